What follows belongs to an exercise in optimizing a design on an open flow for small area, a short achievable clock period and few clock cycles; a production flow would make more cautious choices.
RTL that was checked went through simulation tests only; none was proved equivalent to the original.
Order is by start time. A run may have started before the one above it ended, and the first run may already hold edits.
Some runs may be left out. An edit can pass the tests and still lose a function that they never use.
No functional check of the RTL was part of run 2.
Power is estimated from default activity; no workload was simulated.

$ cat design/flow/run.sh
#!/bin/bash
# synth_recipe.tcl (not shown) runs the flow's synth.tcl, then flattens the netlist and writes it again
# the make line also repeats each setting of config.mk as NAME=value (left out here)
make -C /OpenROAD-flow-scripts/flow DESIGN_CONFIG=/design/flow/config.mk WORK_HOME=/design/flow/orfs CLKGATE_MAP_FILE= SYNTH_SCRIPT=/design/flow/synth_recipe.tcl finish
$ cat design/flow/constraint.sdc
create_clock -name core_clock -period 8.0 [get_ports {i_clk}]
set_input_delay 1.6000 -clock core_clock [delete_from_list [all_inputs] [get_ports {i_clk}]]
set_output_delay 1.6000 -clock core_clock [all_outputs]
set_load 0.01 [all_outputs]
$ cat design/flow/design.v
module ADD(i_data1,i_data2,o_sum);
	input [31:0] i_data1,i_data2;
	output [31:0] o_sum;
	cla32 U0_cla32(.a(i_data1),.b(i_data2),.ci(1'b0),.s(o_sum),.co());
endmodule  
module cla32(a,b,ci,s,co);
	input [31:0] a,b;
	input ci;
	output [31:0] s;
	output co;
	wire c1,c2,c3,c4,c5,c6,c7;
	cla4 U0_cla4(.a(a[3:0]), .b(b[3:0]), .ci(ci), .s(s[3:0]), .co(c1));
	cla4 U1_cla4(.a(a[7:4]), .b(b[7:4]), .ci(c1), .s(s[7:4]), .co(c2));
	cla4 U2_cla4(.a(a[11:8]), .b(b[11:8]), .ci(c2), .s(s[11:8]), .co(c3));
	cla4 U3_cla4(.a(a[15:12]), .b(b[15:12]), .ci(c3), .s(s[15:12]), .co(c4));
	cla4 U4_cla4(.a(a[19:16]), .b(b[19:16]), .ci(c4), .s(s[19:16]), .co(c5));
	cla4 U5_cla4(.a(a[23:20]), .b(b[23:20]), .ci(c5), .s(s[23:20]), .co(c6));
	cla4 U6_cla4(.a(a[27:24]), .b(b[27:24]), .ci(c6), .s(s[27:24]), .co(c7));
	cla4 U7_cla4(.a(a[31:28]), .b(b[31:28]), .ci(c7), .s(s[31:28]), .co(co));
endmodule  
module cla4(a,b,ci,s,co);
	input [3:0] a, b;
	input ci;
	output [3:0] s;
	output co;
	wire [3:0] g,p;
	wire c1, c2, c3;
	wire w0_c2, w1_c2;
	wire w0_c3, w1_c3, w2_c3;
	wire w0_co, w1_co, w2_co, w3_co;
	assign g=a&b;
	assign p=a|b;
	assign c1=(g[0])|(p[0]&ci);
	assign w0_c2=p[1]&g[0];
	assign w1_c2=p[1]&p[0]&ci;
	assign c2=g[1]|w0_c2|w1_c2;
	assign w0_c3=p[2]&g[1];
	assign w1_c3=p[2]&p[1]&g[0];
	assign w2_c3=p[2]&p[1]&p[0]&ci;
	assign c3=g[2]|w0_c3|w1_c3|w2_c3;
	assign w0_co=p[3]&g[2];
	assign w1_co=p[3]&p[2]&g[1];
	assign w2_co=p[3]&p[2]&p[1]&g[0];
	assign w3_co=p[3]&p[2]&p[1]&p[0]&ci;
	assign co=g[3]|w0_co|w1_co|w2_co|w3_co;
	assign s[0]=a[0]^b[0]^ci;
	assign s[1]=a[1]^b[1]^c1;
	assign s[2]=a[2]^b[2]^c2;
	assign s[3]=a[3]^b[3]^c3;
endmodule  
module ALU(i_data1, i_data2, shamt, ALUop, o_result, o_zero);
	input [31:0] i_data1, i_data2;
	input [4:0] shamt;
	input [3:0] ALUop;	
	output reg [31:0] o_result;
	output o_zero;
	wire [31:0] w_and, w_or, w_add, w_sub, w_slt, w_nor, w_sll, w_srl, w_sra;
	parameter AND = 4'b0000;
	parameter OR = 4'b0001;
	parameter ADD = 4'b0010;
	parameter SUB = 4'b0110;
	parameter SLT = 4'b0111;
	parameter NOR = 4'b1100;
	parameter SLL = 4'b1000;
	parameter SRL = 4'b1001;
	parameter SRA = 4'b1010;
	assign w_and = i_data1&i_data2;  
	assign w_or = i_data1|i_data2;  
	assign w_nor = ~(i_data1|i_data2);  
	assign w_slt = (i_data1<i_data2) ? 32'h0000_0001 : 32'h0000_0000;  
	assign w_sll = i_data2<<shamt;  
	assign w_srl = i_data2>>shamt;  
	assign o_zero = (o_result==32'b0) ? 1'b1 : 1'b0;   
	cla32 U0_cla32(.a(i_data1),.b(i_data2),.ci(1'b0),.s(w_add));  
	cla32 U1_cla32(.a(i_data1),.b(~i_data2),.ci(1'b1),.s(w_sub));  
	ASR32 U2_ASR32(.d_in(i_data2), .shamt(shamt), .d_out(w_sra));  
	always@(*)
		begin
		case(ALUop)
			AND	: o_result <= w_and;
			OR : o_result <= w_or;
			ADD : o_result <= w_add;
			SUB : o_result <= w_sub;
			SLT : o_result <= w_slt;
			NOR : o_result <= w_nor;
			SLL : o_result <= w_sll;
			SRL : o_result <= w_srl;
			SRA : o_result <= w_sra;
			default	: o_result <= 32'h00;
		endcase
		end
endmodule
module ASR32(d_in, shamt, d_out);
	input[31:0] d_in;  
	input[4:0] shamt;  
	output reg[31:0] d_out;  
	always@(*)
	begin
		case(shamt)
			5'b00000 : d_out <= d_in[31:0];
			5'b00001 : d_out <= {d_in[31],d_in[31:1]};
			5'b00010 : d_out <= {d_in[31],d_in[31],d_in[31:2]};
			5'b00011 : d_out <= {d_in[31],d_in[31],d_in[31],d_in[31:3]};
			5'b00100 : d_out <= {d_in[31],d_in[31],d_in[31],d_in[31],d_in[31:4]};
			5'b00101 : d_out <= {d_in[31],d_in[31],d_in[31],d_in[31],d_in[31],d_in[31:5]};
			5'b00110 : d_out <= {d_in[31],d_in[31],d_in[31],d_in[31],d_in[31],d_in[31],d_in[31:6]};
			5'b00111 : d_out <= {d_in[31],d_in[31],d_in[31],d_in[31],d_in[31],d_in[31],d_in[31],d_in[31:7]};
			5'b01000 : d_out <= {d_in[31],d_in[31],d_in[31],d_in[31],d_in[31],d_in[31],d_in[31],d_in[31],d_in[31:8]};
			5'b01001 : d_out <= {d_in[31],d_in[31],d_in[31],d_in[31],d_in[31],d_in[31],d_in[31],d_in[31],d_in[31],d_in[31:9]};
			5'b01010 : d_out <= {d_in[31],d_in[31],d_in[31],d_in[31],d_in[31],d_in[31],d_in[31],d_in[31],d_in[31],d_in[31],d_in[31:10]};
			5'b01011 : d_out <= {d_in[31],d_in[31],d_in[31],d_in[31],d_in[31],d_in[31],d_in[31],d_in[31],d_in[31],d_in[31],d_in[31],d_in[31:11]};
			5'b01100 : d_out <= {d_in[31],d_in[31],d_in[31],d_in[31],d_in[31],d_in[31],d_in[31],d_in[31],d_in[31],d_in[31],d_in[31],d_in[31],d_in[31:12]};
			5'b01101 : d_out <= {d_in[31],d_in[31],d_in[31],d_in[31],d_in[31],d_in[31],d_in[31],d_in[31],d_in[31],d_in[31],d_in[31],d_in[31],d_in[31],d_in[31:13]};
			5'b01110 : d_out <= {d_in[31],d_in[31],d_in[31],d_in[31],d_in[31],d_in[31],d_in[31],d_in[31],d_in[31],d_in[31],d_in[31],d_in[31],d_in[31],d_in[31],d_in[31:14]};
			5'b01111 : d_out <= {d_in[31],d_in[31],d_in[31],d_in[31],d_in[31],d_in[31],d_in[31],d_in[31],d_in[31],d_in[31],d_in[31],d_in[31],d_in[31],d_in[31],d_in[31],d_in[31:15]};
			5'b10000 : d_out <= {d_in[31],d_in[31],d_in[31],d_in[31],d_in[31],d_in[31],d_in[31],d_in[31],d_in[31],d_in[31],d_in[31],d_in[31],d_in[31],d_in[31],d_in[31],d_in[31],d_in[31:16]};
			5'b10001 : d_out <= {d_in[31],d_in[31],d_in[31],d_in[31],d_in[31],d_in[31],d_in[31],d_in[31],d_in[31],d_in[31],d_in[31],d_in[31],d_in[31],d_in[31],d_in[31],d_in[31],d_in[31],d_in[31:17]};
			5'b10010 : d_out <= {d_in[31],d_in[31],d_in[31],d_in[31],d_in[31],d_in[31],d_in[31],d_in[31],d_in[31],d_in[31],d_in[31],d_in[31],d_in[31],d_in[31],d_in[31],d_in[31],d_in[31],d_in[31],d_in[31:18]};
			5'b10011 : d_out <= {d_in[31],d_in[31],d_in[31],d_in[31],d_in[31],d_in[31],d_in[31],d_in[31],d_in[31],d_in[31],d_in[31],d_in[31],d_in[31],d_in[31],d_in[31],d_in[31],d_in[31],d_in[31],d_in[31],d_in[31:19]};
			5'b10100 : d_out <= {d_in[31],d_in[31],d_in[31],d_in[31],d_in[31],d_in[31],d_in[31],d_in[31],d_in[31],d_in[31],d_in[31],d_in[31],d_in[31],d_in[31],d_in[31],d_in[31],d_in[31],d_in[31],d_in[31],d_in[31],d_in[31:20]};
			5'b10101 : d_out <= {d_in[31],d_in[31],d_in[31],d_in[31],d_in[31],d_in[31],d_in[31],d_in[31],d_in[31],d_in[31],d_in[31],d_in[31],d_in[31],d_in[31],d_in[31],d_in[31],d_in[31],d_in[31],d_in[31],d_in[31],d_in[31],d_in[31:21]};
			5'b10110 : d_out <= {d_in[31],d_in[31],d_in[31],d_in[31],d_in[31],d_in[31],d_in[31],d_in[31],d_in[31],d_in[31],d_in[31],d_in[31],d_in[31],d_in[31],d_in[31],d_in[31],d_in[31],d_in[31],d_in[31],d_in[31],d_in[31],d_in[31],d_in[31:22]};
			5'b10111 : d_out <= {d_in[31],d_in[31],d_in[31],d_in[31],d_in[31],d_in[31],d_in[31],d_in[31],d_in[31],d_in[31],d_in[31],d_in[31],d_in[31],d_in[31],d_in[31],d_in[31],d_in[31],d_in[31],d_in[31],d_in[31],d_in[31],d_in[31],d_in[31],d_in[31:23]};
			5'b11000 : d_out <= {d_in[31],d_in[31],d_in[31],d_in[31],d_in[31],d_in[31],d_in[31],d_in[31],d_in[31],d_in[31],d_in[31],d_in[31],d_in[31],d_in[31],d_in[31],d_in[31],d_in[31],d_in[31],d_in[31],d_in[31],d_in[31],d_in[31],d_in[31],d_in[31],d_in[31:24]};
			5'b11001 : d_out <= {d_in[31],d_in[31],d_in[31],d_in[31],d_in[31],d_in[31],d_in[31],d_in[31],d_in[31],d_in[31],d_in[31],d_in[31],d_in[31],d_in[31],d_in[31],d_in[31],d_in[31],d_in[31],d_in[31],d_in[31],d_in[31],d_in[31],d_in[31],d_in[31],d_in[31],d_in[31:25]};
			5'b11010 : d_out <= {d_in[31],d_in[31],d_in[31],d_in[31],d_in[31],d_in[31],d_in[31],d_in[31],d_in[31],d_in[31],d_in[31],d_in[31],d_in[31],d_in[31],d_in[31],d_in[31],d_in[31],d_in[31],d_in[31],d_in[31],d_in[31],d_in[31],d_in[31],d_in[31],d_in[31],d_in[31],d_in[31:26]};
			5'b11011 : d_out <= {d_in[31],d_in[31],d_in[31],d_in[31],d_in[31],d_in[31],d_in[31],d_in[31],d_in[31],d_in[31],d_in[31],d_in[31],d_in[31],d_in[31],d_in[31],d_in[31],d_in[31],d_in[31],d_in[31],d_in[31],d_in[31],d_in[31],d_in[31],d_in[31],d_in[31],d_in[31],d_in[31],d_in[31:27]};
			5'b11100 : d_out <= {d_in[31],d_in[31],d_in[31],d_in[31],d_in[31],d_in[31],d_in[31],d_in[31],d_in[31],d_in[31],d_in[31],d_in[31],d_in[31],d_in[31],d_in[31],d_in[31],d_in[31],d_in[31],d_in[31],d_in[31],d_in[31],d_in[31],d_in[31],d_in[31],d_in[31],d_in[31],d_in[31],d_in[31],d_in[31:28]};
			5'b11101 : d_out <= {d_in[31],d_in[31],d_in[31],d_in[31],d_in[31],d_in[31],d_in[31],d_in[31],d_in[31],d_in[31],d_in[31],d_in[31],d_in[31],d_in[31],d_in[31],d_in[31],d_in[31],d_in[31],d_in[31],d_in[31],d_in[31],d_in[31],d_in[31],d_in[31],d_in[31],d_in[31],d_in[31],d_in[31],d_in[31],d_in[31:29]};
			5'b11110 : d_out <= {d_in[31],d_in[31],d_in[31],d_in[31],d_in[31],d_in[31],d_in[31],d_in[31],d_in[31],d_in[31],d_in[31],d_in[31],d_in[31],d_in[31],d_in[31],d_in[31],d_in[31],d_in[31],d_in[31],d_in[31],d_in[31],d_in[31],d_in[31],d_in[31],d_in[31],d_in[31],d_in[31],d_in[31],d_in[31],d_in[31],d_in[31:30]};
			5'b11111 : d_out <= {d_in[31],d_in[31],d_in[31],d_in[31],d_in[31],d_in[31],d_in[31],d_in[31],d_in[31],d_in[31],d_in[31],d_in[31],d_in[31],d_in[31],d_in[31],d_in[31],d_in[31],d_in[31],d_in[31],d_in[31],d_in[31],d_in[31],d_in[31],d_in[31],d_in[31],d_in[31],d_in[31],d_in[31],d_in[31],d_in[31],d_in[31],d_in[31:31]};
			default : d_out <= 32'b0;
		endcase
	end
endmodule
module ALUControl(funct,ALUOp,ALU_control_signal);
	input [5:0] funct;
	input [1:0] ALUOp;
	output reg [3:0] ALU_control_signal;
	always@(funct or ALUOp)
	begin
	casex({funct,ALUOp})
		{6'bxxxxxx,2'b00} : ALU_control_signal<=4'b0010;  
		{6'bxxxxxx,2'b01} : ALU_control_signal<=4'b0110;  
		{6'b100000,2'b10} : ALU_control_signal<=4'b0010;  
		{6'b100010,2'b10} : ALU_control_signal<=4'b0110;  
		{6'b100100,2'b10} : ALU_control_signal<=4'b0000;  
		{6'b100101,2'b10} : ALU_control_signal<=4'b0001;  
		{6'b101010,2'b10} : ALU_control_signal<=4'b0111;  
		{6'b100111,2'b10} : ALU_control_signal<=4'b1100;  
		{6'b000000,2'b10} : ALU_control_signal<=4'b1000;  
		{6'b000010,2'b10} : ALU_control_signal<=4'b1001;  
		{6'b000011,2'b10} : ALU_control_signal<=4'b1010;  
		default : ALU_control_signal<=4'b1111;  
	endcase
	end
endmodule  
module MainControl(op,RegDst,Jump,Branch,MemRead,MemtoReg,ALUOp,MemWrite,ALUSrc,RegWrite);
	input [5:0] op;
	output reg RegDst,Jump,Branch,MemRead,MemtoReg,MemWrite,ALUSrc,RegWrite;
	output reg [1:0] ALUOp;
	parameter R_format = 6'b000000;
	parameter lw = 6'b100011;
	parameter sw = 6'b101011;
	parameter beq = 6'b000100;
	parameter addi = 6'b001000;
	parameter j = 6'b000010;
	always@(op)
	begin
	case(op)
		R_format :  
		begin
			RegDst<=1'b1;
			ALUSrc<=1'b0;
			MemtoReg<=1'b0;
			RegWrite<=1'b1;
			MemRead<=1'b0;
			MemWrite<=1'b0;
			Branch<=1'b0;
			Jump<=1'b0;
			ALUOp<=2'b10;
		end
		lw :  
		begin
			RegDst<=1'b0;
			ALUSrc<=1'b1;
			MemtoReg<=1'b1;
			RegWrite<=1'b1;
			MemRead<=1'b1;
			MemWrite<=1'b0;
			Branch<=1'b0;
			Jump<=1'b0;
			ALUOp<=2'b00;
		end
		sw :  
		begin
			RegDst<=1'b0;
			ALUSrc<=1'b1;
			MemtoReg<=1'b0;
			RegWrite<=1'b0;
			MemRead<=1'b0;
			MemWrite<=1'b1;
			Branch<=1'b0;
			Jump<=1'b0;
			ALUOp<=2'b00;
		end
		beq :  
		begin
			RegDst<=1'b0;
			ALUSrc<=1'b0;
			MemtoReg<=1'b0;
			RegWrite<=1'b0;
			MemRead<=1'b0;
			MemWrite<=1'b0;
			Branch<=1'b1;
			Jump<=1'b0;
			ALUOp<=2'b01;
		end
		addi :  
		begin
			RegDst<=1'b0;
			ALUSrc<=1'b1;
			MemtoReg<=1'b0;
			RegWrite<=1'b1;
			MemRead<=1'b0;
			MemWrite<=1'b0;
			Branch<=1'b0;
			Jump<=1'b0;
			ALUOp<=2'b00;
		end
		j :  
		begin
			RegDst<=1'b0;
			ALUSrc<=1'b0;
			MemtoReg<=1'b0;
			RegWrite<=1'b0;
			MemRead<=1'b0;
			MemWrite<=1'b0;
			Branch<=1'b0;
			Jump<=1'b1;
			ALUOp<=2'b00;
		end
		default :  
		begin
			RegDst<=1'b0;
			ALUSrc<=1'b0;
			MemtoReg<=1'b0;
			RegWrite<=1'b0;
			MemRead<=1'b0;
			MemWrite<=1'b0;
			Branch<=1'b0;
			Jump<=1'b0;
			ALUOp<=2'b00;
		end
	endcase
	end
endmodule  
module SEU(i_halfword,o_word);
	input [15:0] i_halfword;
	output [31:0] o_word;
	wire [15:0] sign;
	assign sign[0]=i_halfword[15]&1'b1;
	assign sign[1]=i_halfword[15]&1'b1;
	assign sign[2]=i_halfword[15]&1'b1;
	assign sign[3]=i_halfword[15]&1'b1;
	assign sign[4]=i_halfword[15]&1'b1;
	assign sign[5]=i_halfword[15]&1'b1;
	assign sign[6]=i_halfword[15]&1'b1;
	assign sign[7]=i_halfword[15]&1'b1;
	assign sign[8]=i_halfword[15]&1'b1;
	assign sign[9]=i_halfword[15]&1'b1;
	assign sign[10]=i_halfword[15]&1'b1;
	assign sign[11]=i_halfword[15]&1'b1;
	assign sign[12]=i_halfword[15]&1'b1;
	assign sign[13]=i_halfword[15]&1'b1;
	assign sign[14]=i_halfword[15]&1'b1;
	assign sign[15]=i_halfword[15]&1'b1;
	assign o_word={sign, i_halfword};
endmodule
module MUX32_1(i_data0,i_data1,i_data2,i_data3,i_data4,i_data5,i_data6,i_data7,i_data8,i_data9,i_data10,i_data11,i_data12,i_data13,i_data14,i_data15,i_data16,i_data17,i_data18,i_data19,i_data20,i_data21,i_data22,i_data23,i_data24,i_data25,i_data26,i_data27,i_data28,i_data29,i_data30,i_data31,sel,o_data);
	input [31:0] i_data0,i_data1,i_data2,i_data3,i_data4,i_data5,i_data6,i_data7,i_data8,i_data9,i_data10,i_data11,i_data12,i_data13,i_data14,i_data15,i_data16,i_data17,i_data18,i_data19,i_data20,i_data21,i_data22,i_data23,i_data24,i_data25,i_data26,i_data27,i_data28,i_data29,i_data30,i_data31;
	input [4:0] sel;
	output [31:0] o_data;
	wire [31:0] w_data1,w_data2,w_data3,w_data4,w_data5,w_data6,w_data7,w_data8,w_data9,w_data10,w_data11,w_data12,w_data13,w_data14,w_data15,w_data16,w_data17,w_data18,w_data19,w_data20,w_data21,w_data22,w_data23,w_data24,w_data25,w_data26,w_data27,w_data28,w_data29,w_data30;
	assign w_data1=(sel[0]==0) ? i_data0 : i_data1;
	assign w_data2=(sel[0]==0) ? i_data2 : i_data3;
	assign w_data3=(sel[0]==0) ? i_data4 : i_data5;
	assign w_data4=(sel[0]==0) ? i_data6 : i_data7;
	assign w_data5=(sel[0]==0) ? i_data8 : i_data9;
	assign w_data6=(sel[0]==0) ? i_data10 : i_data11;
	assign w_data7=(sel[0]==0) ? i_data12 : i_data13;
	assign w_data8=(sel[0]==0) ? i_data14 : i_data15;
	assign w_data9=(sel[0]==0) ? i_data16 : i_data17;
	assign w_data10=(sel[0]==0) ? i_data18 : i_data19;
	assign w_data11=(sel[0]==0) ? i_data20 : i_data21;
	assign w_data12=(sel[0]==0) ? i_data22 : i_data23;
	assign w_data13=(sel[0]==0) ? i_data24 : i_data25;
	assign w_data14=(sel[0]==0) ? i_data26 : i_data27;
	assign w_data15=(sel[0]==0) ? i_data28 : i_data29;
	assign w_data16=(sel[0]==0) ? i_data30 : i_data31;
	assign w_data17=(sel[1]==0) ? w_data1 : w_data2;
	assign w_data18=(sel[1]==0) ? w_data3 : w_data4;
	assign w_data19=(sel[1]==0) ? w_data5 : w_data6;
	assign w_data20=(sel[1]==0) ? w_data7 : w_data8;
	assign w_data21=(sel[1]==0) ? w_data9 : w_data10;
	assign w_data22=(sel[1]==0) ? w_data11 : w_data12;
	assign w_data23=(sel[1]==0) ? w_data13 : w_data14;
	assign w_data24=(sel[1]==0) ? w_data15 : w_data16;
	assign w_data25=(sel[2]==0) ? w_data17 : w_data18;
	assign w_data26=(sel[2]==0) ? w_data19 : w_data20;
	assign w_data27=(sel[2]==0) ? w_data21 : w_data22;
	assign w_data28=(sel[2]==0) ? w_data23 : w_data24;
	assign w_data29=(sel[3]==0) ? w_data25 : w_data26;
	assign w_data30=(sel[3]==0) ? w_data27 : w_data28;
	assign o_data=(sel[4]==0) ? w_data29 : w_data30;
endmodule  
module MUX4_1(i_data1,i_data2,i_data3,i_data4,sel,o_data);
	input [31:0] i_data1,i_data2,i_data3,i_data4;
	input [1:0] sel;
	output [31:0] o_data;
	wire [31:0] w_data1,w_data2;
	assign w_data1=(sel[0]==0) ? i_data1 : i_data2;
	assign w_data2=(sel[0]==0) ? i_data3 : i_data4;
	assign o_data=(sel[1]==0) ? w_data1 : w_data2;
endmodule  
module MUX3_1(i_data1,i_data2,i_data3,sel,o_data);
	input [31:0] i_data1,i_data2,i_data3;
	input [1:0] sel;
	output [31:0] o_data;
	wire [31:0] w_data1,w_data2;
	assign w_data1=(sel[0]==0) ? i_data1 : i_data2;
	assign o_data=(sel[1]==0) ? w_data1 : i_data3;
endmodule  
module MUX2_1(i_data1,i_data2,sel,o_data);
	input [31:0] i_data1,i_data2;
	input sel;
	output [31:0] o_data;
	assign o_data=(sel==0) ? i_data1 : i_data2;
endmodule  
module MUX2_1_5bits(i_data1,i_data2,sel,o_data);
	input [4:0] i_data1,i_data2;
	input sel;
	output [4:0] o_data;
	assign o_data=(sel==0) ? i_data1 : i_data2;
endmodule  
module RF(i_Write_reg,RegWrite,i_Write_data,i_rst_n,i_clk,i_Read_reg1,i_Read_reg2,o_Read_data1,o_Read_data2);
	input RegWrite,i_rst_n,i_clk;
	input [4:0] i_Write_reg,i_Read_reg1,i_Read_reg2;
	input [31:0] i_Write_data;
	output [31:0] o_Read_data1,o_Read_data2;
	wire [31:0] w_dec0,w_dec1,
					w_reg0,w_reg1,w_reg2,w_reg3,w_reg4,w_reg5,w_reg6,w_reg7,w_reg8,w_reg9,w_reg10,w_reg11,
					w_reg12,w_reg13,w_reg14,w_reg15,w_reg16,w_reg17,w_reg18,w_reg19,w_reg20,w_reg21,
					w_reg22,w_reg23,w_reg24,w_reg25,w_reg26,w_reg27,w_reg28,w_reg29,w_reg30,w_reg31;
	wire [31:0] w_rd1,w_rd2;
	assign o_Read_data1 = (RegWrite && (i_Write_reg!=5'd0) && (i_Write_reg==i_Read_reg1)) ? i_Write_data : w_rd1;
	assign o_Read_data2 = (RegWrite && (i_Write_reg!=5'd0) && (i_Write_reg==i_Read_reg2)) ? i_Write_data : w_rd2;
	assign w_dec1[31:0]={w_dec0[31:1],1'b0}&{RegWrite,RegWrite,RegWrite,RegWrite,RegWrite,RegWrite,RegWrite,RegWrite,
												RegWrite,RegWrite,RegWrite,RegWrite,RegWrite,RegWrite,RegWrite,RegWrite,
												RegWrite,RegWrite,RegWrite,RegWrite,RegWrite,RegWrite,RegWrite,RegWrite,
												RegWrite,RegWrite,RegWrite,RegWrite,RegWrite,RegWrite,RegWrite,RegWrite};
	MUX32_1 U0_MUX32_1(.i_data0(w_reg0),.i_data1(w_reg1),.i_data2(w_reg2),.i_data3(w_reg3),.i_data4(w_reg4),.i_data5(w_reg5),
						.i_data6(w_reg6),.i_data7(w_reg7),.i_data8(w_reg8),.i_data9(w_reg9),.i_data10(w_reg10),.i_data11(w_reg11),
						.i_data12(w_reg12),.i_data13(w_reg13),.i_data14(w_reg14),.i_data15(w_reg15),.i_data16(w_reg16),.i_data17(w_reg17),
						.i_data18(w_reg18),.i_data19(w_reg19),.i_data20(w_reg20),.i_data21(w_reg21),.i_data22(w_reg22),.i_data23(w_reg23),
						.i_data24(w_reg24),.i_data25(w_reg25),.i_data26(w_reg26),.i_data27(w_reg27),.i_data28(w_reg28),.i_data29(w_reg29),
						.i_data30(w_reg30),.i_data31(w_reg31),.sel(i_Read_reg1),.o_data(w_rd1));
	MUX32_1 U1_MUX32_1(.i_data0(w_reg0),.i_data1(w_reg1),.i_data2(w_reg2),.i_data3(w_reg3),.i_data4(w_reg4),.i_data5(w_reg5),
						.i_data6(w_reg6),.i_data7(w_reg7),.i_data8(w_reg8),.i_data9(w_reg9),.i_data10(w_reg10),.i_data11(w_reg11),
						.i_data12(w_reg12),.i_data13(w_reg13),.i_data14(w_reg14),.i_data15(w_reg15),.i_data16(w_reg16),.i_data17(w_reg17),
						.i_data18(w_reg18),.i_data19(w_reg19),.i_data20(w_reg20),.i_data21(w_reg21),.i_data22(w_reg22),.i_data23(w_reg23),
						.i_data24(w_reg24),.i_data25(w_reg25),.i_data26(w_reg26),.i_data27(w_reg27),.i_data28(w_reg28),.i_data29(w_reg29),
						.i_data30(w_reg30),.i_data31(w_reg31),.sel(i_Read_reg2),.o_data(w_rd2));
	_register32 U2_register32(.clk(i_clk),.reset_n(i_rst_n),.en(w_dec1[0]),.d(i_Write_data),.q(w_reg0));
	_register32 U3_register32(.clk(i_clk),.reset_n(i_rst_n),.en(w_dec1[1]),.d(i_Write_data),.q(w_reg1));
	_register32 U4_register32(.clk(i_clk),.reset_n(i_rst_n),.en(w_dec1[2]),.d(i_Write_data),.q(w_reg2));
	_register32 U5_register32(.clk(i_clk),.reset_n(i_rst_n),.en(w_dec1[3]),.d(i_Write_data),.q(w_reg3));
	_register32 U6_register32(.clk(i_clk),.reset_n(i_rst_n),.en(w_dec1[4]),.d(i_Write_data),.q(w_reg4));
	_register32 U7_register32(.clk(i_clk),.reset_n(i_rst_n),.en(w_dec1[5]),.d(i_Write_data),.q(w_reg5));
	_register32 U8_register32(.clk(i_clk),.reset_n(i_rst_n),.en(w_dec1[6]),.d(i_Write_data),.q(w_reg6));
	_register32 U9_register32(.clk(i_clk),.reset_n(i_rst_n),.en(w_dec1[7]),.d(i_Write_data),.q(w_reg7));
	_register32 U10_register32(.clk(i_clk),.reset_n(i_rst_n),.en(w_dec1[8]),.d(i_Write_data),.q(w_reg8));
	_register32 U11_register32(.clk(i_clk),.reset_n(i_rst_n),.en(w_dec1[9]),.d(i_Write_data),.q(w_reg9));
	_register32 U12_register32(.clk(i_clk),.reset_n(i_rst_n),.en(w_dec1[10]),.d(i_Write_data),.q(w_reg10));
	_register32 U13_register32(.clk(i_clk),.reset_n(i_rst_n),.en(w_dec1[11]),.d(i_Write_data),.q(w_reg11));
	_register32 U14_register32(.clk(i_clk),.reset_n(i_rst_n),.en(w_dec1[12]),.d(i_Write_data),.q(w_reg12));
	_register32 U15_register32(.clk(i_clk),.reset_n(i_rst_n),.en(w_dec1[13]),.d(i_Write_data),.q(w_reg13));
	_register32 U16_register32(.clk(i_clk),.reset_n(i_rst_n),.en(w_dec1[14]),.d(i_Write_data),.q(w_reg14));
	_register32 U17_register32(.clk(i_clk),.reset_n(i_rst_n),.en(w_dec1[15]),.d(i_Write_data),.q(w_reg15));
	_register32 U18_register32(.clk(i_clk),.reset_n(i_rst_n),.en(w_dec1[16]),.d(i_Write_data),.q(w_reg16));
	_register32 U19_register32(.clk(i_clk),.reset_n(i_rst_n),.en(w_dec1[17]),.d(i_Write_data),.q(w_reg17));
	_register32 U20_register32(.clk(i_clk),.reset_n(i_rst_n),.en(w_dec1[18]),.d(i_Write_data),.q(w_reg18));
	_register32 U21_register32(.clk(i_clk),.reset_n(i_rst_n),.en(w_dec1[19]),.d(i_Write_data),.q(w_reg19));
	_register32 U22_register32(.clk(i_clk),.reset_n(i_rst_n),.en(w_dec1[20]),.d(i_Write_data),.q(w_reg20));
	_register32 U23_register32(.clk(i_clk),.reset_n(i_rst_n),.en(w_dec1[21]),.d(i_Write_data),.q(w_reg21));
	_register32 U24_register32(.clk(i_clk),.reset_n(i_rst_n),.en(w_dec1[22]),.d(i_Write_data),.q(w_reg22));
	_register32 U25_register32(.clk(i_clk),.reset_n(i_rst_n),.en(w_dec1[23]),.d(i_Write_data),.q(w_reg23));
	_register32 U26_register32(.clk(i_clk),.reset_n(i_rst_n),.en(w_dec1[24]),.d(i_Write_data),.q(w_reg24));
	_register32 U27_register32(.clk(i_clk),.reset_n(i_rst_n),.en(w_dec1[25]),.d(i_Write_data),.q(w_reg25));
	_register32 U28_register32(.clk(i_clk),.reset_n(i_rst_n),.en(w_dec1[26]),.d(i_Write_data),.q(w_reg26));
	_register32 U29_register32(.clk(i_clk),.reset_n(i_rst_n),.en(w_dec1[27]),.d(i_Write_data),.q(w_reg27));
	_register32 U30_register32(.clk(i_clk),.reset_n(i_rst_n),.en(w_dec1[28]),.d(i_Write_data),.q(w_reg28));
	_register32 U31_register32(.clk(i_clk),.reset_n(i_rst_n),.en(w_dec1[29]),.d(i_Write_data),.q(w_reg29));
	_register32 U32_register32(.clk(i_clk),.reset_n(i_rst_n),.en(w_dec1[30]),.d(i_Write_data),.q(w_reg30));
	_register32 U33_register32(.clk(i_clk),.reset_n(i_rst_n),.en(w_dec1[31]),.d(i_Write_data),.q(w_reg31));
	dec532 U34_dec532(.a(i_Write_reg),.y(w_dec0));
endmodule
module dec532(a,y);
	input [4:0] a;
	output reg [32:0] y;
	always@(a)
	begin
	case(a)
		5'b00000 : y <= 32'b00000000_00000000_00000000_00000001;
		5'b00001 : y <= 32'b00000000_00000000_00000000_00000010;
		5'b00010 : y <= 32'b00000000_00000000_00000000_00000100;
		5'b00011 : y <= 32'b00000000_00000000_00000000_00001000;
		5'b00100 : y <= 32'b00000000_00000000_00000000_00010000; 
		5'b00101 : y <= 32'b00000000_00000000_00000000_00100000; 
		5'b00110 : y <= 32'b00000000_00000000_00000000_01000000; 
		5'b00111 : y <= 32'b00000000_00000000_00000000_10000000; 
		5'b01000 : y <= 32'b00000000_00000000_00000001_00000000; 
		5'b01001 : y <= 32'b00000000_00000000_00000010_00000000; 
		5'b01010 : y <= 32'b00000000_00000000_00000100_00000000; 
		5'b01011 : y <= 32'b00000000_00000000_00001000_00000000; 
		5'b01100 : y <= 32'b00000000_00000000_00010000_00000000; 
		5'b01101 : y <= 32'b00000000_00000000_00100000_00000000;
		5'b01110 : y <= 32'b00000000_00000000_01000000_00000000;
		5'b01111 : y <= 32'b00000000_00000000_10000000_00000000;
		5'b10000 : y <= 32'b00000000_00000001_00000000_00000000;
		5'b10001 : y <= 32'b00000000_00000010_00000000_00000000;
		5'b10010 : y <= 32'b00000000_00000100_00000000_00000000;
		5'b10011 : y <= 32'b00000000_00001000_00000000_00000000;
		5'b10100 : y <= 32'b00000000_00010000_00000000_00000000;
		5'b10101 : y <= 32'b00000000_00100000_00000000_00000000;
		5'b10110 : y <= 32'b00000000_01000000_00000000_00000000;
		5'b10111 : y <= 32'b00000000_10000000_00000000_00000000;
		5'b11000 : y <= 32'b00000001_00000000_00000000_00000000;
		5'b11001 : y <= 32'b00000010_00000000_00000000_00000000;
		5'b11010 : y <= 32'b00000100_00000000_00000000_00000000;
		5'b11011 : y <= 32'b00001000_00000000_00000000_00000000;
		5'b11100 : y <= 32'b00010000_00000000_00000000_00000000;
		5'b11101 : y <= 32'b00100000_00000000_00000000_00000000;
		5'b11110 : y <= 32'b01000000_00000000_00000000_00000000;
		5'b11111 : y <= 32'b10000000_00000000_00000000_00000000;
	endcase
	end
endmodule 
module _register32(clk,reset_n,en,d,q);
	input clk,reset_n,en;  
	input [31:0] d;  
	output reg [31:0] q;  
	always@(posedge clk or negedge reset_n)
	begin
		if(reset_n==0) q <= 32'b0;
		else if(en==1) q <= d;
	end
endmodule  
module R_IF_ID(i_clk,i_rst_n,IFID_Write,IFFlush,i_next_pc,i_data,o_next_pc,o_data);
	input i_clk,i_rst_n,IFID_Write,IFFlush;
	input [31:0] i_next_pc,i_data;
	output reg [31:0] o_next_pc,o_data;
	always@(posedge i_clk or negedge i_rst_n) begin
		if(i_rst_n==0) o_next_pc <= 32'b0;
		else if(IFFlush==1) o_next_pc <= 32'b0;
		else if(IFID_Write==1) o_next_pc <= i_next_pc;
		else o_next_pc <= o_next_pc;
	end
	always@(posedge i_clk or negedge i_rst_n) begin
		if(i_rst_n==0) o_data <= 32'b0;
		else if(IFFlush==1) o_data <= 32'b0;
		else if(IFID_Write==1) o_data <= i_data;
		else o_data <= o_data;
	end
endmodule  
module R_ID_EX(i_clk,i_rst_n,i_next_pc,i_read_data1,i_read_data2,i_imm,i_src_reg,i_tar_reg,i_des_reg,i_WB_control,i_MEM_control,i_EX_control,o_next_pc,o_read_data1,o_read_data2,o_imm,o_src_reg,o_tar_reg,o_des_reg,o_WB_control,o_MEM_control,o_EX_control);
	input i_clk,i_rst_n;
	input [1:0] i_WB_control;
	input [2:0] i_MEM_control;
	input [3:0] i_EX_control;
	input [4:0] i_src_reg,i_tar_reg,i_des_reg;
	input [31:0] i_next_pc,i_read_data1,i_read_data2,i_imm;
	output reg [1:0] o_WB_control;
	output reg [2:0] o_MEM_control;
	output reg [3:0] o_EX_control;
	output reg [4:0] o_src_reg,o_tar_reg,o_des_reg;
	output reg [31:0] o_next_pc,o_read_data1,o_read_data2,o_imm;
	always@(posedge i_clk or negedge i_rst_n) begin
		if(i_rst_n==0) o_WB_control <= 2'b0;
		else o_WB_control <= i_WB_control;
	end
	always@(posedge i_clk or negedge i_rst_n) begin
		if(i_rst_n==0) o_MEM_control <= 3'b0;
		else o_MEM_control <= i_MEM_control;
	end
	always@(posedge i_clk or negedge i_rst_n) begin
		if(i_rst_n==0) o_EX_control <= 4'b0;
		else o_EX_control <= i_EX_control;
	end
	always@(posedge i_clk or negedge i_rst_n) begin
		if(i_rst_n==0) o_src_reg <= 5'b0;
		else o_src_reg <= i_src_reg;
	end
	always@(posedge i_clk or negedge i_rst_n) begin
		if(i_rst_n==0) o_tar_reg <= 5'b0;
		else o_tar_reg <= i_tar_reg;
	end
	always@(posedge i_clk or negedge i_rst_n) begin
		if(i_rst_n==0) o_des_reg <= 5'b0;
		else o_des_reg <= i_des_reg;
	end
	always@(posedge i_clk or negedge i_rst_n) begin
		if(i_rst_n==0) o_next_pc <= 32'b0;
		else o_next_pc <= i_next_pc;
	end
	always@(posedge i_clk or negedge i_rst_n) begin
		if(i_rst_n==0) o_read_data1 <= 32'b0;
		else o_read_data1 <= i_read_data1;
	end
	always@(posedge i_clk or negedge i_rst_n) begin
		if(i_rst_n==0) o_read_data2 <= 32'b0;
		else o_read_data2 <= i_read_data2;
	end
	always@(posedge i_clk or negedge i_rst_n) begin
		if(i_rst_n==0) o_imm <= 32'b0;
		else o_imm <= i_imm;
	end
endmodule  
module R_EX_MEM(i_clk,i_rst_n,i_branch_pc,i_result,i_zero,i_read_data2,i_write_reg,i_WB_control,i_MEM_control,o_branch_pc,o_result,o_zero,o_read_data2,o_write_reg,o_WB_control,o_MEM_control);
	input i_clk,i_rst_n,i_zero;
	input [1:0] i_WB_control;
	input [2:0] i_MEM_control;
	input [4:0] i_write_reg;
	input [31:0] i_branch_pc,i_result,i_read_data2;
	output reg o_zero;
	output reg [1:0] o_WB_control;
	output reg [2:0] o_MEM_control;
	output reg [4:0] o_write_reg;
	output reg [31:0] o_branch_pc,o_result,o_read_data2;
	always@(posedge i_clk or negedge i_rst_n) begin
		if(i_rst_n==0) o_zero <= 1'b0;
		else o_zero <= i_zero;
	end
	always@(posedge i_clk or negedge i_rst_n) begin
		if(i_rst_n==0) o_WB_control <= 2'b0;
		else o_WB_control <= i_WB_control;
	end
	always@(posedge i_clk or negedge i_rst_n) begin
		if(i_rst_n==0) o_MEM_control <= 3'b0;
		else o_MEM_control <= i_MEM_control;
	end
	always@(posedge i_clk or negedge i_rst_n) begin
		if(i_rst_n==0) o_write_reg <= 5'b0;
		else o_write_reg <= i_write_reg;
	end
	always@(posedge i_clk or negedge i_rst_n) begin
		if(i_rst_n==0) o_branch_pc <= 32'b0;
		else o_branch_pc <= i_branch_pc;
	end
	always@(posedge i_clk or negedge i_rst_n) begin
		if(i_rst_n==0) o_result <= 32'b0;
		else o_result <= i_result;
	end
	always@(posedge i_clk or negedge i_rst_n) begin
		if(i_rst_n==0) o_read_data2 <= 32'b0;
		else o_read_data2 <= i_read_data2;
	end
endmodule  
module R_MEM_WB(i_clk,i_rst_n,i_write_reg,i_write_data,i_result,i_WB_control,o_write_reg,o_write_data,o_result,o_WB_control);
	input i_clk,i_rst_n;
	input [1:0] i_WB_control;
	input [4:0] i_write_reg;
	input [31:0] i_write_data,i_result;
	output reg [1:0] o_WB_control;
	output reg [4:0] o_write_reg;
	output reg [31:0] o_write_data,o_result;
	always@(posedge i_clk or negedge i_rst_n) begin
		if(i_rst_n==0) o_WB_control <= 2'b0;
		else o_WB_control <= i_WB_control;
	end
	always@(posedge i_clk or negedge i_rst_n) begin
		if(i_rst_n==0) o_write_reg <= 5'b0;
		else o_write_reg <= i_write_reg;
	end
	always@(posedge i_clk or negedge i_rst_n) begin
		if(i_rst_n==0) o_write_data <= 32'b0;
		else o_write_data <= i_write_data;
	end
	always@(posedge i_clk or negedge i_rst_n) begin
		if(i_rst_n==0) o_result <= 32'b0;
		else o_result <= i_result;
	end
endmodule  
module PC(i_next_pc,o_pc,i_rst_n,i_clk,PC_Write);
	input [31:0] i_next_pc;
 	input i_rst_n,i_clk,PC_Write;
	output reg [31:0] o_pc;
	always @ (posedge i_clk or negedge i_rst_n)  
	begin
		if(i_rst_n==0) o_pc <= 32'h0000_0000;  
		else if(PC_Write==1) o_pc <= i_next_pc;  
		else o_pc <= o_pc;
	end
endmodule
module FU(IDEX_Rs,IDEX_Rt,EXMEM_Rd,EXMEM_RegWrite,MEMWB_Rd,MEMWB_RegWrite,ForwardA,ForwardB);
	input EXMEM_RegWrite,MEMWB_RegWrite;
	input [4:0] IDEX_Rs,IDEX_Rt,EXMEM_Rd,MEMWB_Rd;
	output reg [1:0] ForwardA,ForwardB;
	always @ (*)
	begin
		if(EXMEM_RegWrite && (EXMEM_Rd != 0) && (EXMEM_Rd == IDEX_Rs))	 
			ForwardA <= 2'b10;
		else if(MEMWB_RegWrite && (MEMWB_Rd != 0) && (MEMWB_Rd == IDEX_Rs))	 
			ForwardA <= 2'b01;
		else
			ForwardA <= 2'b00;
		if(EXMEM_RegWrite && (EXMEM_Rd != 0) && (EXMEM_Rd == IDEX_Rt))	 
			ForwardB <= 2'b10;
		else if(MEMWB_RegWrite && (MEMWB_Rd != 0) && (MEMWB_Rd == IDEX_Rt))	 
			ForwardB <= 2'b01;
		else
			ForwardB <= 2'b00;
	end
endmodule  
module HDU(IDEX_Rt,IFID_Rs,IFID_Rt,IDEX_MemRead,EX_Bubble,PC_Write,IFID_Write);
	input IDEX_MemRead;
	input [4:0] IDEX_Rt,IFID_Rs,IFID_Rt;
	output reg EX_Bubble,PC_Write,IFID_Write;
	always @ (*)
	begin
		if(IDEX_MemRead && ((IDEX_Rt == IFID_Rs) || (IDEX_Rt == IFID_Rt)))
		begin
			EX_Bubble <= 1'b1;
			PC_Write <= 1'b0;
			IFID_Write <= 1'b0;
		end
		else
		begin
			EX_Bubble <= 1'b0;
			PC_Write <= 1'b1;
			IFID_Write <= 1'b1;
		end
	end
endmodule  
module IF(i_clk,i_rst_n,i_PCSrc,i_jump_addr,i_branch_addr,PC_Write,IFID_Write,Jump,o_imem_addr,i_imem_data,o_next_pc,o_data);
	input i_clk,i_rst_n,i_PCSrc,PC_Write,IFID_Write,Jump;
	input [31:0] i_jump_addr,i_branch_addr;
	input [31:0] i_imem_data;  
	output [31:0] o_imem_addr;  
	output [31:0] o_next_pc,o_data;
	wire IFFlush;
	wire [31:0] w_pc,w_ADD_pc,w_next_pc,w_data;
	assign IFFlush = i_PCSrc | Jump;
	assign w_next_pc = (i_PCSrc==1) ? i_branch_addr : ((Jump==0) ? w_ADD_pc : i_jump_addr);  
	PC				U0_PC(.i_next_pc(w_next_pc),.o_pc(w_pc),.i_rst_n(i_rst_n),.i_clk(i_clk),.PC_Write(PC_Write|IFFlush));  
	assign o_imem_addr = w_pc;  
	assign w_data = i_imem_data;
	R_IF_ID		U2_IF_ID(.i_clk(i_clk),.i_rst_n(i_rst_n),.IFID_Write(IFID_Write),.IFFlush(IFFlush),.i_next_pc(w_ADD_pc),.i_data(w_data),.o_next_pc(o_next_pc),.o_data(o_data));  
	ADD			U3_ADD_PC(.i_data1(w_pc),.i_data2(32'h0000_0004),.o_sum(w_ADD_pc));  
endmodule  
module ID(i_clk,i_rst_n,RegWrite,i_next_PC,i_write_reg,i_write_data,i_data,IDFlush,EX_Bubble,o_jump,o_next_pc,o_read_data1,o_read_data2,o_imm,o_src_reg,o_tar_reg,o_des_reg,o_WB_control,o_MEM_control,o_EX_control);
	input i_clk,i_rst_n,RegWrite,IDFlush,EX_Bubble;
	input [4:0] i_write_reg;
	input [31:0]i_next_PC,i_data,i_write_data;
	output o_jump;
	output [1:0] o_WB_control;
	output [2:0] o_MEM_control;
	output [3:0] o_EX_control;
	output [4:0] o_src_reg,o_tar_reg,o_des_reg;
	output [31:0]o_next_pc,o_read_data1,o_read_data2,o_imm;
	wire w_RegDst,w_Branch,w_MemRead,w_MemtoReg,w_MemWrite,w_ALUSrc,w_RegWrite,w_sel;
	wire [1:0] w_ALUOp;
	wire [8:0] w_control;
	wire [31:0] w_read_data1,w_read_data2,w_imm,w_next_pc;
	assign w_sel = EX_Bubble | IDFlush;
	assign w_control = (w_sel==0) ? {w_MemtoReg,w_RegWrite,w_MemWrite,w_MemRead,w_Branch,w_ALUSrc,w_ALUOp,w_RegDst} : 9'b0;
	RF				U0_RF(.i_Write_reg(i_write_reg),.RegWrite(RegWrite),.i_Write_data(i_write_data),.i_rst_n(i_rst_n),.i_clk(i_clk),
						.i_Read_reg1(i_data[25:21]),.i_Read_reg2(i_data[20:16]),.o_Read_data1(w_read_data1),.o_Read_data2(w_read_data2));  
	R_ID_EX		U1_ID_EX(.i_clk(i_clk),.i_rst_n(i_rst_n),.i_next_pc(w_next_pc),.i_read_data1(w_read_data1),.i_read_data2(w_read_data2),
						.i_imm(w_imm),.i_src_reg(i_data[25:21]),.i_tar_reg(i_data[20:16]),.i_des_reg(i_data[15:11]),.i_WB_control(w_control[8:7]),
						.i_MEM_control(w_control[6:4]),.i_EX_control(w_control[3:0]),.o_next_pc(o_next_pc),
						.o_read_data1(o_read_data1),.o_read_data2(o_read_data2),.o_imm(o_imm),.o_src_reg(o_src_reg),.o_tar_reg(o_tar_reg),
						.o_des_reg(o_des_reg),.o_WB_control(o_WB_control),.o_MEM_control(o_MEM_control),.o_EX_control(o_EX_control));  
	MainControl	U2_MainControl(.op(i_data[31:26]),.RegDst(w_RegDst),.Jump(o_jump),.Branch(w_Branch),.MemRead(w_MemRead),
										.MemtoReg(w_MemtoReg),.ALUOp(w_ALUOp),.MemWrite(w_MemWrite),.ALUSrc(w_ALUSrc),.RegWrite(w_RegWrite));  
	SEU			U3_SEU(.i_halfword(i_data[15:0]),.o_word(w_imm));  
	assign w_next_pc = i_next_PC;  
endmodule  
module EX(i_clk,i_rst_n,i_next_pc,i_read_data1,i_read_data2,i_imm,i_tar_reg,i_des_reg,i_WB_control,i_MEM_control,i_EX_control,ForwardA,ForwardB,i_mem_data,EXFlush,o_branch_pc,o_result,o_zero,o_read_data2,o_write_reg,o_WB_control,o_MEM_control);
	input i_clk,i_rst_n,EXFlush;
	input [1:0] i_WB_control,ForwardA,ForwardB;
	input [2:0] i_MEM_control;
	input [3:0] i_EX_control;
	input [4:0] i_tar_reg,i_des_reg;
	input [31:0] i_next_pc,i_read_data1,i_read_data2,i_imm,i_mem_data;
	output o_zero;
	output [1:0] o_WB_control;
	output [2:0] o_MEM_control;
	output [4:0] o_write_reg;
	output [31:0] o_branch_pc,o_result,o_read_data2;
	wire w_zero;
	wire [1:0] w_WB_control;
	wire [2:0] w_MEM_control;
	wire [3:0] w_ALUop;
	wire [31:0] w_result,w_branch_pc,w_read_data1,w_read_data2,w_read_data3,w_write_reg;
	assign w_WB_control = (EXFlush==0) ? i_WB_control : 2'b0;
	assign w_MEM_control = (EXFlush==0) ? i_MEM_control : 3'b0;
	assign w_read_data1 = (ForwardA[1]==0) ? ((ForwardA[0]==0) ? i_read_data1 : i_mem_data) : o_result;
	assign w_read_data2 = (ForwardB[1]==0) ? ((ForwardB[0]==0) ? i_read_data2 : i_mem_data) : o_result;
	assign w_read_data3 = (i_EX_control[3]==0) ? w_read_data2 : i_imm;
	assign w_write_reg = (i_EX_control[0]==0) ? i_tar_reg : i_des_reg;
	ALU				U0_ALU(.i_data1(w_read_data1),.i_data2(w_read_data3),.shamt(i_imm[10:6]),.ALUop(w_ALUop),.o_result(w_result),.o_zero(w_zero));  
	R_EX_MEM			U1_EX_MEM(.i_clk(i_clk),.i_rst_n(i_rst_n),.i_branch_pc(w_branch_pc),.i_result(w_result),.i_zero(w_zero),.i_read_data2(w_read_data2),
									.i_write_reg(w_write_reg),.i_WB_control(w_WB_control),.i_MEM_control(w_MEM_control),.o_branch_pc(o_branch_pc),.o_result(o_result),
									.o_zero(o_zero),.o_read_data2(o_read_data2),.o_write_reg(o_write_reg),.o_WB_control(o_WB_control),.o_MEM_control(o_MEM_control));  
	ADD				U3_ADD_Branch(.i_data1(i_next_pc),.i_data2({i_imm[29:0],2'b00}),.o_sum(w_branch_pc));  
	ALUControl		U6_ALUControl(.funct(i_imm[5:0]),.ALUOp(i_EX_control[2:1]),.ALU_control_signal(w_ALUop));  
endmodule  
module MEM(i_clk,i_rst_n,i_result,i_zero,i_read_data2,i_write_reg,i_WB_control,i_MEM_control,i_branch_pc,o_write_reg,o_write_data,o_result,o_WB_control,o_branch,o_branch_pc,o_dmem_addr,o_dmem_wdata,o_dmem_we,o_dmem_re,i_dmem_rdata);
	input i_clk,i_rst_n,i_zero;
	input [1:0] i_WB_control;
	input [2:0] i_MEM_control;
	input [4:0] i_write_reg;
	input [31:0] i_result,i_read_data2,i_branch_pc;
	output o_branch;
	output [1:0] o_WB_control;
	output [4:0] o_write_reg;
	output [31:0] o_write_data,o_result,o_branch_pc;
	input [31:0] i_dmem_rdata;  
	output [31:0] o_dmem_addr,o_dmem_wdata;  
	output o_dmem_we,o_dmem_re;  
	wire [31:0] w_data;
	assign o_branch_pc=i_branch_pc;
	assign o_branch=i_MEM_control[0]&i_zero;
	assign o_dmem_addr = i_result;
	assign o_dmem_wdata = i_read_data2;
	assign o_dmem_we = i_MEM_control[2] & ~i_MEM_control[1];
	assign o_dmem_re = i_MEM_control[1] & ~i_MEM_control[2];
	assign w_data = o_dmem_re ? i_dmem_rdata : 32'h0000_0000;
	R_MEM_WB		U1_MEM_WB(.i_clk(i_clk),.i_rst_n(i_rst_n),.i_write_reg(i_write_reg),.i_write_data(w_data),.i_result(i_result),.i_WB_control(i_WB_control),
								.o_write_reg(o_write_reg),.o_write_data(o_write_data),.o_result(o_result),.o_WB_control(o_WB_control));  
endmodule  
module WB(i_clk,i_rst_n,i_write_reg,i_write_data,i_result,i_WB_control,o_write_reg,o_write_data,o_RegWrite);
	input i_clk,i_rst_n;
	input [1:0] i_WB_control;
	input [4:0] i_write_reg;
	input [31:0] i_write_data,i_result;
	output o_RegWrite;
	output [4:0] o_write_reg;
	output [31:0] o_write_data;
	assign o_RegWrite=i_WB_control[0];
	assign o_write_reg=i_write_reg;
	MUX2_1		U4_MUX_data(.i_data1(i_result),.i_data2(i_write_data),.sel(i_WB_control[1]),.o_data(o_write_data));  
endmodule  
module PipelineCPU_Hazards(i_clk,i_rst_n,o_imem_addr,i_imem_data,o_dmem_addr,o_dmem_wdata,o_dmem_we,o_dmem_re,i_dmem_rdata);
	input i_clk,i_rst_n;
	input [31:0] i_imem_data,i_dmem_rdata;  
	output [31:0] o_imem_addr,o_dmem_addr,o_dmem_wdata;  
	output o_dmem_we,o_dmem_re;  
	wire w_PCSrc,w_RegWrite,w_EX_MEM_zero,EX_Bubble,PC_Write,IFID_Write,Jump;
	wire [1:0] w_ID_EX_WB,w_EX_MEM_WB,w_MEM_WB_ctrl,ForwardA,ForwardB;
	wire [2:0] w_ID_EX_MEM,w_EX_MEM_ctrl;
	wire [3:0] w_ID_EX_ctrl;
	wire [4:0] w_WB_ID_reg,w_ID_FU_reg,w_ID_EX_tar,w_ID_EX_des,w_EX_MEM_reg,w_MEM_WB_reg;
	wire [31:0] w_IF_ID_PC,w_IF_ID_data,
					w_ID_EX_PC,w_ID_EX_read1,w_ID_EX_read2,w_ID_EX_imm,
					w_EX_MEM_PC,w_EX_MEM_result,w_EX_MEM_read,
					w_MEM_IF_PC,w_MEM_WB_data,w_MEM_WB_result,
					w_WB_ID_data;
	IF		U0_IF(.i_clk(i_clk),.i_rst_n(i_rst_n),.i_PCSrc(w_PCSrc),.i_jump_addr({w_IF_ID_PC[31:28],w_IF_ID_data[25:0],2'b0}),.i_branch_addr(w_MEM_IF_PC),.PC_Write(PC_Write),.IFID_Write(IFID_Write),.Jump(Jump),.o_imem_addr(o_imem_addr),.i_imem_data(i_imem_data),.o_next_pc(w_IF_ID_PC),.o_data(w_IF_ID_data));
	ID		U1_ID(.i_clk(i_clk),.i_rst_n(i_rst_n),.RegWrite(w_RegWrite),.i_next_PC(w_IF_ID_PC),.i_write_reg(w_WB_ID_reg),.i_write_data(w_WB_ID_data),
					.i_data(w_IF_ID_data),.IDFlush(w_PCSrc),.EX_Bubble(EX_Bubble),.o_jump(Jump),.o_next_pc(w_ID_EX_PC),.o_read_data1(w_ID_EX_read1),.o_read_data2(w_ID_EX_read2),
					.o_imm(w_ID_EX_imm),.o_src_reg(w_ID_FU_reg),.o_tar_reg(w_ID_EX_tar),.o_des_reg(w_ID_EX_des),.o_WB_control(w_ID_EX_WB),.o_MEM_control(w_ID_EX_MEM),.o_EX_control(w_ID_EX_ctrl));
	EX		U2_EX(.i_clk(i_clk),.i_rst_n(i_rst_n),.i_next_pc(w_ID_EX_PC),.i_read_data1(w_ID_EX_read1),.i_read_data2(w_ID_EX_read2),.i_imm(w_ID_EX_imm),
					.i_tar_reg(w_ID_EX_tar),.i_des_reg(w_ID_EX_des),.i_WB_control(w_ID_EX_WB),.i_MEM_control(w_ID_EX_MEM),.i_EX_control(w_ID_EX_ctrl),
					.ForwardA(ForwardA),.ForwardB(ForwardB),.i_mem_data(w_WB_ID_data),.EXFlush(w_PCSrc),.o_branch_pc(w_EX_MEM_PC),.o_result(w_EX_MEM_result),
					.o_zero(w_EX_MEM_zero),.o_read_data2(w_EX_MEM_read),.o_write_reg(w_EX_MEM_reg),.o_WB_control(w_EX_MEM_WB),.o_MEM_control(w_EX_MEM_ctrl));
	MEM	U3_MEM(.i_clk(i_clk),.i_rst_n(i_rst_n),.i_result(w_EX_MEM_result),.i_zero(w_EX_MEM_zero),.i_read_data2(w_EX_MEM_read),.i_write_reg(w_EX_MEM_reg),
					.i_WB_control(w_EX_MEM_WB),.i_MEM_control(w_EX_MEM_ctrl),.i_branch_pc(w_EX_MEM_PC),.o_write_reg(w_MEM_WB_reg),.o_write_data(w_MEM_WB_data),
					.o_result(w_MEM_WB_result),.o_WB_control(w_MEM_WB_ctrl),.o_branch(w_PCSrc),.o_branch_pc(w_MEM_IF_PC),
					.o_dmem_addr(o_dmem_addr),.o_dmem_wdata(o_dmem_wdata),.o_dmem_we(o_dmem_we),.o_dmem_re(o_dmem_re),.i_dmem_rdata(i_dmem_rdata));
	WB		U4_WB(.i_clk(i_clk),.i_rst_n(i_rst_n),.i_write_reg(w_MEM_WB_reg),.i_write_data(w_MEM_WB_data),.i_result(w_MEM_WB_result),
					.i_WB_control(w_MEM_WB_ctrl),.o_write_reg(w_WB_ID_reg),.o_write_data(w_WB_ID_data),.o_RegWrite(w_RegWrite));
	FU		U5_FU(.IDEX_Rs(w_ID_FU_reg),.IDEX_Rt(w_ID_EX_tar),.EXMEM_Rd(w_EX_MEM_reg),.EXMEM_RegWrite(w_EX_MEM_WB[0]),.MEMWB_Rd(w_MEM_WB_reg),.MEMWB_RegWrite(w_MEM_WB_ctrl[0]),.ForwardA(ForwardA),.ForwardB(ForwardB));
	HDU	U6_HDU(.IDEX_Rt(w_ID_EX_tar),.IFID_Rs(w_IF_ID_data[25:21]),.IFID_Rt(w_IF_ID_data[20:16]),.IDEX_MemRead(w_ID_EX_MEM[1]),.EX_Bubble(EX_Bubble),.PC_Write(PC_Write),.IFID_Write(IFID_Write));
endmodule
$ cat design/flow/config.mk
export PLATFORM = sky130hd
export DESIGN_NAME = PipelineCPU_Hazards
export DESIGN_NICKNAME = PipelineCPU_Hazards
export VERILOG_FILES = /design/flow/design.v
export SDC_FILE = /design/flow/constraint.sdc
export NUM_CORES = 8
export LEC_CHECK = 0
export CAP_MARGIN = 20
export CORE_MARGIN = 2
export CORE_UTILIZATION = 40
export SLEW_MARGIN = 20
==> run_results.csv, run 1 <==
group,metric,value,unit
outcome,status,"timing/DRC/antenna clean",
timing,max_freq,0.1324,GHz
floorplan,core-area,0.2146,sq mm
cells_and_area,drive_gt1_frac,0.1987,
place,place_area,0.09321,sq mm
clock_tree,hold_buffers,0,
timing,slew_headroom,0.1402,
timing,grt_setup_unrepaired,"false",
timing,drv_slew,0,
floorplan,floorplan.die_area,0.2197,sq mm
clock_tree,cts_tree,"built",
power_and_ir_drop,finalPower,22.15,mW
place,port_buffers,163,
clock_tree,clock_path_buffers,3,
cells_and_area,nFillCells,19990,
critical_path,crit_slowest_cell,"a21oi_1",
floorplan,ios,164,
cells_and_area,area_growth,14.73,%
detailed_routing,drc,0,
logic_synthesis,synth_area_leader_cell,"dfrtp_1",
detailed_routing,vias,81879,
cells_and_area,final_core_util,0.4617,
detailed_routing,ant_nets,0,
place,gp_congestion,1.155,
critical_path,critical_path.startpoint_type,"flip-flop",
global_route,grt_pass1_wl,666.9,mm
timing,holdWs,349.3,ps
clock_tree,htree_levels,4,
critical_path,end_kind,"flip-flop",
power_and_ir_drop,vdd_ir_drop_max,0.2290,mV
critical_path,slowest_delay,540,ps
clock_tree,path_clk_slew,60,ps
timing,setup_ws,445.6,ps
global_route,grt_pass1_vias,78909,
critical_path,worstPathRequired,8720,ps
logic_synthesis,yosys-top-cells-area,"dfrtp_1 (40%), mux4_2 (15%), a21oi_1 (5.9%)",
logic_synthesis,synth_edf_count,0,
detailed_routing,drt-pass1-iter-count,15,
logic_synthesis,synth_warnings,15,
logic_synthesis,async_flop_share,1.000,
place,place_hpwl,332.0,mm
logic_synthesis,netlist_instances,8806,
critical_path,crit_type,"flip-flop to flip-flop",
timing,final_hold_viol_count,0,
logic_synthesis,synth.most_common_cell,"dfrtp_1",
place,dp_slack,260.4,ps
job,max_cap_violations,0,
logic_synthesis,yosysSeqAreaShare,0.4039,
logic_synthesis,syn_area_per_cell,9.808,sq um
global_route,grt_overflow,0,
min_path,hp-class,"flip-flop to flip-flop",
cells_and_area,nets,9058,
logic_synthesis,ys_types,104,
global_route,grt_max_degree,171,
floorplan,dieHeight,468.7,um
logic_synthesis,syn_area,0.08637,sq mm
timing,tightest_slew,1276,ps
detailed_routing,wl,489.7,mm
critical_path,crit_family,"simple AND/OR/NAND/NOR gates",
logic_synthesis,ys_ff_latch,1394,
detailed_routing,wl_per_cell,41.55,um
floorplan,die_w,468.7,um
global_route,grtUsageTotal,0.4407,
clock_tree,postCtsSetupBuffers,0,
cells_and_area,stdcell_count,11787,
timing,setup_violations,0,
clock_tree,root_buffer,"clkbuf_16",
timing,skew,83.10,ps
critical_path,critPathArrivalTime,8270,ps
power_and_ir_drop,leakage,41.32,nW
place,dp.cells,11445,
clock_tree,clk_latency,860,ps
floorplan,initial_core_util,0.4024,
floorplan,core.rowCount,170,
global_route,antenna_found_initial,72,
clock_tree,cts_buffers,161,
critical_path,critPathMaxFanout,23,
logic_synthesis,ys.flop_type,"dfrtp_1",
detailed_routing,drtIter0Drc,12804,
timing,finalCritPeriodShare,0.9443,
detailed_routing,routed_via_density,6.947,
logic_synthesis,ys_top_cells_by_count,"dfrtp_1 (1394), nor2_1 (1087), a21oi_1 (1020)",
critical_path,crit_top_cell,"buf_4",
cells_and_area,stdcell_area,0.09909,sq mm
timing,fin_setup_tns,0,ps
power_and_ir_drop,powerDensity,223.6,mW/mm^2
logic_synthesis,synth.top_cell.area_share,0.4039,
timing,fin_crit,7554,ps
clock_tree,clock-sinks,1394,
critical_path,critPathBufInv,5,
==> layer usage <==
| layer | part of all wire | global-route usage | up-vias |
|---|---|---|---|
| met5 | 0.0011 | 0.009307 | - |
| met4 | 0.092 | 0.3225 | 50 |
| met3 | 0.11 | 0.1620 | 2109 |
| met2 | 0.43 | 0.6393 | 5899 |
| met1 | 0.37 | 0.5373 | 41232 |
| li1 | - | - | 32589 |
==> worst register-to-register path: cells and delay by family, from the launching register on <==
kind,cells,cell delay [ps]
AOI/OAI and AO/OA,10,2470
adders and majority gates,2,790
buffers and inverters,5,890
DFF,1,440
and+or+nand+nor,11,2860
==> area by class of cell <==
type / instances / area, sq um / area share
diodes: 39 / 97.59 / 0.0009849
clock buffers: 230 / 4628 / 0.04671
clock inverters: 68 / 960.9 / 0.009698
inverters: 174 / 654.4 / 0.006604
multi-input cells: 6349 / 48340 / 0.4878
flip-flops and latches: 1394 / 34930 / 0.3526
well taps: 2838 / 3551 / 0.03584
repair buffers: 695 / 5923 / 0.05978
==> layout by cell type, fill, tap and decap left out, drive strengths merged, types with 33 or more instances in the layout <==
cell type and n:
mux2 139, o31ai 33, nand2 803, clkinv 46, xor2 33, a31oi 107, xnor2 62, buf 532
a221oi 93, mux4 588, o221ai 74, and2 55, nor2 1087, nand3 111, mux2i 80, and3 51
a21oi 1023, nand4 33, o211ai 71, clkdlybuf4s50 162, a22o 83, o21ai 579, inv 180, a22oi 137
clkbuf 231, nor2b 35, diode 39, dfrtp 1394, ha 194, o22ai 104, a211oi 74, nor4 43
nor3 122
==> where the power goes <==
| part | internal, mW | total [mW] | switching (mW) |
|---|---|---|---|
| Combinational | 1.96 | 5.86 | 3.90 |
| Sequential | 7.75 | 8.51 | 0.761 |
| Clock | 4.42 | 7.78 | 3.36 |
==> kinds of logic (layout without fill, tap and decap cells) <==
logic type | after synthesis | after routing | share of synthesized area
AOI/OAI and AO/OA | 2717 | 2717 | 0.1972
and+or+nand+nor | 2513 | 2513 | 0.1267
DFF | 1394 | 1394 | 0.4039
buffers and inverters | 1063 | 1167 | 0.04839
muxes | 807 | 807 | 0.1807
adders and majority gates | 217 | 217 | 0.03344
xor gates and xnor gates | 95 | 95 | 0.009634
other | 0 | 39 | 0
==> what timing repair did <==
action                                 CTS  global route
setup endpoints to repair                0             1
endpoints found under the hold margin    0             0
gates resized for setup                  0            15
==> worst paths after layout <==
check | end | start | cells past startpoint | slack [ps]
hold / removal | U2_EX.U1_EX_MEM.o_branch_pc[0] | U1_ID.U1_ID_EX.o_next_pc[0] | 0 | 350
min in group asynchronous | U1_ID.U0_RF.U27_register32.q[29] | i_rst_n | 1 | 710
setup / recovery | U2_EX.U1_EX_MEM.o_zero | U3_MEM.U1_MEM_WB.o_write_reg[2] | 28 | 450
hold reg to reg | U2_EX.U1_EX_MEM.o_branch_pc[0] | U1_ID.U1_ID_EX.o_next_pc[0] | 0 | 350
max in group asynchronous | U1_ID.U0_RF.U9_register32.q[4] | i_rst_n | 3 | 5200
setup reg to reg | U2_EX.U1_EX_MEM.o_zero | U3_MEM.U1_MEM_WB.o_write_reg[2] | 28 | 450
Testbench counts, summed over its fixed seeds: cycles 24,930.
==> inputs of run 2 (changes only) <==
==> design/flow/design.v (replaced) <==
module PipelineCPU_Hazards(i_clk,i_rst_n,o_imem_addr,i_imem_data,o_dmem_addr,o_dmem_wdata,o_dmem_we,o_dmem_re,i_dmem_rdata);
	input i_clk,i_rst_n;
	input [31:0] i_imem_data,i_dmem_rdata;
	output [31:0] o_imem_addr,o_dmem_addr,o_dmem_wdata;
	output o_dmem_we,o_dmem_re;
	reg [31:2] pc;             
	reg        e_we;           
	reg        e_ld, e_st, e_br;
	reg [4:0]  e_rd;
	reg [31:0] e_a, e_b;       
	reg [15:0] e_imm;          
	reg        e_isub;         
	reg        e_sub;          
	reg        e_addi;         
	reg        e_add;          
	reg        e_slt, e_and, e_or, e_nor, e_sll, e_srl, e_sra;
	reg [31:1] rf_v;           
	wire [31:0] rf [0:31];
	wire [31:0] simm_e = {{16{e_imm[15]}}, e_imm};
	wire [31:0] addr = e_a + simm_e;
	wire [32:0] as = {1'b0, e_a} + {1'b0, e_b ^ {32{e_sub}}} + {32'b0, e_sub};
	wire        ltu = ~as[32];
	wire [4:0]  sh = e_imm[10:6];
	wire [31:0] b_rev;
	genvar gi;
	generate for (gi = 0; gi < 32; gi = gi + 1) begin : g_rev
		assign b_rev[gi] = e_b[31-gi];
	end endgenerate
	wire [31:0] sh_in = e_sll ? b_rev : e_b;
	wire        sh_fill = e_sra & e_b[31];
	wire [63:0] sh_ext = {{32{sh_fill}}, sh_in} >> sh;
	wire [31:0] sh_r = sh_ext[31:0];
	wire [31:0] sh_l;
	generate for (gi = 0; gi < 32; gi = gi + 1) begin : g_revo
		assign sh_l[gi] = sh_r[31-gi];
	end endgenerate
	wire [31:0] result = ({32{e_addi}} & addr)
	                   | ({32{e_add}} & as[31:0])
	                   | {31'b0, e_slt & ltu}
	                   | ({32{e_and}} & (e_a & e_b))
	                   | ({32{e_or}} & (e_a | e_b))
	                   | ({32{e_nor}} & ~(e_a | e_b))
	                   | ({32{e_sll}} & sh_l)
	                   | ({32{e_srl | e_sra}} & sh_r);
	wire [31:0] wd = e_ld ? i_dmem_rdata : result;
	wire        taken = e_br & (e_a == e_b);
	assign o_dmem_addr = addr;
	assign o_dmem_wdata = e_b;
	assign o_dmem_we = e_st;
	assign o_dmem_re = e_ld;
	assign rf[0] = 32'b0;
	generate for (gi = 1; gi < 32; gi = gi + 1) begin : g_rf
		reg [31:0] q;
		always @(posedge i_clk) begin
			if (e_we && e_rd == gi) q <= wd;
		end
		assign rf[gi] = q;
	end endgenerate
	always @(posedge i_clk or negedge i_rst_n) begin
		if (!i_rst_n) rf_v <= 31'b0;
		else if (e_we) rf_v[e_rd] <= 1'b1;
	end
	wire [31:0] ins = i_imem_data;
	wire [5:0]  op = ins[31:26];
	wire [4:0]  rs = ins[25:21];
	wire [4:0]  rt = ins[20:16];
	wire [4:0]  rd = ins[15:11];
	wire [5:0]  fn = ins[5:0];
	wire is_r    = (op == 6'h00);
	wire is_addi = (op == 6'h08);
	wire is_lw   = (op == 6'h23);
	wire is_sw   = (op == 6'h2B);
	wire is_beq  = (op == 6'h04);
	wire is_j    = (op == 6'h02);
	wire [4:0] dst = is_r ? rd : rt;
	wire       wen = (is_r | is_addi | is_lw) & (dst != 5'd0);
	wire [31:0] v = {rf_v, 1'b0};
	reg  [31:0] rf_a, rf_b;
	integer k;
	always @(*) begin
		rf_a = 32'b0;
		rf_b = 32'b0;
		for (k = 1; k < 32; k = k + 1) begin
			rf_a = rf_a | ({32{v[k] && rs == k}} & rf[k]);
			rf_b = rf_b | ({32{v[k] && rt == k}} & rf[k]);
		end
	end
	wire fwd_a = e_we & (e_rd == rs);
	wire fwd_b = e_we & (e_rd == rt);
	wire [31:0] a_n = fwd_a ? wd : rf_a;
	wire [31:0] b_n = fwd_b ? wd : rf_b;
	wire [31:2] pc4 = pc + 30'd1;
	always @(posedge i_clk) begin
		e_rd   <= dst;
		e_a    <= a_n;
		e_b    <= b_n;
		e_imm  <= ins[15:0];
		e_addi <= is_addi | is_lw | is_sw;
		e_sub  <= (fn == 6'h22) | (fn == 6'h2A);
		e_add  <= is_r & ((fn == 6'h20) | (fn == 6'h22));
		e_slt  <= is_r & (fn == 6'h2A);
		e_and  <= is_r & (fn == 6'h24);
		e_or   <= is_r & (fn == 6'h25);
		e_nor  <= is_r & (fn == 6'h27);
		e_sll  <= is_r & (fn == 6'h00);
		e_srl  <= is_r & (fn == 6'h02);
		e_sra  <= is_r & (fn == 6'h03);
	end
	always @(posedge i_clk or negedge i_rst_n) begin
		if (!i_rst_n) begin
			pc   <= 30'b0;
			e_we <= 1'b0;
			e_ld <= 1'b0;
			e_st <= 1'b0;
			e_br <= 1'b0;
		end else begin
			e_we <= wen & ~taken;
			e_ld <= is_lw & ~taken;
			e_st <= is_sw & ~taken;
			e_br <= is_beq & ~taken;
			if (taken)     pc <= pc + {{14{e_imm[15]}}, e_imm};    
			else if (is_j) pc <= {pc4[31:28], ins[25:0]};
			else           pc <= pc4;
		end
	end
	assign o_imem_addr = {pc, 2'b00};
endmodule
==> run_results.csv, run 2 <==
group,metric,value,unit
power_and_ir_drop,vdd_ir_drop_max,0.1654,mV
global_route,antenna_found_initial,22,
power_and_ir_drop,seqPwrFrac,0.478,
timing,setup_ws,1393,ps
clock_tree,clk_latency,780,ps
floorplan,ios,164,
critical_path,slowest_delay,930,ps
critical_path,crit_family,"compound AO/OA/AOI/OAI gates",
logic_synthesis,synth_warnings,1,
floorplan,core-area,0.1438,sq mm
detailed_routing,wl_per_cell,42.82,um
critical_path,critPathMaxFanout,36,
logic_synthesis,yosys-top-cells-area,"edfxtp_1 (51%), a221oi_1 (5.0%), a22o_1 (4.8%)",
timing,slew_headroom,0.1198,
critical_path,crit_slowest_cell,"dfxtp_2",
place,dp.cells,6524,
cells_and_area,nFillCells,12678,
cells_and_area,stdcell_area,0.06652,sq mm
place,dp_slack,2196,ps
outcome,status,"timing/DRC/antenna clean",
place,gp_congestion,1.025,
logic_synthesis,ys_top_cells_by_count,"edfxtp_1 (992), clkbuf_1 (339), a221oi_1 (332)",
logic_synthesis,synth.most_common_cell,"edfxtp_1",
timing,fin_crit,6607,ps
critical_path,end_kind,"primary output",
floorplan,die_w,384.8,um
power_and_ir_drop,switching_share,0.2630,
timing,grt_setup_unrepaired,"false",
global_route,grt_pass1_vias,47946,
global_route,grt_max_degree,66,
clock_tree,clock_path_buffers,3,
clock_tree,hold_buffers,0,
cells_and_area,stdcell_count,6758,
timing,finalCritPeriodShare,0.8259,
power_and_ir_drop,leakage,23.19,nW
timing,tightest_slew,1310,ps
logic_synthesis,ys.flop_type,"edfxtp_1",
timing,drv_slew,0,
floorplan,dieHeight,384.8,um
place,place_area,0.06262,sq mm
power_and_ir_drop,p_int,10.50,mW
detailed_routing,wl,289.4,mm
detailed_routing,ant_nets,0,
detailed_routing,routed_via_density,7.598,
timing,skew,61.14,ps
job,max_cap_violations,0,
clock_tree,clock-sinks,1152,
power_and_ir_drop,powerDensity,214.2,mW/mm^2
logic_synthesis,ys_ff_latch,1152,
floorplan,core.rowCount,139,
power_and_ir_drop,p_comb_frac,0.132,
cells_and_area,reg_top3,"g_rf.q x992, e_a x32, e_b x32",
critical_path,critPathBufInv,1,
cells_and_area,drive_gt1_frac,0.1278,
logic_synthesis,synth_edf_count,992,
global_route,grt_pass1_wl,391.3,mm
min_path,hp-class,"flip-flop to flip-flop",
power_and_ir_drop,p_switching,3.746,mW
power_and_ir_drop,finalPower,14.25,mW
detailed_routing,drt-pass1-iter-count,15,
critical_path,path_depth,10,
place,place_hpwl,178.6,mm
timing,fin_setup_tns,0,ps
logic_synthesis,syn_area,0.05800,sq mm
cells_and_area,final_core_util,0.4625,
cells_and_area,top_register,"g_rf.q",
clock_tree,cts_buffers,114,
clock_tree,htree_levels,3,
timing,max_freq,0.1514,GHz
cells_and_area,final_cell_mix,"edfxtp_1 (992), a221oi_1 (332), a22o_1 (315)",
detailed_routing,drc,0,
place,port_buffers,161,
logic_synthesis,syn_area_per_cell,12.50,sq um
clock_tree,postCtsSetupBuffers,0,
logic_synthesis,ys_types,94,
global_route,grt_overflow,0,
cells_and_area,nets,4976,
critical_path,worstPathRequired,6400,ps
logic_synthesis,synth.top_cell.area_share,0.5136,
detailed_routing,drtIter0Drc,11671,
floorplan,floorplan.die_area,0.1481,sq mm
cells_and_area,area_growth,14.70,%
logic_synthesis,async_flop_share,0.05642,
clock_tree,cts_tree,"built",
cells_and_area,layout_commonest_cell,"edfxtp_1",
global_route,grtUsageTotal,0.3808,
logic_synthesis,netlist_instances,4638,
logic_synthesis,yosysSeqAreaShare,0.5744,
critical_path,crit_top_cell,"a21oi_1",
critical_path,critPathArrivalTime,5010,ps
clock_tree,post_cts_resized,0,
critical_path,critical_path.startpoint_type,"flip-flop",
power_and_ir_drop,p_clk_frac,0.390,
logic_synthesis,synth_area_leader_cell,"edfxtp_1",
critical_path,crit_chain,"ha_1 -> a21oi_1 -> nand2b_1 -> o311ai_0 -> a21oi_1 -> nor3_1 -> o21ai_1 -> o21ai_0 -> xor2_1 -> clkdlybuf4s50_1",
clock_tree,path_clk_slew,70,ps
timing,setup_violations,0,
floorplan,initial_core_util,0.4032,
min_path,holdPathStages,1,
timing,holdWs,476.2,ps
detailed_routing,vias,51349,
cells_and_area,largest_register_ffs,992,
critical_path,crit_type,"flip-flop to primary output",
critical_path,reg2regPathDepth,11,
timing,final_hold_viol_count,0,
clock_tree,root_buffer,"clkbuf_16",
## run 2: power by group through the flow
stage	Combinational (mW)	Sequential (mW)	Clock (mW)
2_1_floorplan	1.12	6.88	0
3_3_place_gp	1.82	6.93	0
3_5_place_dp	1.83	6.93	0
4_1_cts	1.84	6.81	5.55
5_1_grt	2.03	6.83	5.77
6_report	1.87	6.82	5.55
## run 2: worst paths after layout
path	start	to	slack, ps
max in group asynchronous	i_rst_n	e_ld	6410
min in group asynchronous	i_rst_n	rf_v[27]	940
setup / recovery	e_imm[15]	o_dmem_addr[30]	1390
setup reg to reg	e_imm[6]	g_rf[15].q[15]	2710
hold reg to reg	pc[31]	pc[31]	480
hold / removal	pc[31]	pc[31]	480
## run 2: per-layer routing
metal  wire length, um  track usage
met3             46110       0.1532
met2            118300       0.5517
met5               480     0.009747
met4             30710       0.2985
met1             93840       0.4479
## run 2: cells by family (layout without fill, tap and decap cells)
kind of cell,Yosys count,in the layout,synth area share
compound gates,1603,1603,0.2138
flops,1152,1152,0.5744
simple gates,891,891,0.07827
buf+inv,515,711,0.03434
fa+ha+maj,171,171,0.03728
mux,155,155,0.03918
xor+xnor,150,150,0.02265
other cells,1,22,0.00006466
## run 2: final cells by class
class	count	area, sq um	share of cell area
sequential	1152	33330	0.5010
multi-input combinational	2972	23160	0.3481
timing repair buffer	374	3343	0.05026
clock buffer	147	3058	0.04597
tap	1903	2381	0.03579
clock inverter	65	737.0	0.01108
inverter	125	469.2	0.007053
antenna	20	50.05	0.0007523
## run 2: worst reg2reg max path, delay by kind of cell (launching register included)
| kind | cells | cell delay (ps) |
|---|---|---|
| multiplexers | 3 | 1440 |
| AO/OA/AOI/OAI | 4 | 1440 |
| buffers and inverters | 2 | 1290 |
| flip-flops | 1 | 490 |
| AND/OR/NAND/NOR | 2 | 140 |
==> inputs of run 3 (changes only) <==
==> design/flow/design.v (replaced) <==
module PipelineCPU_Hazards(i_clk,i_rst_n,o_imem_addr,i_imem_data,o_dmem_addr,o_dmem_wdata,o_dmem_we,o_dmem_re,i_dmem_rdata);
	input i_clk,i_rst_n;
	input [31:0] i_imem_data,i_dmem_rdata;
	output [31:0] o_imem_addr,o_dmem_addr,o_dmem_wdata;
	output o_dmem_we,o_dmem_re;
	genvar gi;
	integer k;
	reg [31:2] pc;             
	reg        e_we, e_ld, e_st, e_br;
	reg [4:0]  e_rd;
	reg [31:0] e_a, e_b;       
	reg        e_fa_m, e_fa_l, e_fa_r, e_fb_m, e_fb_l, e_fb_r;
	reg [15:0] e_imm;          
	reg [31:2] e_tgt;          
	reg        e_sub;          
	reg        e_addi;         
	reg        e_add;          
	reg        e_slt, e_and, e_or, e_nor, e_sll, e_srl, e_sra;
	reg        m_we, m_ld, m_st;
	reg [4:0]  m_rd;
	reg [31:0] m_res;          
	reg [31:0] m_sd;           
	reg [31:1] rf_v;           
	wire [31:0] rf [0:31];
	wire [31:0] wd = m_ld ? i_dmem_rdata : m_res;
	assign o_dmem_addr  = m_res;
	assign o_dmem_wdata = m_sd;
	assign o_dmem_we    = m_st;
	assign o_dmem_re    = m_ld;
	assign rf[0] = 32'b0;
	generate for (gi = 1; gi < 32; gi = gi + 1) begin : g_rf
		reg [31:0] q;
		always @(posedge i_clk) begin
			if (m_we && m_rd == gi) q <= wd;
		end
		assign rf[gi] = q;
	end endgenerate
	always @(posedge i_clk or negedge i_rst_n) begin
		if (!i_rst_n) rf_v <= 31'b0;
		else if (m_we) rf_v[m_rd] <= 1'b1;
	end
	wire [31:0] a = ({32{e_fa_m}} & m_res) | ({32{e_fa_l}} & i_dmem_rdata) | ({32{e_fa_r}} & e_a);
	wire [31:0] b = ({32{e_fb_m}} & m_res) | ({32{e_fb_l}} & i_dmem_rdata) | ({32{e_fb_r}} & e_b);
	wire [31:0] simm_e = {{16{e_imm[15]}}, e_imm};
	wire [31:0] addr, as;
	wire        as_co;
	add32 u_addr(.a(a), .b(simm_e), .ci(1'b0), .s(addr), .co());
	add32 u_as(.a(a), .b(b ^ {32{e_sub}}), .ci(e_sub), .s(as), .co(as_co));
	wire        ltu = ~as_co;
	wire [4:0]  sh = e_imm[10:6];
	wire [31:0] b_rev;
	generate for (gi = 0; gi < 32; gi = gi + 1) begin : g_rev
		assign b_rev[gi] = b[31-gi];
	end endgenerate
	wire [31:0] sh_in = e_sll ? b_rev : b;
	wire        sh_fill = e_sra & b[31];
	wire [63:0] sh_ext = {{32{sh_fill}}, sh_in} >> sh;
	wire [31:0] sh_r = sh_ext[31:0];
	wire [31:0] sh_l;
	generate for (gi = 0; gi < 32; gi = gi + 1) begin : g_revo
		assign sh_l[gi] = sh_r[31-gi];
	end endgenerate
	wire [31:0] result = ({32{e_addi}} & addr)
	                   | ({32{e_add}} & as)
	                   | {31'b0, e_slt & ltu}
	                   | ({32{e_and}} & (a & b))
	                   | ({32{e_or}} & (a | b))
	                   | ({32{e_nor}} & ~(a | b))
	                   | ({32{e_sll}} & sh_l)
	                   | ({32{e_srl | e_sra}} & sh_r);
	wire taken = e_br & (a == b);
	always @(posedge i_clk) begin
		m_rd  <= e_rd;
		m_res <= result;
		m_sd  <= b;
	end
	always @(posedge i_clk or negedge i_rst_n) begin
		if (!i_rst_n) begin
			m_we <= 1'b0;
			m_ld <= 1'b0;
			m_st <= 1'b0;
		end else begin
			m_we <= e_we;
			m_ld <= e_ld;
			m_st <= e_st;
		end
	end
	wire [31:0] ins = i_imem_data;
	wire [5:0]  op = ins[31:26];
	wire [4:0]  rs = ins[25:21];
	wire [4:0]  rt = ins[20:16];
	wire [4:0]  rd = ins[15:11];
	wire [5:0]  fn = ins[5:0];
	wire is_r    = (op == 6'h00);
	wire is_addi = (op == 6'h08);
	wire is_lw   = (op == 6'h23);
	wire is_sw   = (op == 6'h2B);
	wire is_beq  = (op == 6'h04);
	wire is_j    = (op == 6'h02);
	wire [4:0] dst = is_r ? rd : rt;
	wire       wen = (is_r | is_addi | is_lw) & (dst != 5'd0);
	wire       ub  = is_beq & (rs == rt);       
	wire d_go  = ~taken;                        
	wire [31:0] v = {rf_v, 1'b0};
	reg  [31:0] rf_a, rf_b;
	always @(*) begin
		rf_a = 32'b0;
		rf_b = 32'b0;
		for (k = 1; k < 32; k = k + 1) begin
			rf_a = rf_a | ({32{v[k] && rs == k}} & rf[k]);
			rf_b = rf_b | ({32{v[k] && rt == k}} & rf[k]);
		end
	end
	wire [31:0] a_n = (m_we && m_rd == rs) ? wd : rf_a;
	wire [31:0] b_n = (m_we && m_rd == rt) ? wd : rf_b;
	wire [31:2] pc4 = pc + 30'd1;
	wire [30:0] tsum = {pc, 1'b1} + {{14{ins[15]}}, ins[15:0], 1'b1};
	wire [31:2] d_tgt = tsum[30:1];
	always @(posedge i_clk) begin
		e_rd   <= dst;
		e_a    <= a_n;
		e_b    <= b_n;
		e_fa_m <= e_we & ~e_ld & (e_rd == rs);
		e_fa_l <= e_we & e_ld & (e_rd == rs);
		e_fa_r <= ~(e_we & (e_rd == rs));
		e_fb_m <= e_we & ~e_ld & (e_rd == rt);
		e_fb_l <= e_we & e_ld & (e_rd == rt);
		e_fb_r <= ~(e_we & (e_rd == rt));
		e_imm  <= ins[15:0];
		e_tgt  <= d_tgt;
		e_addi <= is_addi | is_lw | is_sw;
		e_sub  <= is_r & ((fn == 6'h22) | (fn == 6'h2A));
		e_add  <= is_r & ((fn == 6'h20) | (fn == 6'h22));
		e_slt  <= is_r & (fn == 6'h2A);
		e_and  <= is_r & (fn == 6'h24);
		e_or   <= is_r & (fn == 6'h25);
		e_nor  <= is_r & (fn == 6'h27);
		e_sll  <= is_r & (fn == 6'h00);
		e_srl  <= is_r & (fn == 6'h02);
		e_sra  <= is_r & (fn == 6'h03);
	end
	always @(posedge i_clk or negedge i_rst_n) begin
		if (!i_rst_n) begin
			pc   <= 30'b0;
			e_we <= 1'b0;
			e_ld <= 1'b0;
			e_st <= 1'b0;
			e_br <= 1'b0;
		end else begin
			e_we <= d_go & wen;
			e_ld <= d_go & is_lw;
			e_st <= d_go & is_sw;
			e_br <= d_go & is_beq & ~ub;
			if (taken)              pc <= e_tgt;
			else if (is_j)          pc <= {pc4[31:28], ins[25:0]};
			else if (ub)            pc <= d_tgt;
			else                    pc <= pc4;
		end
	end
	assign o_imem_addr = {pc, 2'b00};
endmodule
module add32(a, b, ci, s, co);
	input [31:0] a, b;
	input ci;
	output [31:0] s;
	output co;
	assign {co, s} = {1'b0, a} + {1'b0, b} + {32'b0, ci};
endmodule
--- a/design/flow/config.mk
+++ b/design/flow/config.mk
@@ -6,6 +6,10 @@
 export NUM_CORES = 8
 export LEC_CHECK = 0
+export ABC_AREA = 1
 export CAP_MARGIN = 20
 export CORE_MARGIN = 2
 export CORE_UTILIZATION = 40
+export SETUP_SLACK_MARGIN = 4.5
 export SLEW_MARGIN = 20
+export SYNTH_HIERARCHICAL = 1
+export SYNTH_MINIMUM_KEEP_SIZE = 0
==> run_results.csv, run 3 <==
group,metric,value,unit
critical_path,critical_path.startpoint_type,"input port",
critical_path,worstPathRequired,8690,ps
timing,drv_slew,0,
floorplan,dieHeight,417.6,um
power_and_ir_drop,p_clk_frac,0.413,
timing,skew,71.11,ps
logic_synthesis,netlist_instances,8070,
timing,max_freq,0.2837,GHz
detailed_routing,drt-pass1-iter-count,9,
place,dp_slack,2186,ps
detailed_routing,ant_nets,0,
cells_and_area,final_cell_mix,"nand2_1 (1826), inv_1 (1308), edfxtp_1 (992)",
critical_path,timing.rr.end,"e_b[9]",
logic_synthesis,syn_area,0.06842,sq mm
critical_path,critPathArrivalTime,4210,ps
power_and_ir_drop,seqPwrFrac,0.437,
timing,fin_setup_tns,0,ps
clock_tree,clk_latency,850,ps
place,place_hpwl,253.5,mm
timing,grt_setup_unrepaired,"true",
global_route,grt_max_degree,69,
global_route,grtUsageTotal,0.4437,
critical_path,crit_chain,"clkbuf_2 -> inv_2 -> nand2_1 -> inv_1 -> nand3_1 -> buf_4 -> buf_6 -> o22ai_1 -> nor2_1 -> nand2_1 -> nor2_1 -> nand3_1 -> o21ai_2 -> inv_1",
timing,setup_violations,0,
cells_and_area,drive_gt1_frac,0.1523,
detailed_routing,wl,399.5,mm
outcome,status,"timing/DRC/antenna clean",
floorplan,die_w,417.6,um
power_and_ir_drop,p_comb_frac,0.150,
cells_and_area,area_growth,21.46,%
floorplan,ios,164,
timing,slew_headroom,0.1146,
cells_and_area,layout_commonest_cell,"nand2_1",
place,gp_congestion,1.069,
clock_tree,clock_path_buffers,3,
critical_path,slowest_delay,360,ps
critical_path,critPathMaxFanout,12,
detailed_routing,wl_per_cell,36.82,um
detailed_routing,drc,0,
cells_and_area,nets,8722,
min_path,hp-class,"flip-flop to flip-flop",
clock_tree,cts_tree,"built",
critical_path,end_kind,"flip-flop",
floorplan,core.rowCount,151,
power_and_ir_drop,vdd_ir_drop_max,0.2279,mV
clock_tree,cts_buffers,145,
critical_path,reg2regPathDepth,6,
detailed_routing,vias,68768,
detailed_routing,routed_via_density,6.337,
timing,setup_ws,4475,ps
min_path,holdPathStages,0,
place,port_buffers,161,
logic_synthesis,syn_area_per_cell,8.479,sq um
critical_path,crit_type,"input port to flip-flop",
critical_path,critPathBufInv,6,
cells_and_area,final_core_util,0.4898,
clock_tree,root_buffer,"clkbuf_16",
cells_and_area,top_register,"g_rf.q",
critical_path,r2r_start,"m_ld",
critical_path,path_depth,14,
timing,fin_crit,3525,ps
global_route,grt_pass1_wl,527.5,mm
critical_path,crit_family,"buffers and inverters",
power_and_ir_drop,switching_share,0.2875,
global_route,antenna_found_initial,31,
detailed_routing,drtIter0Drc,12382,
job,max_cap_violations,0,
power_and_ir_drop,powerDensity,207.0,mW/mm^2
floorplan,floorplan.die_area,0.1744,sq mm
logic_synthesis,synth_warnings,7,
clock_tree,path_clk_slew,60,ps
power_and_ir_drop,p_switching,4.945,mW
critical_path,crit_slowest_cell,"buf_4",
timing,finalCritPeriodShare,0.4407,
timing,final_hold_viol_count,0,
clock_tree,htree_levels,4,
floorplan,core-area,0.1697,sq mm
cells_and_area,largest_register_ffs,992,
critical_path,crit_start,"i_imem_data[17]",
global_route,grt_pass1_vias,62780,
critical_path,crit_path_end,"e_b[28]",
critical_path,r2r_slack,4570,ps
power_and_ir_drop,leakage,38.23,nW
clock_tree,clock-sinks,1260,
power_and_ir_drop,p_int,12.25,mW
timing,tightest_slew,1319,ps
global_route,grt_overflow,0,
floorplan,initial_core_util,0.4033,
==> run 3: cell count changes in the layout (fill, tap and decap cells not counted), moves of 124 or more <==
cell	previous run	this run
a221oi_1	332	9
a22o_1	315	3
a22oi_1	282	3
inv_1	122	1308
nand2_1	180	1826
nand2_2	0	124
nand3_1	107	557
nor2_1	143	688
o22ai_1	9	536
==> run 3: routing by layer <==
layer,vias up,routed length (um),track usage
li1,27959,-,-
met1,32565,137700,0.5396
met2,6343,165100,0.6491
met3,1873,57460,0.1513
met4,28,39080,0.3343
met5,-,197,0
==> run 3: cell type report <==
type / count / area [sq um]
Antenna cell: 36 / 90.09
Clock buffer: 189 / 3989
Clock inverter: 74 / 993.5
Fill cell: 16265 / 86560
Inverter: 1396 / 5426
Multi-Input combinational cell: 5138 / 29240
Sequential cell: 1260 / 35580
Tap cell: 2218 / 2775
Timing Repair Buffer: 540 / 5006
==> run 3: worst min-delay path by stage <==
stage / from / end
after floorplan: e_st / m_st
after global placement: e_st / m_st
after detailed placement: e_st / m_st
after CTS: e_rd[1] / m_rd[1]
after global routing: e_st / m_st
final: e_rd[1] / m_rd[1]
==> run 3: metrics by stage <==
stage               cells  total power, mW  instance area [sq um]  hold slack, ps
CTS                 10755            17.03                  81640           338.4
global route        10818            17.61                  83020           348.6
global placement    10369            9.954                  73410           334.8
floorplan            8072            8.916                  68590           331.2
detailed placement  10369            9.934                  73410           334.7
finish              10851            17.20                  83100           333.4
==> run 3: what timing repair did <==
action | in CTS | in global routing
pin swaps | 60 | 69
gates cloned | 2 | 4
gates resized for setup | 602 | 249
buffers inserted | 121 | 56
setup endpoints to repair | 219 | 142
hold buffers | 0 | 0
==> run 3: power by group through the flow <==
stage,clock [mW],sequential [mW],combinational [mW]
floorplan,0,7.54,1.38
global placement,0,7.64,2.32
detailed placement,0,7.63,2.30
CTS,7.07,7.51,2.45
global route,7.31,7.53,2.77
finish,7.10,7.52,2.58
Testbench counts for the RTL of run 3, summed over its fixed seeds: cycles 21,541.
==> inputs of run 4 (changes only) <==
--- a/design/flow/design.v
+++ b/design/flow/design.v
@@ -9,6 +9,6 @@
 	reg        e_we, e_ld, e_st, e_br;
 	reg [4:0]  e_rd;
-	reg [31:0] e_a, e_b;       
-	reg        e_fa_m, e_fa_l, e_fa_r, e_fb_m, e_fb_l, e_fb_r;
+	reg [31:0] e_a;            
+	reg [31:0] e_b;            
 	reg [15:0] e_imm;          
 	reg [31:2] e_tgt;          
@@ -40,11 +40,11 @@
 		else if (m_we) rf_v[m_rd] <= 1'b1;
 	end
-	wire [31:0] a = ({32{e_fa_m}} & m_res) | ({32{e_fa_l}} & i_dmem_rdata) | ({32{e_fa_r}} & e_a);
-	wire [31:0] b = ({32{e_fb_m}} & m_res) | ({32{e_fb_l}} & i_dmem_rdata) | ({32{e_fb_r}} & e_b);
+	wire [31:0] a = e_a;
+	wire [31:0] b = e_b;
 	wire [31:0] simm_e = {{16{e_imm[15]}}, e_imm};
 	wire [31:0] addr, as;
 	wire        as_co;
 	add32 u_addr(.a(a), .b(simm_e), .ci(1'b0), .s(addr), .co());
-	add32 u_as(.a(a), .b(b ^ {32{e_sub}}), .ci(e_sub), .s(as), .co(as_co));
+	add32 u_as(.a(a), .b(b), .ci(e_sub), .s(as), .co(as_co));
 	wire        ltu = ~as_co;
 	wire [4:0]  sh = e_imm[10:6];
@@ -101,5 +101,9 @@
 	wire       wen = (is_r | is_addi | is_lw) & (dst != 5'd0);
 	wire       ub  = is_beq & (rs == rt);       
-	wire d_go  = ~taken;                        
+	wire       use_rs = is_r | is_addi | is_lw | is_sw | (is_beq & ~ub);
+	wire       use_rt = is_r | is_sw | (is_beq & ~ub);
+	wire       sub_n = is_r & ((fn == 6'h22) | (fn == 6'h2A));
+	wire stall = e_ld & e_we & ((use_rs & (e_rd == rs)) | (use_rt & (e_rd == rt)));
+	wire d_go  = ~stall & ~taken;               
 	wire [31:0] v = {rf_v, 1'b0};
 	reg  [31:0] rf_a, rf_b;
@@ -112,6 +116,6 @@
 		end
 	end
-	wire [31:0] a_n = (m_we && m_rd == rs) ? wd : rf_a;
-	wire [31:0] b_n = (m_we && m_rd == rt) ? wd : rf_b;
+	wire [31:0] a_n = (e_we && e_rd == rs) ? result : (m_we && m_rd == rs) ? wd : rf_a;
+	wire [31:0] b_n = (e_we && e_rd == rt) ? result : (m_we && m_rd == rt) ? wd : rf_b;
 	wire [31:2] pc4 = pc + 30'd1;
 	wire [30:0] tsum = {pc, 1'b1} + {{14{ins[15]}}, ins[15:0], 1'b1};
@@ -120,15 +124,9 @@
 		e_rd   <= dst;
 		e_a    <= a_n;
-		e_b    <= b_n;
-		e_fa_m <= e_we & ~e_ld & (e_rd == rs);
-		e_fa_l <= e_we & e_ld & (e_rd == rs);
-		e_fa_r <= ~(e_we & (e_rd == rs));
-		e_fb_m <= e_we & ~e_ld & (e_rd == rt);
-		e_fb_l <= e_we & e_ld & (e_rd == rt);
-		e_fb_r <= ~(e_we & (e_rd == rt));
+		e_b    <= b_n ^ {32{sub_n}};
 		e_imm  <= ins[15:0];
 		e_tgt  <= d_tgt;
 		e_addi <= is_addi | is_lw | is_sw;
-		e_sub  <= is_r & ((fn == 6'h22) | (fn == 6'h2A));
+		e_sub  <= sub_n;
 		e_add  <= is_r & ((fn == 6'h20) | (fn == 6'h22));
 		e_slt  <= is_r & (fn == 6'h2A);
@@ -153,4 +151,5 @@
 			e_br <= d_go & is_beq & ~ub;
 			if (taken)              pc <= e_tgt;
+			else if (stall)         pc <= pc;
 			else if (is_j)          pc <= {pc4[31:28], ins[25:0]};
 			else if (ub)            pc <= d_tgt;
@@ -165,4 +164,5 @@
 	output [31:0] s;
 	output co;
-	assign {co, s} = {1'b0, a} + {1'b0, b} + {32'b0, ci};
+	wire [33:0] t = {1'b0, a, 1'b1} + {1'b0, b, ci};
+	assign {co, s} = t[33:1];
 endmodule
--- a/design/flow/config.mk
+++ b/design/flow/config.mk
@@ -6,10 +6,9 @@
 export NUM_CORES = 8
 export LEC_CHECK = 0
-export ABC_AREA = 1
 export CAP_MARGIN = 20
 export CORE_MARGIN = 2
 export CORE_UTILIZATION = 40
+export CTS_CLUSTER_DIAMETER = 80
+export CTS_CLUSTER_SIZE = 24
 export SETUP_SLACK_MARGIN = 4.5
 export SLEW_MARGIN = 20
-export SYNTH_HIERARCHICAL = 1
-export SYNTH_MINIMUM_KEEP_SIZE = 0
==> run_results.csv, run 4 <==
group,metric,value,unit
clock_tree,root_buffer,"clkbuf_16",
place,dp.cells,7040,
critical_path,r2r_slack,4430,ps
critical_path,timing.rr.end,"pc[27]",
clock_tree,cts_tree,"built",
logic_synthesis,async_flop_share,0.05423,
logic_synthesis,netlist_instances,5099,
min_path,hp-start,"e_st",
logic_synthesis,synth_area_leader_cell,"edfxtp_1",
logic_synthesis,ys.flop_type,"edfxtp_1",
floorplan,initial_core_util,0.4040,
place,gp_congestion,1.040,
cells_and_area,ff_latch_area,0.03553,sq mm
power_and_ir_drop,vdd_ir_drop_max,0.1493,mV
global_route,grt_overflow,0,
min_path,holdPathStages,0,
floorplan,die_w,396.2,um
critical_path,critPathArrivalTime,4330,ps
cells_and_area,largest_register_ffs,992,
timing,slew_headroom,0.2252,
critical_path,r2r_start,"e_b[30]",
global_route,grt_pass1_vias,51683,
logic_synthesis,synth_warnings,1,
logic_synthesis,ys_ff_latch,1254,
cells_and_area,layout_commonest_cell,"edfxtp_1",
cells_and_area,drive_gt1_frac,0.1957,
floorplan,core.rowCount,143,
cells_and_area,nets,5485,
clock_tree,cts_buffers,71,
timing,holdWs,348.3,ps
timing,tightest_slew,1157,ps
cells_and_area,final_core_util,0.4768,
detailed_routing,routed_via_density,7.644,
cells_and_area,top_register,"g_rf.q",
logic_synthesis,ys_types,84,
logic_synthesis,synth_edf_count,992,
place,port_buffers,161,
place,place_area,0.06592,sq mm
detailed_routing,wl_met1,105.0,mm
detailed_routing,route.met2.wl,129.5,mm
logic_synthesis,yosys-top-cells-area,"edfxtp_1 (48%), a22oi_1 (6.4%), dfxtp_1 (6.3%)",
timing,fin_crit,3674,ps
detailed_routing,drc,0,
global_route,grt_pass1_wl,429.1,mm
timing,max_freq,0.2722,GHz
floorplan,dieHeight,396.2,um
outcome,status,"timing/DRC/antenna clean",
critical_path,crit_type,"input port to flip-flop",
timing,fin_setup_tns,0,ps
timing,setup_violations,0,
timing,finalCritPeriodShare,0.4593,
place,dp_slack,2034,ps
detailed_routing,vias,56503,
detailed_routing,drtIter0Drc,11947,
clock_tree,path_clk_slew,100,ps
detailed_routing,drt-pass1-iter-count,17,
clock_tree,clk_latency,740,ps
logic_synthesis,synth.most_common_cell,"edfxtp_1",
timing,drv_slew,0,
clock_tree,clock-sinks,1254,
min_path,hp-class,"flip-flop to flip-flop",
power_and_ir_drop,powerDensity,192.7,mW/mm^2
clock_tree,clock_path_buffers,3,
min_path,whs_endpoint,"m_st",
logic_synthesis,yosysSeqAreaShare,0.5750,
job,max_cap_violations,0,
cells_and_area,multi_input_area,0.02638,sq mm
timing,skew,47.23,ps
critical_path,end_kind,"flip-flop",
cells_and_area,area_growth,18.00,%
global_route,antenna_found_initial,21,
detailed_routing,wl_per_cell,43.65,um
floorplan,core-area,0.1523,sq mm
critical_path,reg2regPathDepth,11,
critical_path,critPathMaxFanout,23,
clock_tree,hold_buffers,0,
logic_synthesis,syn_area_per_cell,12.06,sq um
logic_synthesis,ys_top_cells_by_count,"edfxtp_1 (992), a22oi_1 (528), clkbuf_1 (347)",
detailed_routing,ant_nets,0,
global_route,grtUsageTotal,0.3934,
power_and_ir_drop,finalPower,13.99,mW
cells_and_area,final_cell_mix,"edfxtp_1 (992), a22oi_1 (527), buf_4 (249)",
detailed_routing,wl,322.6,mm
timing,setup_ws,4326,ps
cells_and_area,stdcell_count,7392,
power_and_ir_drop,leakage,25.41,nW
cells_and_area,stdcell_area,0.07259,sq mm
floorplan,floorplan.die_area,0.1570,sq mm
critical_path,critical_path.startpoint_type,"input port",
timing,final_hold_viol_count,0,
global_route,grt_max_degree,69,
clock_tree,htree_levels,3,
logic_synthesis,syn_area,0.06152,sq mm
detailed_routing,top_layer,"met5",
cells_and_area,nFillCells,13338,
logic_synthesis,synth.top_cell.area_share,0.4842,
detailed_routing,wl_met3,54.16,mm
timing,grt_setup_unrepaired,"true",
critical_path,worstPathRequired,8650,ps
place,place_hpwl,184.7,mm
floorplan,ios,164,
-- run 4: changes by cell type in the layout (fill, tap and decap cells not counted), sizes merged, moves of 192 or more --
cell and change:
nand2 -1756, inv -1209, nor2 -548, a22oi +525, o22ai -507, nand3 -473, a221oi +215, a22o +192
-- run 4: worst max-delay path by stage --
stage | to | slack [ps] | depth (start not counted) | start
2_1_floorplan | e_tgt[30] | 4030 | 15 | i_imem_data[0]
3_3_place_gp | e_b[20] | 2050 | 11 | i_imem_data[16]
3_5_place_dp | e_b[11] | 2030 | 11 | i_imem_data[16]
4_1_cts | e_b[20] | 4410 | 13 | e_a[0]
5_1_grt | e_tgt[30] | 4370 | 16 | i_imem_data[0]
6_report | e_b[31] | 4330 | 12 | i_imem_data[16]
-- run 4: logic make-up (layout without fill, tap and decap cells) --
logic type | count (synthesis) | count (layout) | synth area share
AOI/OAI and AO/OA | 1715 | 1715 | 0.2081
DFF | 1254 | 1254 | 0.5750
and+or+nand+nor | 1114 | 1119 | 0.09110
buffers and inverters | 545 | 775 | 0.03480
muxes | 178 | 178 | 0.04047
xor gates and xnor gates | 152 | 152 | 0.02164
adders and majority gates | 140 | 140 | 0.02884
other | 1 | 29 | 0.00006096
-- run 4: cell type report --
cell class / instances / share of cell area
Timing Repair Buffer: 510 / 0.07244
Sequential cell: 1254 / 0.4894
Multi-Input combinational cell: 3306 / 0.3633
Tap cell: 2030 / 0.03499
Timing Repair inverter: 1 / 0.00006894
Antenna cell: 27 / 0.0009307
Clock buffer: 97 / 0.02627
Clock inverter: 32 / 0.004912
Inverter: 135 / 0.007670
-- run 4: worst max-delay path, cell delays in order --
cell	delay, ps
buf_16	120
buf_4	130
nor2_4	290
and3_4	500
buf_12	340
a22oi_1	140
nand3_1	120
nor4_2	50
nand2_1	70
o211ai_1	470
o21ai_1	290
xnor2_1	140
-- run 4: what timing repair did --
action	in CTS	in global routing
gates cloned	10	9
hold endpoints to repair	0	0
resized for setup	451	258
setup buffers	91	86
endpoints found under the setup margin	179	128
pin swaps	57	63
-- run 4: metal layers --
| metal | up-vias | global-route usage |
|---|---|---|
| met2 | 6300 | 0.5571 |
| li1 | 20944 | - |
| met5 | - | 0.02863 |
| met4 | 24 | 0.2938 |
| met1 | 26970 | 0.4646 |
| met3 | 2265 | 0.1780 |
-- run 4: report_power, final --
| group | total, mW | internal, mW | switching [mW] |
|---|---|---|---|
| clock | 4.20 | 1.80 | 2.40 |
| sequential | 7.48 | 7.19 | 0.293 |
| combinational | 2.31 | 1.05 | 1.26 |
Testbench counts for the RTL of run 4, summed over its fixed seeds: cycles 21,767.
==> inputs of run 5 (changes only) <==
--- a/design/flow/design.v
+++ b/design/flow/design.v
@@ -17,9 +17,11 @@
 	reg        e_add;          
 	reg        e_slt, e_and, e_or, e_nor, e_sll, e_srl, e_sra;
+	reg [3:0]  e_sa, e_sb;     
+	reg [1:0]  e_sc;           
 	reg        m_we, m_ld, m_st;
 	reg [4:0]  m_rd;
 	reg [31:0] m_res;          
 	reg [31:0] m_sd;           
-	reg [31:1] rf_v;           
+	reg [31:0] rf_v;           
 	wire [31:0] rf [0:31];
 	wire [31:0] wd = m_ld ? i_dmem_rdata : m_res;
@@ -36,8 +38,11 @@
 		assign rf[gi] = q;
 	end endgenerate
-	always @(posedge i_clk or negedge i_rst_n) begin
-		if (!i_rst_n) rf_v <= 31'b0;
-		else if (m_we) rf_v[m_rd] <= 1'b1;
-	end
+	always @(*) rf_v[0] = 1'b0;
+	generate for (gi = 1; gi < 32; gi = gi + 1) begin : g_rfv
+		always @(posedge i_clk or negedge i_rst_n) begin
+			if (!i_rst_n) rf_v[gi] <= 1'b0;
+			else if (m_we && m_rd == gi) rf_v[gi] <= 1'b1;
+		end
+	end endgenerate
 	wire [31:0] a = e_a;
 	wire [31:0] b = e_b;
@@ -48,5 +53,4 @@
 	add32 u_as(.a(a), .b(b), .ci(e_sub), .s(as), .co(as_co));
 	wire        ltu = ~as_co;
-	wire [4:0]  sh = e_imm[10:6];
 	wire [31:0] b_rev;
 	generate for (gi = 0; gi < 32; gi = gi + 1) begin : g_rev
@@ -55,6 +59,13 @@
 	wire [31:0] sh_in = e_sll ? b_rev : b;
 	wire        sh_fill = e_sra & b[31];
-	wire [63:0] sh_ext = {{32{sh_fill}}, sh_in} >> sh;
-	wire [31:0] sh_r = sh_ext[31:0];
+	wire [34:0] sx = {{3{sh_fill}}, sh_in};
+	wire [31:0] sy, sz, sh_r;
+	wire [43:0] syx = {{12{sh_fill}}, sy};
+	wire [47:0] szx = {{16{sh_fill}}, sz};
+	generate for (gi = 0; gi < 32; gi = gi + 1) begin : g_sh
+		assign sy[gi] = |(e_sa & {sx[gi+3], sx[gi+2], sx[gi+1], sx[gi]});
+		assign sz[gi] = |(e_sb & {syx[gi+12], syx[gi+8], syx[gi+4], syx[gi]});
+		assign sh_r[gi] = |(e_sc & {szx[gi+16], szx[gi]});
+	end endgenerate
 	wire [31:0] sh_l;
 	generate for (gi = 0; gi < 32; gi = gi + 1) begin : g_revo
@@ -106,5 +117,5 @@
 	wire stall = e_ld & e_we & ((use_rs & (e_rd == rs)) | (use_rt & (e_rd == rt)));
 	wire d_go  = ~stall & ~taken;               
-	wire [31:0] v = {rf_v, 1'b0};
+	wire [31:0] v = rf_v;
 	reg  [31:0] rf_a, rf_b;
 	always @(*) begin
@@ -121,4 +132,11 @@
 	wire [30:0] tsum = {pc, 1'b1} + {{14{ins[15]}}, ins[15:0], 1'b1};
 	wire [31:2] d_tgt = tsum[30:1];
+	wire p_t = taken;
+	wire p_s = ~taken & stall;
+	wire p_j = ~taken & ~stall & is_j;
+	wire p_u = ~taken & ~stall & ~is_j & ub;
+	wire p_4 = ~taken & ~stall & ~is_j & ~ub;
+	wire [31:2] pc_n = ({30{p_t}} & e_tgt) | ({30{p_s}} & pc) | ({30{p_j}} & {pc4[31:28], ins[25:0]})
+	                 | ({30{p_u}} & d_tgt) | ({30{p_4}} & pc4);
 	always @(posedge i_clk) begin
 		e_rd   <= dst;
@@ -137,4 +155,7 @@
 		e_srl  <= is_r & (fn == 6'h02);
 		e_sra  <= is_r & (fn == 6'h03);
+		e_sa   <= 4'b0001 << ins[7:6];
+		e_sb   <= 4'b0001 << ins[9:8];
+		e_sc   <= 2'b01 << ins[10];
 	end
 	always @(posedge i_clk or negedge i_rst_n) begin
@@ -150,9 +171,5 @@
 			e_st <= d_go & is_sw;
 			e_br <= d_go & is_beq & ~ub;
-			if (taken)              pc <= e_tgt;
-			else if (stall)         pc <= pc;
-			else if (is_j)          pc <= {pc4[31:28], ins[25:0]};
-			else if (ub)            pc <= d_tgt;
-			else                    pc <= pc4;
+			pc <= pc_n;
 		end
 	end
==> run_results.csv, run 5 <==
group,metric,value,unit
logic_synthesis,yosysSeqAreaShare,0.5913,
floorplan,dieHeight,391.7,um
clock_tree,root_buffer,"clkbuf_16",
clock_tree,cts_tree,"built",
power_and_ir_drop,vdd_ir_drop_max,0.1531,mV
timing,skew,53.43,ps
detailed_routing,routed_via_density,7.566,
detailed_routing,wl_per_cell,44.78,um
clock_tree,hold_buffers,0,
floorplan,ios,164,
timing,tightest_slew,1201,ps
floorplan,floorplan.die_area,0.1534,sq mm
critical_path,reg2regPathDepth,11,
timing,fin_crit,3670,ps
critical_path,crit_type,"input port to flip-flop",
place,place_hpwl,186.4,mm
min_path,hp-start,"e_st",
cells_and_area,largest_register_ffs,992,
cells_and_area,nets,5298,
outcome,status,"timing/DRC/antenna clean",
logic_synthesis,netlist_instances,4938,
critical_path,end_kind,"flip-flop",
logic_synthesis,synth_warnings,1,
place,gp_congestion,1.039,
min_path,holdPathStages,0,
critical_path,worstPathRequired,8680,ps
floorplan,initial_core_util,0.4019,
detailed_routing,drc,0,
cells_and_area,top_register,"g_rf.q",
clock_tree,cts_buffers,72,
global_route,antenna_found_initial,27,
detailed_routing,wl,322.0,mm
logic_synthesis,yosys-top-cells-area,"edfxtp_1 (50%), a22oi_1 (7.4%), dfxtp_1 (6.8%)",
critical_path,critPathArrivalTime,4350,ps
floorplan,die_w,391.7,um
logic_synthesis,async_flop_share,0.05384,
logic_synthesis,synth.top_cell.area_share,0.4954,
global_route,grt_pass1_vias,50119,
critical_path,timing.rr.end,"e_a[7]",
logic_synthesis,syn_area,0.06013,sq mm
timing,setup_violations,0,
clock_tree,clock-sinks,1263,
clock_tree,clk_latency,760,ps
timing,slew_headroom,0.1994,
global_route,grt_max_degree,69,
timing,finalCritPeriodShare,0.4587,
logic_synthesis,syn_area_per_cell,12.18,sq um
logic_synthesis,ys_top_cells_by_count,"edfxtp_1 (992), a22oi_1 (589), clkbuf_1 (343)",
timing,max_freq,0.2725,GHz
detailed_routing,drtIter0Drc,12560,
detailed_routing,vias,54408,
timing,grt_setup_unrepaired,"true",
critical_path,r2r_start,"e_sll",
logic_synthesis,synth_edf_count,992,
critical_path,r2r_slack,4500,ps
timing,setup_ws,4330,ps
floorplan,core-area,0.1496,sq mm
clock_tree,path_clk_slew,100,ps
min_path,hp-class,"flip-flop to flip-flop",
floorplan,core.rowCount,142,
cells_and_area,layout_commonest_cell,"edfxtp_1",
logic_synthesis,ys.flop_type,"edfxtp_1",
logic_synthesis,synth.most_common_cell,"edfxtp_1",
detailed_routing,drt-pass1-iter-count,20,
cells_and_area,area_growth,17.48,%
place,dp_slack,2264,ps
timing,fin_setup_tns,0,ps
critical_path,critPathMaxFanout,21,
cells_and_area,drive_gt1_frac,0.1875,
critical_path,critical_path.startpoint_type,"input port",
cells_and_area,final_core_util,0.4722,
global_route,grtUsageTotal,0.4064,
logic_synthesis,synth_area_leader_cell,"edfxtp_1",
place,port_buffers,161,
global_route,grt_pass1_wl,426.2,mm
job,max_cap_violations,0,
timing,drv_slew,0,
logic_synthesis,ys_types,90,
timing,final_hold_viol_count,0,
power_and_ir_drop,powerDensity,198.3,mW/mm^2
timing,holdWs,358.4,ps
cells_and_area,final_cell_mix,"edfxtp_1 (992), a22oi_1 (583), buf_4 (248)",
clock_tree,htree_levels,3,
power_and_ir_drop,leakage,24.26,nW
min_path,whs_endpoint,"m_st",
clock_tree,clock_path_buffers,3,
logic_synthesis,ys_ff_latch,1263,
detailed_routing,ant_nets,0,
global_route,grt_overflow,0,
[run 5: cell types whose count changed after synthesis, sizes merged, moves of 20 or more]
cell / change
o21ai: -54
a21oi: +26
or2: +32
a22oi: +64
mux2i: -32
nand2: -55
nand3: -30
o221ai: -20
inv: -28
o211ai: -23
mux4: -50
[run 5: critical path: stages]
cell and delay [ps]:
clkbuf_4 240, nor3b_4 540, and3_4 550, buf_8 420, a22o_1 210, a221oi_1 50, nand3_1 110, nor2_1 60
nand4_1 100, o22ai_2 190, a21oi_1 210
[run 5: timing repair]
action,in CTS,in global routing
resized for setup,408,178
setup endpoints to repair,153,111
pin swaps,61,59
gates cloned,11,1
buffers inserted,103,58
[run 5: logic make-up (layout without fill, tap and decap cells)]
family,Yosys count,count (layout),synth area share
AOI/OAI and AO/OA,1746,1746,0.2192
and+or+nand+nor,1038,1046,0.08840
DFF,1263,1263,0.5913
muxes,111,111,0.02060
adders and majority gates,128,128,0.02701
other,1,14,0.00006237
buffers and inverters,508,724,0.03259
xor gates and xnor gates,143,143,0.02083
[run 5: cell type report]
type	instances	area, sq um
sequential	1263	35650
timing repair buffer	478	4633
fill	13371	78960
inverter	113	454.2
antenna	12	30.03
clock buffer	106	2013
clock inverter	27	435.4
multi-input combinational	3176	24900
tap	2016	2522
[run 5: power by group]
| group | internal [mW] | switching, mW | leakage [nW] |
|---|---|---|---|
| Sequential | 7.24 | 0.323 | 11.6 |
| Clock | 1.95 | 2.42 | 1.18 |
| Combinational | 0.916 | 1.16 | 11.5 |
[run 5: how the worst max path moves through the flow]
stage,start,endpoint
detailed placement,i_imem_data[20],e_b[20]
floorplan,i_imem_data[0],pc[26]
global route,e_a[22],e_b[31]
finish,i_imem_data[21],e_a[20]
CTS,pc[18],o_imem_addr[18]
global placement,i_imem_data[20],e_b[20]
[run 5: layer usage]
layer / up-vias / global-route usage / routed length, um
met1: 26054 / 0.4660 / 103900
met2: 5906 / 0.5720 / 128100
met5: - / 0.008612 / 260
met4: 24 / 0.3322 / 36520
met3: 2113 / 0.1953 / 53180
li1: 20311 / - / -
[run 5: stage by stage]
stage	instances	instance area (sq um)	power, mW
after floorplan	4939	60800	8.736
after global placement	6871	64550	9.465
after detailed placement	6872	64560	9.482
after CTS	7119	69400	13.81
after global routing	7183	70620	14.38
final	7191	70640	14.01
Testbench counts for the RTL of run 5, summed over its fixed seeds: cycles 21,767.
==> inputs of run 6 (changes only) <==
==> design/flow/flow/run.sh (new file) <==
#!/bin/bash
# The standard layout (standard.sh, standard synthesis and all ORFS
# steps unchanged), except that the input and output port buffers are
# sky130_fd_sc_hd__buf_2 cells instead of the delay cell buffer_ports picks
# by default. Every port still gets its own buffer.
set -euo pipefail
bash standard.sh 'BUFFER_PORTS_ARGS=-buffer_cell sky130_fd_sc_hd__buf_2' finish > standard_flow.log 2>&1
==> design/flow/standard.sh (new file) <==
#!/bin/bash
# synth_recipe.tcl (not shown) runs the flow's synth.tcl, then flattens the netlist and writes it again
# the make line also repeats each setting of config.mk as NAME=value (left out here)
make -C /OpenROAD-flow-scripts/flow DESIGN_CONFIG=/design/flow/config.mk WORK_HOME=/design/flow/orfs CLKGATE_MAP_FILE= SYNTH_SCRIPT=/design/flow/synth_recipe.tcl "${@:-finish}"
removed: design/flow/run.sh
==> run_results.csv, run 6 <==
group,metric,value,unit
logic_synthesis,ys_ff_latch,1263,
detailed_routing,ant_nets,0,
detailed_routing,wl_per_cell,43.53,um
power_and_ir_drop,finalPower,13.90,mW
timing,slew_headroom,0.1615,
timing,fin_setup_tns,0,ps
min_path,whs_endpoint,"m_st",
global_route,grt_pass1_vias,49732,
detailed_routing,drc,0,
clock_tree,htree_levels,3,
critical_path,timing.rr.end,"g_rf[31].q[3]",
cells_and_area,layout_commonest_cell,"edfxtp_1",
detailed_routing,route.met2.wl,124.4,mm
clock_tree,cts_buffers,73,
critical_path,crit_family,"simple AND/OR/NAND/NOR gates",
critical_path,end_kind,"flip-flop",
timing,grt_setup_unrepaired,"true",
place,place_area,0.06375,sq mm
timing,fin_crit,3729,ps
floorplan,core.rowCount,142,
clock_tree,cts_tree,"built",
critical_path,critPathMaxFanout,13,
global_route,grt_pass1_wl,414.6,mm
critical_path,r2r_slack,4330,ps
min_path,hp-start,"e_st",
global_route,grt_max_degree,69,
clock_tree,clock-sinks,1263,
job,max_cap_violations,0,
place,place_hpwl,184.0,mm
logic_synthesis,yosysSeqAreaShare,0.5913,
cells_and_area,final_cell_mix,"edfxtp_1 (992), a22oi_1 (581), buf_4 (219)",
logic_synthesis,ys.flop_type,"edfxtp_1",
timing,skew,62.89,ps
detailed_routing,wl_met3,51.99,mm
floorplan,dieHeight,391.7,um
logic_synthesis,yosys-top-cells-area,"edfxtp_1 (50%), a22oi_1 (7.4%), dfxtp_1 (6.8%)",
detailed_routing,drt-pass1-iter-count,11,
critical_path,reg2regPathDepth,3,
logic_synthesis,syn_area_per_cell,12.18,sq um
logic_synthesis,async_flop_share,0.05384,
detailed_routing,wl,311.7,mm
floorplan,initial_core_util,0.4019,
critical_path,crit_top_cell,"buf_4",
cells_and_area,area_growth,15.14,%
detailed_routing,vias,53882,
critical_path,slowest_delay,500,ps
global_route,antenna_found_initial,22,
clock_tree,clk_latency,770,ps
cells_and_area,largest_register_ffs,992,
floorplan,core-area,0.1496,sq mm
cells_and_area,stdcell_area,0.06923,sq mm
min_path,hp-class,"flip-flop to flip-flop",
critical_path,critPathArrivalTime,4410,ps
cells_and_area,nFillCells,13458,
logic_synthesis,synth_warnings,1,
critical_path,r2r_start,"m_we",
critical_path,crit_chain,"buf_4 -> nor3b_2 -> and3_4 -> buf_4 -> buf_4 -> a22oi_1 -> nand4_1 -> nor3_2 -> nand2_1 -> o211ai_1 -> o21ai_1",
logic_synthesis,netlist_instances,4938,
critical_path,critPathBufInv,3,
logic_synthesis,synth_area_leader_cell,"edfxtp_1",
power_and_ir_drop,leakage,24.11,nW
global_route,grt_overflow,0,
clock_tree,hold_buffers,0,
cells_and_area,drive_gt1_frac,0.2018,
floorplan,floorplan.die_area,0.1534,sq mm
detailed_routing,top_layer,"met5",
place,gp_congestion,1.029,
logic_synthesis,synth_edf_count,992,
power_and_ir_drop,powerDensity,200.8,mW/mm^2
logic_synthesis,synth.most_common_cell,"edfxtp_1",
global_route,grtUsageTotal,0.3917,
clock_tree,clock_path_buffers,3,
timing,setup_violations,0,
logic_synthesis,ys_types,90,
detailed_routing,drtIter0Drc,11795,
critical_path,worstPathRequired,8690,ps
cells_and_area,ff_latch_area,0.03562,sq mm
timing,tightest_slew,1252,ps
cells_and_area,nets,5263,
floorplan,die_w,391.7,um
timing,max_freq,0.2682,GHz
critical_path,critical_path.startpoint_type,"input port",
clock_tree,root_buffer,"clkbuf_16",
timing,final_hold_viol_count,0,
min_path,holdPathStages,0,
logic_synthesis,syn_area,0.06013,sq mm
critical_path,crit_slowest_cell,"o211ai_1",
cells_and_area,multi_input_area,0.02459,sq mm
place,port_buffers,161,
timing,drv_slew,0,
clock_tree,path_clk_slew,100,ps
logic_synthesis,ys_top_cells_by_count,"edfxtp_1 (992), a22oi_1 (589), clkbuf_1 (343)",
timing,finalCritPeriodShare,0.4661,
outcome,status,"timing/DRC/antenna clean",
detailed_routing,wl_met1,102.0,mm
detailed_routing,routed_via_density,7.525,
floorplan,ios,164,
critical_path,crit_type,"input port to flip-flop",
cells_and_area,top_register,"g_rf.q",
power_and_ir_drop,vdd_ir_drop_max,0.1539,mV
logic_synthesis,synth.top_cell.area_share,0.4954,
run 6: cell counts after synthesis:
Identical to the previous run, type by type.
run 6: where the power goes:
part	internal [mW]	total, mW	switching (mW)
registers	7.24	7.52	0.286
clock network	2.03	4.45	2.42
logic	0.777	1.93	1.16
run 6: what timing repair did:
| item | in CTS | in global routing |
|---|---|---|
| endpoints found under the setup margin | 133 | 117 |
| gates resized for setup | 235 | 190 |
| cloned | 6 | 3 |
| pin swaps | 36 | 55 |
| setup buffers | 72 | 55 |
run 6: layout make-up:
class / instances / share of cell area
clock buffers: 99 / 0.02931
repair buffers: 443 / 0.05080
well taps: 2016 / 0.03643
inverters: 113 / 0.006434
diodes: 19 / 0.0006867
flip-flops and latches: 1263 / 0.5145
multi-input cells: 3175 / 0.3552
clock inverters: 32 / 0.006542
run 6: per-layer routing:
layer / global-route usage / vias up
met5: 0.007656 / -
met1: 0.4639 / 25779
li1: - / 20253
met2: 0.5519 / 5809
met3: 0.1740 / 2017
met4: 0.3055 / 24
run 6: cell families (layout without fill, tap and decap cells):
group,Yosys count,in the layout,synth area share
AO/OA/AOI/OAI,1746,1746,0.2192
multiplexers,111,111,0.02060
other,1,21,0.00006237
buffers and inverters,508,687,0.03259
adder cells (fa/ha/maj),128,128,0.02701
flip-flops,1263,1263,0.5913
XOR/XNOR,143,143,0.02083
AND/OR/NAND/NOR,1038,1045,0.08840
run 6: worst register-to-register path, stage by stage (launching register included):
cell	delay, ps
dfrtp_1	1030
nand4_1	580
nor2_4	1090
buf_4	600
run 6: worst max-delay path by stage:
stage | cells past startpoint | endpoint | start | slack, ps
floorplan | 13 | pc[26] | i_imem_data[0] | 4350
global placement | 9 | e_a[7] | i_imem_data[23] | 2650
detailed placement | 10 | e_a[7] | i_imem_data[21] | 2690
CTS | 12 | e_b[22] | e_imm[15] | 4420
global route | 11 | e_a[27] | i_imem_data[22] | 4290
finish | 11 | e_a[27] | i_imem_data[23] | 4270
run 6: through the flow:
step	utilization	instances	hold slack [ps]	setup slack, ps
6_report	0.4628	7160	365.9	4271
5_1_grt	0.4625	7144	379.0	4287
2_1_floorplan	-	4939	331.2	4350
4_1_cts	0.4534	7081	373.1	4416
3_5_place_dp	0.4262	6872	336.3	2689
3_3_place_gp	0.4258	6869	337.5	2649
==> inputs of run 7 (changes only) <==
--- a/design/flow/design.v
+++ b/design/flow/design.v
@@ -119,14 +119,24 @@
 	wire [31:0] v = rf_v;
 	reg  [31:0] rf_a, rf_b;
+	wire [3:0] rs_h = 4'b0001 << rs[4:3];
+	wire [7:0] rs_l = 8'b00000001 << rs[2:0];
+	wire [3:0] rt_h = 4'b0001 << rt[4:3];
+	wire [7:0] rt_l = 8'b00000001 << rt[2:0];
 	always @(*) begin
 		rf_a = 32'b0;
 		rf_b = 32'b0;
 		for (k = 1; k < 32; k = k + 1) begin
-			rf_a = rf_a | ({32{v[k] && rs == k}} & rf[k]);
-			rf_b = rf_b | ({32{v[k] && rt == k}} & rf[k]);
+			rf_a = rf_a | ({32{v[k] & rs_h[k/8] & rs_l[k%8]}} & rf[k]);
+			rf_b = rf_b | ({32{v[k] & rt_h[k/8] & rt_l[k%8]}} & rf[k]);
 		end
 	end
-	wire [31:0] a_n = (e_we && e_rd == rs) ? result : (m_we && m_rd == rs) ? wd : rf_a;
-	wire [31:0] b_n = (e_we && e_rd == rt) ? result : (m_we && m_rd == rt) ? wd : rf_b;
+	wire ea = e_we && e_rd == rs;
+	wire eb = e_we && e_rd == rt;
+	wire ma = !ea && m_we && m_rd == rs;
+	wire mb = !eb && m_we && m_rd == rt;
+	wire ra = !ea && !ma;
+	wire rb = !eb && !mb;
+	wire [31:0] a_n = ({32{ea}} & result) | ({32{ma}} & wd) | ({32{ra}} & rf_a);
+	wire [31:0] b_n = ({32{eb}} & result) | ({32{mb}} & wd) | ({32{rb}} & rf_b);
 	wire [31:2] pc4 = pc + 30'd1;
 	wire [30:0] tsum = {pc, 1'b1} + {{14{ins[15]}}, ins[15:0], 1'b1};
--- a/design/flow/config.mk
+++ b/design/flow/config.mk
@@ -11,4 +11,4 @@
 export CTS_CLUSTER_DIAMETER = 80
 export CTS_CLUSTER_SIZE = 24
-export SETUP_SLACK_MARGIN = 4.5
+export SETUP_SLACK_MARGIN = 4.6
 export SLEW_MARGIN = 20
==> run_results.csv, run 7 <==
group,metric,value,unit
clock_tree,clk_latency,750,ps
cells_and_area,drive_gt1_frac,0.2526,
detailed_routing,wl_per_cell,43.76,um
logic_synthesis,yosysSeqAreaShare,0.5874,
timing,tightest_slew,1184,ps
critical_path,crit_chain,"clkbuf_4 -> xor2_1 -> nor4_1 -> nand3_4 -> buf_4 -> o21ai_1 -> o21ai_1",
critical_path,critical_path.startpoint_type,"input port",
floorplan,ios,164,
logic_synthesis,synth_area_leader_cell,"edfxtp_1",
clock_tree,htree_levels,3,
detailed_routing,ant_nets,0,
timing,fin_crit,3625,ps
logic_synthesis,synth_edf_count,992,
global_route,gr-usage-met1,0.4607,
timing,setup_ws,4375,ps
detailed_routing,drt-pass1-iter-count,17,
critical_path,crit_top_cell,"o21ai_1",
global_route,antenna_found_initial,25,
cells_and_area,area_growth,18.52,%
critical_path,critPathArrivalTime,4210,ps
power_and_ir_drop,powerDensity,190.5,mW/mm^2
timing,final_hold_viol_count,0,
place,dp_slack,2706,ps
logic_synthesis,syn_area_per_cell,12.31,sq um
logic_synthesis,yosys-top-cells-area,"edfxtp_1 (49%), dfxtp_1 (6.7%), a221oi_1 (5.9%)",
timing,slew_headroom,0.2109,
logic_synthesis,ys_top_cells_by_count,"edfxtp_1 (992), a221oi_1 (406), a22o_1 (372)",
detailed_routing,wl,316.4,mm
power_and_ir_drop,leakage,25.03,nW
logic_synthesis,synth.top_cell.area_share,0.4922,
logic_synthesis,synth_warnings,1,
outcome,status,"timing/DRC/antenna clean",
place,place_area,0.06499,sq mm
critical_path,worstPathRequired,8580,ps
timing,holdWs,359.4,ps
cells_and_area,final_cell_mix,"edfxtp_1 (992), a22o_1 (372), buf_4 (278)",
floorplan,floorplan.die_area,0.1544,sq mm
cells_and_area,largest_register_ffs,992,
global_route,grt_max_degree,69,
place,port_buffers,161,
job,max_cap_violations,0,
detailed_routing,drtIter0Drc,11443,
place,place_hpwl,184.0,mm
cells_and_area,nets,5327,
clock_tree,path_clk_slew,100,ps
cells_and_area,layout_commonest_cell,"edfxtp_1",
min_path,hp-class,"flip-flop to flip-flop",
floorplan,dieHeight,393.0,um
cells_and_area,final_core_util,0.4784,
global_route,grt_busiest_layer,"met2",
critical_path,end_kind,"flip-flop",
critical_path,slowest_delay,620,ps
timing,setup_violations,0,
global_route,grtUsageTotal,0.3895,
power_and_ir_drop,finalPower,13.66,mW
timing,finalCritPeriodShare,0.4532,
timing,max_freq,0.2758,GHz
power_and_ir_drop,vdd_ir_drop_max,0.1501,mV
clock_tree,cts_tree,"built",
global_route,use_met3,0.1591,
cells_and_area,top_register,"g_rf.q",
critical_path,critPathMaxFanout,25,
clock_tree,cts_buffers,70,
floorplan,die_w,393.0,um
logic_synthesis,async_flop_share,0.05384,
logic_synthesis,netlist_instances,4915,
cells_and_area,stdcell_count,7230,
clock_tree,hold_buffers,0,
logic_synthesis,syn_area,0.06052,sq mm
place,dp.cells,6867,
logic_synthesis,ys.flop_type,"edfxtp_1",
floorplan,core-area,0.1500,sq mm
global_route,grt_pass1_wl,416.2,mm
timing,grt_setup_unrepaired,"true",
cells_and_area,nFillCells,13254,
timing,drv_slew,0,
detailed_routing,routed_via_density,7.615,
logic_synthesis,synth.most_common_cell,"edfxtp_1",
timing,fin_setup_tns,0,ps
global_route,grt_pass1_vias,49817,
place,gp_congestion,1.077,
cells_and_area,stdcell_area,0.07174,sq mm
clock_tree,root_buffer,"clkbuf_16",
timing,skew,48.56,ps
critical_path,crit_type,"input port to flip-flop",
critical_path,crit_slowest_cell,"o21ai_1",
global_route,met2_usage,0.5617,
logic_synthesis,ys_ff_latch,1263,
floorplan,core.rowCount,142,
floorplan,initial_core_util,0.4036,
clock_tree,clock-sinks,1263,
clock_tree,clock_path_buffers,3,
detailed_routing,drc,0,
detailed_routing,vias,55057,
global_route,grt_overflow,0,
logic_synthesis,ys_types,90,
run 7: worst max-delay path: cells and delay by family:
kind                   cells  cell delay [ps]
AO/OA/AOI/OAI              2              740
AND/OR/NAND/NOR            2             1000
buffers and inverters      2              640
XOR/XNOR                   1              160
run 7: layer usage:
layer  routed length [um]  part of all wire
met5                  465            0.0015
met4                34910              0.11
met3                50650              0.16
met2               128000              0.40
met1               102400              0.32
run 7: cells by family after synthesis:
| group | count (synthesis) | share of synthesized area |
|---|---|---|
| other cells | 1 | 0.00006196 |
| buf+inv | 510 | 0.03258 |
| mux | 105 | 0.01951 |
| fa+ha+maj | 128 | 0.02683 |
| xor+xnor | 138 | 0.01997 |
| simple gates | 979 | 0.08348 |
| compound gates | 1791 | 0.2301 |
| flops | 1263 | 0.5874 |
run 7: layout make-up:
type | instances | area [sq um] | area share
repair buffers | 528 | 4462 | 0.06220
clock buffers | 103 | 1949 | 0.02717
inverters | 113 | 442.9 | 0.006174
flip-flops and latches | 1263 | 35640 | 0.4968
diodes | 24 | 60.06 | 0.0008372
multi-input cells | 3156 | 26310 | 0.3667
clock inverters | 26 | 349.1 | 0.004866
well taps | 2016 | 2522 | 0.03516
repair inverters | 1 | 5.005 | 0.00006977
run 7: path summary, 6_finish.rpt:
| path | slack, ps | cells past startpoint | from | end |
|---|---|---|---|---|
| max | 4370 | 7 | i_imem_data[25] | e_a[13] |
| min | 360 | 0 | e_st | m_st |
| max reg2reg | 4450 | 5 | m_ld | e_a[28] |
| min reg2reg | 360 | 0 | e_st | m_st |
| max in group asynchronous | 6270 | 1 | i_rst_n | m_ld |
| min in group asynchronous | 1000 | 1 | i_rst_n | pc[13] |
run 7: power by group:
group          total (mW)  switching (mW)  internal (mW)
combinational        1.89            1.11          0.774
sequential           7.52           0.289           7.23
clock                4.25            2.43           1.83
run 7: repair_timing:
action / in CTS / in global routing
resized for setup: 331 / 287
gates cloned: 8 / 11
endpoints found under the setup margin: 131 / 101
endpoints found under the hold margin: 0 / 0
pin swaps: 74 / 100
setup buffers: 81 / 109
Testbench counts for the RTL of run 7, summed over its fixed seeds: cycles 21,767.
==> inputs of run 8 (changes only) <==
--- a/design/flow/config.mk
+++ b/design/flow/config.mk
@@ -11,4 +11,4 @@
 export CTS_CLUSTER_DIAMETER = 80
 export CTS_CLUSTER_SIZE = 24
-export SETUP_SLACK_MARGIN = 4.6
+export SETUP_SLACK_MARGIN = 4.5
 export SLEW_MARGIN = 20
==> run_results.csv, run 8 <==
group,metric,value,unit
outcome,status,"timing/DRC/antenna clean",
detailed_routing,wl,317.9,mm
power_and_ir_drop,powerDensity,192.1,mW/mm^2
place,place_hpwl,181.6,mm
detailed_routing,drtIter0Drc,12580,
logic_synthesis,ys_top_cells_by_count,"edfxtp_1 (992), a221oi_1 (406), a22o_1 (372)",
detailed_routing,drc,0,
min_path,holdPathStages,0,
clock_tree,hold_buffers,0,
timing,finalCritPeriodShare,0.4554,
logic_synthesis,synth_area_leader_cell,"edfxtp_1",
clock_tree,root_buffer,"clkbuf_16",
logic_synthesis,synth_edf_count,992,
power_and_ir_drop,p_comb_frac,0.132,
clock_tree,clock-sinks,1263,
global_route,grt_max_degree,69,
global_route,grtUsageTotal,0.3896,
clock_tree,clk_latency,770,ps
critical_path,critPathMaxFanout,19,
floorplan,die_w,393.0,um
power_and_ir_drop,vdd_ir_drop_max,0.1369,mV
timing,holdWs,357.6,ps
timing,fin_crit,3643,ps
critical_path,slowest_delay,540,ps
power_and_ir_drop,p_switching,3.768,mW
cells_and_area,stdcell_area,0.07052,sq mm
detailed_routing,vias,55036,
critical_path,timing.rr.end,"e_b[15]",
detailed_routing,ant_nets,0,
detailed_routing,routed_via_density,7.650,
timing,grt_setup_unrepaired,"true",
logic_synthesis,yosysSeqAreaShare,0.5874,
power_and_ir_drop,switching_share,0.2781,
critical_path,reg2regPathDepth,10,
cells_and_area,nets,5279,
cells_and_area,final_core_util,0.4703,
job,max_cap_violations,0,
power_and_ir_drop,p_clk_frac,0.314,
cells_and_area,top_register,"g_rf.q",
floorplan,core-area,0.1500,sq mm
cells_and_area,largest_register_ffs,992,
place,place_area,0.06464,sq mm
cells_and_area,area_growth,16.51,%
power_and_ir_drop,p_int,9.782,mW
logic_synthesis,synth_warnings,1,
floorplan,dieHeight,393.0,um
place,dp.cells,6847,
logic_synthesis,synth.most_common_cell,"edfxtp_1",
timing,final_hold_viol_count,0,
cells_and_area,stdcell_count,7194,
logic_synthesis,async_flop_share,0.05384,
power_and_ir_drop,finalPower,13.55,mW
cells_and_area,drive_gt1_frac,0.2226,
detailed_routing,drt-pass1-iter-count,14,
critical_path,crit_family,"simple AND/OR/NAND/NOR gates",
floorplan,floorplan.die_area,0.1544,sq mm
cells_and_area,final_cell_mix,"edfxtp_1 (992), a22o_1 (372), a221oi_1 (294)",
place,dp_slack,2818,ps
logic_synthesis,ys_types,90,
critical_path,crit_slowest_cell,"nor3b_1",
critical_path,r2r_start,"e_sb[1]",
clock_tree,clock_path_buffers,3,
timing,setup_violations,0,
detailed_routing,wl_per_cell,44.19,um
logic_synthesis,netlist_instances,4915,
critical_path,critPathBufInv,2,
floorplan,initial_core_util,0.4036,
logic_synthesis,ys.flop_type,"edfxtp_1",
timing,setup_ws,4357,ps
critical_path,critPathArrivalTime,4300,ps
min_path,whs_endpoint,"m_st",
critical_path,r2r_slack,4460,ps
logic_synthesis,synth.top_cell.area_share,0.4922,
critical_path,crit_chain,"buf_4 -> nor3b_1 -> and3_2 -> buf_4 -> a22o_1 -> a221oi_2 -> nand4_1 -> nor3_1 -> nand2_2 -> o21ai_0 -> o21ai_0",
critical_path,end_kind,"flip-flop",
timing,max_freq,0.2745,GHz
floorplan,core.rowCount,142,
clock_tree,cts_tree,"built",
logic_synthesis,syn_area_per_cell,12.31,sq um
clock_tree,htree_levels,3,
timing,slew_headroom,0.1822,
floorplan,ios,164,
critical_path,critical_path.startpoint_type,"input port",
clock_tree,path_clk_slew,100,ps
logic_synthesis,ys_ff_latch,1263,
timing,skew,61.78,ps
place,gp_congestion,1.004,
clock_tree,cts_buffers,71,
global_route,grt_pass1_vias,49892,
logic_synthesis,syn_area,0.06052,sq mm
critical_path,crit_start,"i_imem_data[22]",
global_route,antenna_found_initial,33,
global_route,grt_pass1_wl,415.0,mm
timing,fin_setup_tns,0,ps
min_path,hp-class,"flip-flop to flip-flop",
min_path,hp-start,"e_st",
logic_synthesis,yosys-top-cells-area,"edfxtp_1 (49%), dfxtp_1 (6.7%), a221oi_1 (5.9%)",
timing,drv_slew,0,
global_route,grt_overflow,0,
place,port_buffers,161,
timing,tightest_slew,1225,ps
cells_and_area,layout_commonest_cell,"edfxtp_1",
critical_path,worstPathRequired,8660,ps
critical_path,crit_type,"input port to flip-flop",
power_and_ir_drop,seqPwrFrac,0.554,
power_and_ir_drop,leakage,24.60,nW
run 8: cell counts after synthesis:
Identical to the previous run, type by type.
run 8: worst max-delay path by stage:
stage                     endpoint  slack, ps  cells after the start
after floorplan             pc[28]       4330                     13
after global placement     e_b[10]       2880                     11
after detailed placement   e_b[10]       2820                     11
after CTS                  e_a[12]       4380                     10
after global routing       e_b[23]       4440                     10
final                      e_a[11]       4360                     11
run 8: layer usage:
metal	wire length, um	GRT usage	part of all wire
met1	104400	0.4609	0.33
met2	126300	0.5510	0.40
met3	54170	0.1768	0.17
met4	32840	0.2939	0.10
met5	218	0.005423	0.00069
run 8: cell families (layout without fill, tap and decap cells):
| group | count (synthesis) | after routing | share of synthesized area |
|---|---|---|---|
| AO/OA/AOI/OAI | 1791 | 1791 | 0.2301 |
| XOR/XNOR | 138 | 138 | 0.01997 |
| adder cells (fa/ha/maj) | 128 | 128 | 0.02683 |
| buffers and inverters | 510 | 725 | 0.03258 |
| flip-flops | 1263 | 1263 | 0.5874 |
| multiplexers | 105 | 105 | 0.01951 |
| other | 1 | 41 | 0.00006196 |
| AND/OR/NAND/NOR | 979 | 987 | 0.08348 |
run 8: what timing repair did:
action | 4_1_cts | 5_1_grt
setup endpoints to repair | 130 | 97
pin swaps | 32 | 68
buffers inserted | 66 | 100
gates cloned | 5 | 10
gates resized for setup | 241 | 209
hold endpoints to repair | 0 | 0
run 8: power groups by stage:
stage / Sequential (mW) / Clock [mW] / Combinational, mW
3_5_place_dp: 7.64 / 0 / 1.64
2_1_floorplan: 7.57 / 0 / 1.12
6_report: 7.51 / 4.26 / 1.78
5_1_grt: 7.53 / 4.44 / 1.92
3_3_place_gp: 7.64 / 0 / 1.62
4_1_cts: 7.50 / 4.21 / 1.69
run 8: final cells by class:
type	count	area [sq um]
diodes	39	97.59
clock buffers	96	1954
well taps	2016	2522
flip-flops and latches	1263	35610
repair buffers	485	4163
fillers	13308	79430
inverters	113	440.4
multi-input cells	3151	25380
clock inverters	31	347.8
run 8: worst reg2reg max path: cells and delay by family (launching register included):
family / cells / cell delay (ps)
buffers and inverters: 1 / 340
AO/OA/AOI/OAI: 5 / 1000
XOR/XNOR: 1 / 300
flip-flops: 1 / 1140
AND/OR/NAND/NOR: 3 / 660

==> static timing again, ports no longer ideal <==
No port has a modelled driver above. Below, the same layouts with a new extraction and two added sets of constraints. Step 1: set_driving_cell puts a clkbuf_16 on i_clk and a buf_2 on each other input, an assumption about the parent block. Step 2, shift: input delay + t, output delay - t, t = (earliest + latest rising clock arrival at the registers) / 2. This alone moves slack from input paths to output paths. a / b / c = ideal / step 1 / step 2; a / b = the first two.
run	t (ns)	slack for setup (ns)	worst setup path after step 2	latest minus earliest clock arrival (ns)
run 1	0.928	0.446 / 0.446 / 0.446	register to register	0.093 / 0.093
run 2	0.838	1.393 / 1.306 / 2.129	input to register	0.065 / 0.064
run 3	0.895	4.475 / 4.432 / 3.605	input to register	0.071 / 0.071
run 4	0.802	4.326 / 4.308 / 3.506	input to register	0.051 / 0.051
run 5	0.815	4.330 / 4.394 / 3.579	input to register	0.061 / 0.061
run 6	0.827	4.271 / 4.288 / 3.461	input to register	0.067 / 0.067
run 7	0.807	4.375 / 4.434 / 3.627	input to register	0.051 / 0.051
run 8	0.812	4.357 / 4.184 / 3.372	input to register	0.067 / 0.067
After both steps setup and hold are still met in every run listed. The setup slack of run 8, which loses most, moves by -0.173 ns with the drivers and by -0.985 ns with both steps.
